This design comes from an exercise in tuning for small area on the open sky130 flow, not from production work.
Only simulation tests tie the RTL to the original design; equivalence was not proved.
Order is by start time. A run may have started before the one above it ended, and the first run may already hold edits.
The series may have gaps, and a smaller design here may also do less where the tests do not look.
The flow treats the clock pin as an ideal source. Dropping or thinning the clock tree relies on that and would not hold on a real chip.

**design/flow/config.mk**
```make
export PLATFORM = sky130hd
export DESIGN_NAME = traffic_control
export DESIGN_NICKNAME = traffic_control
export VERILOG_FILES = /design/flow/design.v
export SDC_FILE = /design/flow/constraint.sdc
export NUM_CORES = 4
export LEC_CHECK = 0
export ABC_AREA = 1
export CAP_MARGIN = 20
export CORE_AREA = 5 5 80 80
export CTS_BUF_LIST = sky130_fd_sc_hd__clkbuf_1 sky130_fd_sc_hd__clkbuf_2
export DIE_AREA = 0 0 85 85
export GPL_TIMING_DRIVEN = 0
export SLEW_MARGIN = 20
```
**design/flow/constraint.sdc**
```tcl
create_clock -name core_clock -period 5.0 [get_ports {CLK}]
set_input_delay 1.0000 -clock core_clock [delete_from_list [all_inputs] [get_ports {CLK}]]
set_output_delay 1.0000 -clock core_clock [all_outputs]
set_load 0.01 [all_outputs]
```
**design/flow/design.v**
```verilog
module traffic_control(GSN1,GSN2,GWE1,GWE2,RWE,RNS,SN1D1,SN1D2,SN2D1,SN2D2,WE1D1,WE1D2,WE2D1,WE2D2,CLK,RESET);
output GSN1,GSN2,GWE1,GWE2,RWE,RNS;
output [6:0] SN1D1,SN1D2,SN2D1,SN2D2,WE1D1,WE1D2,WE2D1,WE2D2;
input CLK,RESET;
reg [6:0] s;
wire [6:0] ns;
always @(posedge CLK or posedge RESET)
  if (RESET) s <= 0;
  else s <= ns;
wire new_n100, new_n101, new_n102, new_n103, new_n104, new_n105, new_n106, new_n107, new_n108, new_n109, new_n110, new_n111, new_n112, new_n114, new_n115, new_n116, new_n117, new_n118, new_n119, new_n121, new_n122, new_n123, new_n124, new_n125, new_n126, new_n127, new_n128, new_n129, new_n130, new_n131, new_n132, new_n133, new_n134, new_n135, new_n136, new_n137, new_n138, new_n139, new_n140, new_n141, new_n142, new_n145, new_n146, new_n147, new_n148, new_n149, new_n150, new_n151, new_n152, new_n153, new_n155, new_n159, new_n160, new_n161, new_n162, new_n163, new_n165, new_n167, new_n169, new_n170, new_n171, new_n172, new_n173, new_n174, new_n175, new_n176, new_n177, new_n178, new_n179, new_n180, new_n181, new_n182, new_n183, new_n184, new_n186, new_n187, new_n191, new_n192, new_n193, new_n194, new_n196, new_n197, new_n198, new_n199, new_n200, new_n201, new_n202, new_n203, new_n204, new_n206, new_n208, new_n212, new_n214, new_n216, new_n217, new_n218, new_n219, new_n220, new_n221, new_n222, new_n223, new_n224, new_n225, new_n226, new_n227, new_n228, new_n229, new_n231, new_n232, new_n233, new_n234, new_n235, new_n236, new_n237, new_n238, new_n239, new_n240, new_n241, new_n243, new_n244, new_n245, new_n246, new_n247, new_n250, new_n251, new_n252, new_n253, new_n254, new_n255, new_n256, new_n258, new_n259, new_n260, new_n261, new_n262, new_n265, new_n267, new_n268, new_n269, new_n270, new_n271, new_n272, new_n274, new_n275, new_n279, new_n280, new_n281, new_n282, new_n283, new_n284, new_n285, new_n289, new_n292, new_n293, new_n294, new_n295, new_n297, new_n298, new_n300, new_n301, new_n302, new_n304, new_n305, new_n307, new_n309, new_n310, new_n311, new_n312, new_n313, new_n314, new_n315, new_n316, new_n317, new_n318, new_n319, new_n320, new_n322, new_n324, new_n325, new_n326, new_n327, new_n328, new_n329, new_n331, new_n332, new_n333, new_n334, new_n336, new_n337, new_n339, new_n78, new_n79, new_n81, new_n82, new_n85, new_n86, new_n87, new_n88, new_n89, new_n91, new_n92, new_n93, new_n94, new_n95, new_n98, new_n99;
assign new_n78 = s[1] & s[0];
assign new_n79 = s[2] & new_n78;
assign GWE2 = s[5] & s[4];
assign new_n81 = s[3] & GWE2;
assign new_n82 = new_n79 & new_n81;
assign ns[6] = s[6] | new_n82;
assign GSN1 = ~s[5] & ~s[4];
assign new_n85 = ~GWE2 & ~GSN1;
assign new_n86 = ~s[4] & s[3];
assign new_n87 = ~s[1] & ~s[0];
assign new_n88 = ~s[2] & new_n87;
assign new_n89 = new_n86 & ~new_n88;
assign SN1D1[6] = new_n85 & ~new_n89;
assign new_n91 = s[3] & s[2];
assign new_n92 = new_n78 & new_n91;
assign new_n93 = ~s[4] & ~new_n92;
assign new_n94 = s[4] & s[3];
assign new_n95 = new_n79 & new_n94;
assign ns[4] = ~new_n93 & ~new_n95;
assign SN1D1[2] = ~SN1D1[6] | ns[4];
assign new_n98 = s[6] & ~s[5];
assign new_n99 = ~s[4] & s[2];
assign new_n100 = s[4] & ~s[2];
assign new_n101 = ~new_n99 & ~new_n100;
assign new_n102 = ~s[3] & s[1];
assign new_n103 = ~s[2] & ~new_n102;
assign new_n104 = s[3] & ~s[1];
assign new_n105 = s[2] & ~new_n104;
assign new_n106 = ~new_n103 & ~new_n105;
assign new_n107 = ~new_n101 & ~new_n106;
assign new_n108 = ~s[2] & new_n104;
assign new_n109 = ~s[4] & ~new_n108;
assign new_n110 = ~new_n105 & ~new_n109;
assign new_n111 = ~new_n107 & new_n110;
assign new_n112 = new_n98 & new_n111;
assign GWE1 = s[5] & ~s[4];
assign new_n114 = ~new_n102 & ~new_n104;
assign new_n115 = new_n101 & new_n114;
assign new_n116 = ~GWE1 & ~new_n115;
assign new_n117 = ~new_n91 & new_n98;
assign new_n118 = ~new_n116 & ~new_n117;
assign new_n119 = ~new_n112 & ~new_n118;
assign GSN2 = ~s[5] & s[4];
assign new_n121 = s[3] & GSN2;
assign new_n122 = ~s[4] & ~s[3];
assign new_n123 = ~s[0] & ~new_n122;
assign new_n124 = ~GWE1 & ~new_n123;
assign new_n125 = ~new_n121 & new_n124;
assign new_n126 = ~new_n119 & ~new_n125;
assign new_n127 = new_n111 & new_n119;
assign new_n128 = ~s[5] & ~s[1];
assign new_n129 = s[3] & new_n128;
assign new_n130 = ~s[3] & ~new_n128;
assign new_n131 = new_n99 & ~new_n130;
assign new_n132 = ~new_n129 & new_n131;
assign new_n133 = s[5] & new_n102;
assign new_n134 = new_n101 & new_n133;
assign new_n135 = new_n108 & GSN2;
assign new_n136 = ~new_n134 & ~new_n135;
assign new_n137 = ~new_n132 & new_n136;
assign new_n138 = new_n98 & new_n107;
assign new_n139 = new_n137 & new_n138;
assign new_n140 = ~new_n127 & ~new_n139;
assign new_n141 = ~new_n126 & new_n140;
assign new_n142 = new_n86 & new_n141;
assign WE1D1[6] = ~new_n85 & ~new_n142;
assign WE1D1[2] = ns[4] | ~WE1D1[6];
assign new_n145 = ~s[2] & ~new_n78;
assign new_n146 = s[6] & ~new_n145;
assign new_n147 = s[6] & s[0];
assign new_n148 = ~s[1] & ~new_n147;
assign new_n149 = s[2] & ~new_n148;
assign new_n150 = new_n122 & ~new_n149;
assign new_n151 = ~new_n146 & new_n150;
assign new_n152 = ~s[5] & ~new_n151;
assign new_n153 = WE1D1[2] & ~new_n152;
assign ns[5] = ~SN1D1[2] | new_n153;
assign new_n155 = ~s[3] & ~new_n79;
assign ns[3] = ~new_n92 & ~new_n155;
assign ns[2] = ~new_n79 & ~new_n145;
assign ns[1] = ~new_n78 & ~new_n87;
assign new_n159 = s[2] & ~new_n87;
assign new_n160 = ~s[3] & ~new_n159;
assign new_n161 = s[5] & new_n160;
assign new_n162 = ~ns[2] & new_n161;
assign new_n163 = ~new_n85 & ~new_n162;
assign SN1D1[4] = ~SN1D1[2] | new_n163;
assign new_n165 = s[4] & ~new_n160;
assign SN1D1[0] = SN1D1[4] | new_n165;
assign new_n167 = ~s[5] & new_n160;
assign SN1D1[5] = new_n163 | new_n167;
assign new_n169 = ~s[3] & ~s[2];
assign new_n170 = ~s[1] & ~new_n169;
assign new_n171 = s[5] & ~new_n102;
assign new_n172 = ~new_n170 & new_n171;
assign new_n173 = new_n100 & new_n172;
assign new_n174 = new_n106 & GSN2;
assign new_n175 = new_n99 & new_n133;
assign new_n176 = ~new_n174 & ~new_n175;
assign new_n177 = ~new_n173 & new_n176;
assign new_n178 = s[0] & ~new_n177;
assign new_n179 = ~SN1D1[4] & ~new_n170;
assign new_n180 = s[5] & ~s[1];
assign new_n181 = ~new_n91 & new_n180;
assign new_n182 = ~new_n89 & new_n181;
assign new_n183 = ~new_n179 & ~new_n182;
assign new_n184 = s[0] & ~new_n183;
assign SN1D2[5] = new_n177 & ~new_n184;
assign new_n186 = new_n107 & ~new_n183;
assign new_n187 = SN1D2[5] & new_n186;
assign SN1D2[0] = ~new_n178 & ~new_n187;
assign SN1D2[1] = new_n114 | new_n137;
assign SN1D2[2] = s[0] | new_n177;
assign new_n191 = ~s[0] & new_n114;
assign new_n192 = ~new_n107 & ~new_n191;
assign new_n193 = ~new_n110 & new_n192;
assign new_n194 = ~SN1D2[5] & new_n193;
assign SN1D2[3] = SN1D2[0] & ~new_n194;
assign new_n196 = ~new_n91 & ~new_n162;
assign new_n197 = s[4] & ns[1];
assign new_n198 = ~new_n196 & new_n197;
assign new_n199 = ~new_n81 & ~new_n167;
assign new_n200 = s[2] & ~new_n199;
assign new_n201 = ~GSN1 & ~new_n200;
assign new_n202 = ~new_n178 & new_n201;
assign new_n203 = ~new_n198 & new_n202;
assign new_n204 = s[0] & new_n203;
assign SN1D2[4] = SN1D2[0] & ~new_n204;
assign new_n206 = new_n86 & new_n88;
assign SN1D2[6] = new_n203 & ~new_n206;
assign new_n208 = ~new_n88 & new_n94;
assign SN2D1[6] = s[5] & ~new_n208;
assign SN2D1[2] = ~ns[4] | ~SN2D1[6];
assign SN2D1[4] = new_n152 | ~SN2D1[2];
assign new_n212 = GWE1 & ~new_n160;
assign SN2D1[0] = SN2D1[4] | new_n212;
assign new_n214 = GWE1 & new_n160;
assign SN2D1[5] = new_n152 | new_n214;
assign new_n216 = s[5] & ~new_n108;
assign new_n217 = ~new_n116 & ~new_n216;
assign new_n218 = ~new_n141 & new_n217;
assign new_n219 = ~new_n88 & ~new_n140;
assign new_n220 = ~new_n218 & ~new_n219;
assign new_n221 = ~new_n88 & ~new_n98;
assign new_n222 = ~s[5] & ~s[0];
assign new_n223 = s[5] & s[0];
assign new_n224 = ~new_n222 & ~new_n223;
assign new_n225 = ~new_n108 & ~new_n224;
assign new_n226 = ~new_n221 & new_n225;
assign new_n227 = ~new_n117 & new_n224;
assign new_n228 = ~new_n115 & new_n227;
assign new_n229 = ~GSN2 & ~new_n228;
assign SN2D2[4] = new_n226 | ~new_n229;
assign new_n231 = ~s[4] & ~new_n91;
assign new_n232 = s[5] & ~new_n231;
assign new_n233 = GSN1 & new_n106;
assign new_n234 = s[4] & s[2];
assign new_n235 = new_n102 & new_n234;
assign new_n236 = ~new_n172 & ~new_n235;
assign new_n237 = ~new_n233 & new_n236;
assign new_n238 = s[6] & ~new_n237;
assign new_n239 = ~new_n232 & ~new_n238;
assign new_n240 = ~s[6] & ~new_n137;
assign new_n241 = new_n239 & ~new_n240;
assign WE1D2[1] = new_n216 | new_n241;
assign new_n243 = new_n119 & WE1D2[1];
assign new_n244 = ~s[0] & ~new_n243;
assign new_n245 = SN1D2[1] & ~new_n217;
assign new_n246 = ~new_n244 & new_n245;
assign new_n247 = ~SN2D2[4] & ~new_n246;
assign SN2D2[0] = ~new_n220 | ~new_n247;
assign SN2D2[1] = GSN2 | new_n220;
assign new_n250 = s[6] & ~new_n103;
assign new_n251 = ~new_n105 & ~new_n250;
assign new_n252 = ~new_n247 & ~new_n251;
assign new_n253 = new_n247 & new_n251;
assign new_n254 = GSN1 & ~new_n253;
assign new_n255 = ~new_n252 & new_n254;
assign new_n256 = s[0] & new_n243;
assign WE1D2[5] = new_n140 & ~new_n256;
assign new_n258 = SN1D2[0] & WE1D2[5];
assign new_n259 = ~SN2D2[4] & ~new_n258;
assign new_n260 = s[5] & new_n193;
assign new_n261 = ~new_n259 & ~new_n260;
assign new_n262 = ~new_n255 & new_n261;
assign SN2D2[5] = ~new_n220 | new_n262;
assign SN2D2[2] = ~SN2D2[4] | SN2D2[5];
assign new_n265 = ~new_n247 & ~new_n259;
assign SN2D2[3] = ~new_n220 | new_n265;
assign new_n267 = new_n153 & SN1D2[3];
assign new_n268 = new_n262 & ~new_n267;
assign new_n269 = ~new_n247 & ~new_n268;
assign new_n270 = ~WE1D1[2] & new_n152;
assign new_n271 = new_n247 & new_n262;
assign new_n272 = ~new_n270 & ~new_n271;
assign SN2D2[6] = new_n269 | ~new_n272;
assign new_n274 = ~new_n146 & new_n167;
assign new_n275 = new_n85 & ~new_n274;
assign WE1D1[4] = ~WE1D1[2] | new_n275;
assign WE1D1[0] = new_n165 | WE1D1[4];
assign WE1D1[5] = new_n161 | new_n275;
assign new_n279 = ~s[3] & ~new_n99;
assign new_n280 = ~new_n98 & new_n279;
assign new_n281 = new_n117 & ~new_n279;
assign new_n282 = ~new_n280 & ~new_n281;
assign new_n283 = ~ns[1] & new_n282;
assign new_n284 = ns[1] & ~new_n282;
assign new_n285 = ~new_n283 & ~new_n284;
assign WE1D2[3] = ~new_n243 | ~new_n285;
assign WE1D2[0] = new_n193 | WE1D2[3];
assign WE1D2[2] = s[0] | new_n140;
assign new_n289 = ~s[0] & WE1D2[3];
assign WE1D2[4] = new_n126 | new_n289;
assign WE1D2[6] = new_n141 | ~WE1D2[2];
assign new_n292 = s[0] & ~new_n239;
assign new_n293 = ~new_n137 & ~new_n147;
assign new_n294 = ~new_n292 & ~new_n293;
assign new_n295 = new_n94 & new_n294;
assign WE2D1[6] = ~s[5] & ~new_n295;
assign new_n297 = s[6] & ns[4];
assign new_n298 = ~SN1D1[6] & ~new_n297;
assign WE2D1[2] = ~WE2D1[6] | new_n298;
assign new_n300 = s[5] & ~s[2];
assign new_n301 = new_n151 & new_n300;
assign new_n302 = s[5] & ~new_n301;
assign WE2D1[4] = ~WE2D1[2] | new_n302;
assign new_n304 = ~s[3] & ~new_n149;
assign new_n305 = ~s[4] & ~new_n304;
assign WE2D1[0] = WE2D1[4] | new_n305;
assign new_n307 = ~s[5] & ~new_n150;
assign WE2D1[5] = ~new_n301 & ~new_n307;
assign new_n309 = ~s[6] & ~s[0];
assign new_n310 = ~new_n147 & ~new_n309;
assign new_n311 = new_n241 & ~new_n310;
assign new_n312 = SN1D1[2] & WE1D1[4];
assign new_n313 = s[6] & s[1];
assign new_n314 = ~new_n148 & ~new_n313;
assign new_n315 = SN2D1[2] & ~new_n314;
assign new_n316 = SN1D2[0] & new_n315;
assign new_n317 = new_n312 & ~new_n316;
assign new_n318 = ~new_n217 & new_n310;
assign new_n319 = ~GWE2 & ~new_n318;
assign new_n320 = ~new_n317 & new_n319;
assign WE2D2[4] = ~new_n311 & ~new_n320;
assign new_n322 = SN2D2[2] & new_n311;
assign WE2D2[0] = WE2D2[4] | new_n322;
assign new_n324 = ~s[5] & new_n193;
assign new_n325 = ~s[6] & ~new_n314;
assign new_n326 = ~s[0] & ~new_n325;
assign new_n327 = ~new_n108 & new_n314;
assign new_n328 = ~new_n326 & ~new_n327;
assign new_n329 = ~new_n312 & new_n328;
assign WE2D2[3] = ~new_n320 | new_n329;
assign new_n331 = ~new_n324 & WE2D2[3];
assign new_n332 = ~s[5] & ~new_n107;
assign new_n333 = ~new_n175 & ~new_n206;
assign new_n334 = ~new_n332 & new_n333;
assign WE2D2[1] = ~new_n331 | new_n334;
assign new_n336 = new_n103 & GWE1;
assign new_n337 = new_n331 & ~new_n336;
assign WE2D2[2] = ~new_n318 | new_n337;
assign new_n339 = ~new_n147 & new_n217;
assign WE2D2[5] = new_n337 | new_n339;
assign WE2D2[6] = ~GWE2 & new_n294;
assign SN1D1[1] = 1'b1;
assign SN2D1[1] = 1'b1;
assign WE1D1[1] = 1'b1;
assign WE2D1[1] = 1'b1;
assign ns[0] = ~s[0];
assign RWE = ~s[5];
assign RNS = s[5];
assign SN1D1[3] = SN1D1[0];
assign SN2D1[3] = SN2D1[0];
assign WE1D1[3] = WE1D1[0];
assign WE2D1[3] = WE2D1[0];
endmodule
```
**design/flow/flow/run.sh**
```bash
#!/bin/bash
# The standard ORFS layout (standard.sh) with three changes:
#  - synthesis maps the logic with an area-only ABC script (flow/abc_area.script):
#    no buffering or upsizing inside ABC, and no half/full-adder extraction;
#  - ports that carry the same signal are not given extra synthesis buffers
#    (each port still gets its own port buffer in placement);
#  - the port buffers are the smallest buffer cell, buf_1.
set -euo pipefail
W=$PWD
rm -rf "$W/scripts"
cp -r "$FLOW_HOME/scripts" "$W/scripts"
cp "$W/flow/abc_area.script" "$W/scripts/abc_area.script"
export SCRIPTS_DIR="$W/scripts"
export ADDER_MAP_FILE=
export SYNTH_INSBUF=0
export BUFFER_PORTS_ARGS="-buffer_cell sky130_fd_sc_hd__buf_1"
bash standard.sh > "$W/standard.log" 2>&1
```
**design/flow/flow/abc_area.script**
```
strash
dch -f
amap
topo
```
**design/flow/standard.sh**
```bash
#!/bin/bash
# synth_recipe.tcl (not shown) runs the flow's synth.tcl, then flattens the netlist and writes it again
# the make line also repeats each setting of config.mk as NAME=value (left out here)
make -C /OpenROAD-flow-scripts/flow DESIGN_CONFIG=/design/flow/config.mk WORK_HOME=/design/flow/orfs CLKGATE_MAP_FILE= SYNTH_SCRIPT=/design/flow/synth_recipe.tcl "${@:-finish}"
```
==> metrics.cfg, run 1 <==
[outcome]
status=finished clean

[placed_design]
port_buffers=59
routabilityCongestion=0.988
dp_hpwl_mm=4.19
placed_area_mm2=0.00144
place_inst=341
place_ws_ps=-549

[global_routing]
grt_max_degree=18
grt_antenna_before_repair=0
overflow=0
grt_pass1_vias=1757
track_usage_pct=14.0
grt_pass1_wl_mm=8.60

[layout]
diodes=0
nNetsFinal=291
top_register=s
syn_to_final_growth_pct=52.1
fin_cells=360
final_common_cell=buf_1
reg.largest.list=s (7)
drive_gt1_share_pct=17.0
final_cell_mix=58 x buf_1, 43 x nor2_1, 31 x nand2_1, 27 x clkinv_1, 18 x o21ai_0
final_area_mm2=0.00170
largest_reg_flops=7

[critical_path]
worstSetupPathType=flop to output pin
worstSetupEndpointType=output pin
path_common_cell=nand2_1
crit_path_start_kind=flop
critPathRequiredTime_ps=4000
crit_arrival_ps=3760
crit_fanout=5
cpMaxStageDelayCell=dfrtp_2
slowest_delay_ps=410
cp_cell_sequence=clkinvlp_4 > nor2_4 > nor2_1 > nor2_2 > nor2_1 > or2_1 > o22ai_2 > inv_2 > a31oi_4 > nor2_2 > a31oi_2 > nand2_2 > nand2_1 > nand2_1 > a31oi_1 > a211oi_2 > nand2_1 > o21a_1 > o21ai_0 > o21ai_1 > clkbuf_2

[timing]
tns_ps=0
maxSlewViolCount=0
worst_slew_pin_slew_ps=639
post-route-period-util_pct=95.2
max_slew_margin_pct=57.0
worst_slack_ps=238
final_hold_viol_count=0
max_freq_ghz=0.210
skew_ps=1.27
fin_crit_ps=4760
final-setup-viol-count=0

[floorplanning]
rows=27
die_y_um=85
io_pins=64
start_util_pct=20.4
fp.dieW_um=85
core_mm2=0.00547
dieArea_mm2=0.00723

[detailed_routing]
drc_errors=0
wl_per_cell_um=15.2
vias=1836
drt_pass1_iterations=4
avgViaCountPerCell=5.10
postRouteAntennaNets=0
drt_iter0_markers=239
wl_mm=5.46

[yosys]
synth_area_mm2=0.00112
seq_area_frac_synth_pct=15.7
ys_ff_latch=7
syn_inst=207
avgSynthCellArea_um2=5.40
yosysUniqueCellTypes=25
yosys_warnings=1

[clock_network]
insertion_delay_ps=220
cts_tree=yes
path_clk_slew_ps=70
cts_buffers=3
htreeDepth=1
clock_path_buffers=2
clock_sinks=7
cts_hold_buf=0
root_buffer=clkbuf_2

[hold_path]
hold_class=flop to flop

[job]
cap_viol_max_count=0

[logic make-up after synthesis]
| kind of cell | synth area share [%] |
|---|---|
| other | 0.335 |
| AND/OR/NAND/NOR | 33.9 |
| AO/OA/AOI/OAI | 38.7 |
| flip-flops | 15.7 |
| buffers and inverters | 11.4 |
[stage by stage]
stage | hold WS [ps] | utilization (%)
floorplan | 528 | -
global placement | 575 | 26.3
detailed placement | 571 | 26.3
CTS | 586 | 27.7
global route | 615 | 31.1
finish | 581 | 31.1
[path summary, 6_finish.rpt]
kind	start	slack, ps	to	depth (start not counted)
max reg2reg	s[1]	2330	s[5]	14
max in group asynchronous	RESET	4190	s[5]	2
min	s[2]	580	s[2]	1
max	s[1]	240	WE2D2[5]	21
min in group asynchronous	RESET	630	s[1]	2
min reg2reg	s[2]	580	s[2]	1
[final cells by class]
type                    count  area (µm²)
multi-input cells         169         932
fillers                   653        3770
inverters                  34         143
flip-flops and latches      7         183
clock buffers               4        18.8
repair buffers             74         335
well taps                  72        90.1
[timing repair]
action / CTS / global route
setup buffers: 3 / 12
setup endpoints to repair: 12 / 10
gates resized for setup: 15 / 28
cloned: 0 / 0
pin swaps: 1 / 4
[worst max-delay path: cells and delay by family, from the launching register on]
family / cells / cell delay, ps
compound gates: 8 / 1330
buf+inv: 3 / 430
simple gates: 10 / 1370
flops: 1 / 410
[cells in the mapped netlist (all sizes together)]
cell type / instances / share of area, %
o22a: 1 / 0.78
conb: 1 / 0.34
a21o: 2 / 1.3
o211ai: 3 / 2.0
a31oi: 6 / 3.4
o221ai: 2 / 1.6
a211oi: 2 / 1.3
o21a: 2 / 1.3
o2111ai: 1 / 0.78
a21boi: 1 / 0.67
nand3: 4 / 1.8
o22ai: 11 / 6.2
o21bai: 3 / 2.0
a21oi: 7 / 3.1
a221oi: 2 / 1.6
or2: 2 / 1.1
a22oi: 1 / 0.67
o31ai: 2 / 1.3
nand2: 32 / 11
o32ai: 1 / 0.78
o21ai: 22 / 9.8
nor2: 51 / 17
nor3: 7 / 3.1
clkinv: 34 / 11
dfrtp: 7 / 16
[metal layers]
layer  track usage, %  wire, µm
met3             1.94       531
met1             20.0      2350
met4             3.45        38
met2             22.1      2540
met5                0         0
Power of run 1 is not shown: the default activity estimate is doubtful for this run.
==> inputs of run 2 (changes only) <==
==> design/flow/flow/abc_area.script (replaced) <==
strash
dch -f
map
topo
==> metrics.cfg, run 2 <==
[timing]
final_hold_viol_count=0  ; unchanged
fin_crit_ps=4640  ; -123 ps
max_freq_ghz=0.216  ; +2.7%
max_slew_margin_pct=45.2  ; -12 points
rsz0062_at_grt=false
worst_slew_pin_slew_ps=813  ; +175 ps
tns_ps=0  ; unchanged
post-route-period-util_pct=92.8  ; -2.5 points
final-setup-viol-count=0  ; unchanged
skew_ps=0.399  ; -0.866 ps
maxSlewViolCount=0  ; unchanged

[critical_path]
cp_num_buf_inv=2  ; -1
path_common_cell=nand2_1
crit_fanout=12  ; +7
cp_top_family=simple AND/OR/NAND/NOR gates
cpMaxStageDelayCell=o21ai_0
crit_arrival_ps=3640  ; -120 ps
worstSetupPathType=flop to output pin
crit_path_start_kind=flop
cp_cell_sequence=clkinv_1 > nor2_1 > a21oi_1 > o21ai_0 > nand3_1 > nand2_1 > nand4_1 > nand4_1 > a22oi_1 > o21ai_0 > nand3_1 > nand2_1 > nand2_1 > buf_1
worstSetupEndpointType=output pin
slowest_delay_ps=680  ; +270 ps
critPathRequiredTime_ps=4000  ; about the same

[clock_network]
path_clk_slew_ps=60  ; about the same
cts_setup_buffers=0  ; -3
root_buffer=clkbuf_2
clock_sinks=7  ; unchanged
cts_buffers=3  ; unchanged
insertion_delay_ps=220  ; about the same
clock_path_buffers=2  ; unchanged
htreeDepth=1  ; unchanged
cts_tree=yes

[detailed_routing]
drt_iter0_markers=334  ; +40%
drt_pass1_iterations=5  ; +1
postRouteAntennaNets=0  ; unchanged
wl_per_cell_um=14.0  ; -7.6%
vias=1937  ; +5.5%
avgViaCountPerCell=5.14  ; +0.74%
drc_errors=0  ; unchanged
wl_mm=5.29  ; -3.2%

[global_routing]
overflow=0  ; unchanged
grt_pass1_wl_mm=8.15  ; -5.3%
track_usage_pct=13.5  ; -0.53 points
grt_max_degree=22  ; +4
grt_antenna_before_repair=0  ; unchanged
grt_pass1_vias=1697  ; -3.4%

[layout]
final_util_pct=29.1  ; -1.9 points
reg.largest.list=s (7)
drive_gt1_share_pct=3.28  ; -14 points
final_cell_mix=77 x nand2_1, 59 x buf_1, 32 x nor2_1, 29 x clkinv_1, 22 x nand3_1
largest_reg_flops=7  ; unchanged
diodes=0  ; unchanged
nNetsFinal=308  ; +5.8%
top_register=s
seq_area_um2=176  ; -3.4%
final_common_cell=nand2_1
multi_input_area_um2=980  ; +5.1%
fillers=634  ; -2.9%
syn_to_final_growth_pct=27.4

[yosys]
synth-main-ff-cell=dfrtp_1
synth_area_mm2=0.00125  ; +12%
synth_edf_count=0  ; unchanged
syn_inst=239  ; +15%
ys_ff_latch=7  ; unchanged
yosysUniqueCellTypes=27  ; +8.0%
yosys_warnings=1  ; unchanged
synthTopCellsByCount=77 x nand2_1, 32 x nor2_1, 29 x clkinv_1
yosys.area.top_type_share_pct=23.1  ; +6.0 points
seq_area_frac_synth_pct=14.0  ; -1.7 points
async_flop_share_pct=100  ; unchanged
avgSynthCellArea_um2=5.24  ; -3.0%
yosys.cell_count.top_type=nand2_1
synth_top_area_cell=nand2_1
synth_area_leaders=nand2_1 23%, dfrtp_1 14%, nor2_1 9.6%

[placed_design]
routabilityCongestion=0.893  ; -9.6%
dp_hpwl_mm=4.21  ; +0.41%
port_buffers=59  ; unchanged

[floorplanning]
rows=27  ; unchanged
core_mm2=0.00547  ; unchanged
io_pins=64  ; unchanged
start_util_pct=22.9  ; +2.4 points
fp.dieW_um=85  ; unchanged
dieArea_mm2=0.00723  ; unchanged
die_y_um=85  ; unchanged

[job]
cap_viol_max_count=0  ; unchanged

[outcome]
status=finished clean

[hold_path]
hold_class=input port to async pin

run 2: path summary, 6_finish.rpt:
kind	from	to	slack, ps	cells after the start
worst max register to register	s[2]	s[5]	2060	10
worst min-delay path	RESET	s[2]	630	2
max in group asynchronous	RESET	s[5]	4200	2
min in group core_clock	s[3]	s[3]	740	2
worst max-delay path	s[2]	WE2D2[0]	360	14
worst min register to register	s[3]	s[3]	740	2
run 2: logic make-up after synthesis:
kind of cell | count (synthesis) | synth area share (%)
AND/OR/NAND/NOR | 149 | 50.7
other | 1 | 0.299
flip-flops | 7 | 14.0
buffers and inverters | 29 | 8.69
AO/OA/AOI/OAI | 51 | 25.0
XOR/XNOR | 2 | 1.40
run 2: layout make-up:
type / count / area share [%]
repair buffers: 59 / 13.9
well taps: 72 / 5.65
flip-flops and latches: 7 / 11.1
inverters: 29 / 6.82
multi-input cells: 206 / 61.4
clock buffers: 4 / 1.18
run 2: routing by layer:
metal	part of all wire (%)	global-route usage, %
met1	40	16.5
met2	47	24.1
met3	9.9	1.65
met4	2.4	4.75
met5	0	0
run 2: what timing repair did:
action | CTS | global route
gates resized for setup | 0 | 1
hold buffers | 0 | 0
setup endpoints to repair | 0 | 4
run 2: metrics by stage:
| stage | cell area [µm²] | setup slack [ps] | hold WS, ps | cells |
|---|---|---|---|---|
| floorplan | 1260 | 1270 | 630 | 242 |
| global placement | 1580 | 629 | 723 | 373 |
| detailed placement | 1580 | 582 | 723 | 373 |
| CTS | 1590 | 317 | 622 | 377 |
| global route | 1600 | 101 | 630 | 377 |
| finish | 1600 | 361 | 632 | 377 |
Power of run 2 is not shown: the default activity estimate is doubtful for this run.
==> inputs of run 3 (changes only) <==
==> design/flow/flow/abc_area.script (replaced) <==
strash
dch -f
map -D 2000
topo
==> metrics.cfg, run 3 <==
[detailed_routing]
avgViaCountPerCell=5.14  ; about the same
wl_per_cell_um=14.1  ; +0.83%
drc_errors=0  ; unchanged
drt_iter0_markers=166  ; -50%
vias=1902  ; -1.8%
wl_mm=5.23  ; -1.0%
drt_pass1_iterations=5  ; unchanged
postRouteAntennaNets=0  ; unchanged

[placed_design]
dp_hpwl_mm=4.20  ; about the same
place_ws_ps=-88.8  ; -671 ps
routabilityCongestion=0.936  ; +4.7%
placed_area_mm2=0.00150  ; -4.9%
port_buffers=59  ; unchanged

[clock_network]
clock_path_buffers=2  ; unchanged
root_buffer=clkbuf_2
htreeDepth=1  ; unchanged
cts_buffers=3  ; unchanged
cts_tree=yes
insertion_delay_ps=220  ; about the same
path_clk_slew_ps=70  ; about the same
cts_hold_buf=0  ; unchanged
clock_sinks=7  ; unchanged

[critical_path]
cpMaxStageDelayCell=dfrtp_2
crit_path_start_kind=flop
crit_fanout=8  ; -4
worstSetupEndpointType=output pin
slowest_delay_ps=490  ; -190 ps
cp_cell_sequence=nor2_1 > clkinv_1 > a21oi_1 > clkinv_1 > nor3_1 > o21ai_1 > o21ai_1 > a21oi_1 > a31oi_2 > buf_4 > nand2_1 > nand2_1 > clkinv_1 > nor2_1 > nand2_1 > a31oi_1 > o221ai_1 > buf_1
cp_top_family=compound AO/OA/AOI/OAI gates
crit_arrival_ps=3660  ; +20 ps
reg2reg_slack_ps=2220  ; +160 ps
cp_num_buf_inv=5  ; +3
worstSetupPathType=flop to output pin
critPathRequiredTime_ps=4000  ; about the same

[global_routing]
grt_antenna_before_repair=0  ; unchanged
grt_pass1_vias=1755  ; +3.4%
overflow=0  ; unchanged
grt_pass1_wl_mm=8.48  ; +4.1%
grt_max_degree=17  ; -23%
track_usage_pct=14.0  ; +0.51 points

[layout]
top_register=s
reg.largest.list=s (7)
final_common_cell=buf_1
drive_gt1_share_pct=10.1  ; +6.8 points
syn_to_final_growth_pct=37.4
diodes=0  ; unchanged
final_cell_mix=59 x buf_1, 46 x nand2_1, 44 x nor2_1, 33 x clkinv_1, 21 x o21ai_0
final_area_mm2=0.00161  ; +1.2%
largest_reg_flops=7  ; unchanged
nNetsFinal=301  ; -2.3%

[floorplanning]
io_pins=64  ; unchanged
rows=27  ; unchanged
core_mm2=0.00547  ; unchanged
fp.dieW_um=85  ; unchanged
die_y_um=85  ; unchanged
dieArea_mm2=0.00723  ; unchanged
start_util_pct=21.5  ; -1.4 points

[timing]
worst_slew_pin_slew_ps=517  ; -297 ps
final_hold_viol_count=0  ; unchanged
fin_crit_ps=4660  ; +23.1 ps
max_freq_ghz=0.215  ; -0.49%
final-setup-viol-count=0  ; unchanged
post-route-period-util_pct=93.2  ; +0.46 points
max_slew_margin_pct=65.3  ; +20 points
tns_ps=0  ; unchanged
skew_ps=9.06  ; +8.66 ps
worst_slack_ps=338  ; -23.1 ps
hold_ws_ps=640  ; +7.84 ps
maxSlewViolCount=0  ; unchanged

[yosys]
synth-main-ff-cell=dfrtp_1
yosys_warnings=1  ; unchanged
synth_edf_count=0  ; unchanged
ys_ff_latch=7  ; unchanged
yosysUniqueCellTypes=22  ; -19%
synthTopCellsByCount=48 x nor2_1, 47 x nand2_1, 37 x clkinv_1
synth_area_leaders=nor2_1 15%, nand2_1 15%, dfrtp_1 15%
avgSynthCellArea_um2=5.22  ; -0.36%
async_flop_share_pct=100  ; unchanged
syn_inst=225  ; -5.9%
seq_area_frac_synth_pct=14.9  ; +0.92 points
synth_top_area_cell=nor2_1
yosys.area.top_type_share_pct=15.3  ; -7.7 points
yosys.cell_count.top_type=nor2_1
synth_area_mm2=0.00117  ; -6.2%

[outcome]
status=finished clean

[hold_path]
hold_class=input port to async pin

[job]
cap_viol_max_count=0  ; unchanged

-- run 3: changes by cell type in the layout (fill, tap and decap cells not counted), moves of 5 or more --
cell	change
a21oi_1	+5
nand3_1	-9
nand4_1	-7
dfrtp_2	+5
dfrtp_1	-5
nor2_1	+12
nand2_1	-31
buf_4	+7
-- run 3: cells by family after synthesis --
kind of cell	after synthesis	synth area share, %
flip-flops	7	14.9
buffers and inverters	37	11.8
XOR/XNOR	2	1.49
other	1	0.319
AO/OA/AOI/OAI	66	33.7
AND/OR/NAND/NOR	112	37.8
-- run 3: final cells by class --
type / instances / area (µm²)
sequential: 7 / 183
clock buffer: 4 / 18.8
multi-input combinational: 184 / 896
fill: 647 / 3860
tap: 72 / 90.1
timing repair buffer: 66 / 274
inverter: 37 / 153
-- run 3: timing repair --
item,CTS,global route
setup buffers,0,7
gates cloned,0,0
endpoints found under the setup margin,8,10
pin swaps,0,2
gates resized for setup,2,20
-- run 3: stage by stage --
stage,utilization (%),cells
2_1_floorplan,-,228
3_3_place_gp,27.4,359
5_1_grt,29.5,370
3_5_place_dp,27.4,359
6_report,29.5,370
4_1_cts,27.8,363
-- run 3: final timing paths --
kind	from	endpoint	depth (start not counted)
max	s[0]	SN2D2[6]	18
min	RESET	s[6]	2
max reg2reg	s[4]	s[5]	12
min reg2reg	s[3]	s[3]	2
max in group asynchronous	RESET	s[2]	2
min in group core_clock	s[3]	s[3]	2
-- run 3: routing by layer --
metal  vias up  global-route usage [%]  routed length [µm]  share of wire [%]
met5         -                       0                   0                  0
met4         0                    5.61                 130                2.5
met3        16                    1.75                 570                 11
met2       145                    20.1                2270                 43
met1       845                    20.8                2260                 43
li1        896                       -                   -                  -
Power of run 3 is not shown: the default activity estimate is doubtful for this run.
==> inputs of run 4 (changes only) <==
==> design/flow/flow/abc_area.script (replaced) <==
strash
&get -n
&dch -f
&nf -R 1000
&put
topo
==> metrics.cfg, run 4 <==
[global_routing]
track_usage_pct=13.6  ; -0.39 points
overflow=0  ; unchanged
grt_antenna_before_repair=0  ; unchanged
grt_pass1_wl_mm=8.09  ; -4.6%
grt_max_degree=21  ; +4
grt_pass1_vias=1621  ; -7.6%

[clock_network]
path_clk_slew_ps=70  ; about the same
cts_hold_buf=0  ; unchanged
cts_tree=yes
cts_buffers=3  ; unchanged
clock_path_buffers=2  ; unchanged
insertion_delay_ps=240  ; +20 ps
root_buffer=clkbuf_2
clock_sinks=7  ; unchanged
htreeDepth=1  ; unchanged

[detailed_routing]
postRouteAntennaNets=0  ; unchanged
drt_pass1_iterations=4  ; -1
vias=1750  ; -8.0%
wl_per_cell_um=15.7  ; +11%
avgViaCountPerCell=5.09  ; -1.0%
drt_iter0_markers=178  ; +7.2%
wl_mm=5.39  ; +3.1%
drc_errors=0  ; unchanged

[critical_path]
critPathRequiredTime_ps=4000  ; about the same
reg2reg_slack_ps=2490  ; +270 ps
reg2reg_to=s[5]
crit_path_start_kind=flop
worstSetupEndpointType=output pin
r2r_cells=13  ; +1
crit_fanout=15  ; +7
r2r_start=s[3]
crit_arrival_ps=3890  ; +230 ps
worstSetupPathType=flop to output pin
setup.worst_path.start=s[3]

[placed_design]
port_buffers=59  ; unchanged
dp_hpwl_mm=4.01  ; -4.5%
routabilityCongestion=0.880  ; -5.9%

[timing]
worst_slew_pin_slew_ps=885  ; +368 ps
skew_ps=4.88  ; -4.18 ps
max_slew_margin_pct=40.3  ; -25 points
final_hold_viol_count=0  ; unchanged
final-setup-viol-count=0  ; unchanged
maxSlewViolCount=0  ; unchanged
hold_ws_ps=613  ; -26.5 ps
max_freq_ghz=0.204  ; -4.7%
post-route-period-util_pct=97.9  ; +4.6 points
fin_crit_ps=4890  ; +231 ps

[floorplanning]
die_y_um=85  ; unchanged
dieArea_mm2=0.00723  ; unchanged
start_util_pct=21.6  ; +0.16 points
io_pins=64  ; unchanged
core_mm2=0.00547  ; unchanged
rows=27  ; unchanged
fp.dieW_um=85  ; unchanged

[yosys]
yosys_warnings=1  ; unchanged
synth_area_leaders=dfrtp_1 15%, nand2_1 9.8%, nor2_1 9.2%
synth_area_mm2=0.00118  ; +0.75%
synth_top_area_cell=dfrtp_1
syn_inst=194  ; -14%
synthTopCellsByCount=31 x nand2_1, 29 x nor2_1, 17 x a21oi_1
avgSynthCellArea_um2=6.10  ; +17%
seq_area_frac_synth_pct=14.8  ; -0.11 points
synth_edf_count=0  ; unchanged
synth-main-ff-cell=dfrtp_1
yosys.area.top_type_share_pct=14.8  ; -0.54 points
yosys.cell_count.top_type=nand2_1
async_flop_share_pct=100  ; unchanged
yosysUniqueCellTypes=36  ; +64%
ys_ff_latch=7  ; unchanged

[outcome]
status=finished clean

[layout]
reg.largest.list=s (7)
drive_gt1_share_pct=15.4  ; +5.4 points
seq_area_um2=190  ; +4.1%
multi_input_area_mm2=0.00104  ; +16%
final_common_cell=buf_1
top_register=s
fillers=615  ; -4.9%
nNetsFinal=275  ; -8.6%
final_cell_mix=59 x buf_1, 30 x nand2_1, 25 x nor2_1, 15 x a21oi_1, 12 x clkinv_1
diodes=0  ; unchanged
largest_reg_flops=7  ; unchanged
syn_to_final_growth_pct=45.3

[hold_path]
hold_class=input port to async pin

[job]
cap_viol_max_count=0  ; unchanged

[run 4: cell count changes in the layout (fill, tap and decap cells not counted), sizes merged, moves of 4 or more]
| cell | previous run | this run |
|---|---|---|
| nand2b | 0 | 9 |
| nor2b | 0 | 10 |
| or2 | 0 | 4 |
| nor2 | 48 | 29 |
| o21a | 5 | 1 |
| clkinv | 33 | 13 |
| o21ai | 24 | 11 |
| a21boi | 2 | 6 |
| or3 | 0 | 4 |
| a21o | 2 | 6 |
| buf | 66 | 71 |
| nand3 | 13 | 5 |
| nand2 | 47 | 31 |
| xor2 | 2 | 6 |
[run 4: kinds of logic (layout without fill, tap and decap cells)]
family / after synthesis / count (layout) / synth area share [%]
simple gates: 101 / 101 / 39.6
buf+inv: 14 / 89 / 4.44
flops: 7 / 7 / 14.8
compound gates: 63 / 63 / 34.9
xor+xnor: 8 / 8 / 5.92
other cells: 1 / 4 / 0.317
[run 4: worst max path at each step]
stage	slack (ps)	end	cells after the start
after floorplan	190	WE2D2[5]	18
after global placement	-400	WE2D2[5]	18
after detailed placement	-440	WE2D2[5]	18
after CTS	10	WE2D2[5]	19
after global routing	-30	WE2D2[2]	19
final	110	WE2D2[2]	19
[run 4: metal layers]
layer	share of wire [%]	vias to the layer above	global-route usage [%]
met1	45	791	19.1
met5	0	-	0
li1	-	842	-
met2	45	105	20.8
met3	7.6	12	2.04
met4	2.3	0	5.04
[run 4: stage by stage]
stage / setup slack (ps) / setup TNS, ps / cell area, µm² / std cells / utilization [%]
floorplan: 188 / 0 / 1190 / 197 / -
global placement: -398 / -785 / 1510 / 328 / 27.5
detailed placement: -438 / -890 / 1510 / 328 / 27.5
CTS: 13.3 / 0 / 1560 / 333 / 28.6
global route: -27.1 / -27.1 / 1720 / 344 / 31.4
finish: 107 / 0 / 1720 / 344 / 31.4
[run 4: what timing repair did]
action                                  4_1_cts  5_1_grt
endpoints found under the setup margin        6        4
gates resized for setup                      18       19
buffers inserted                              1       11
[run 4: worst max-delay path, cell delays in order (launching register included)]
cell and delay, ps:
dfrtp_4 570, nor2b_4 200, nor2_2 90, a21oi_2 230, nor2b_4 80, nand2b_1 200
o22ai_2 200, o21ai_2 100, nand2b_1 210, nor2_1 120, nor2_1 70, nand2_1 140
nand2_1 110, nand2_1 120, o221ai_1 150, a21o_1 200, a21boi_2 180, a21boi_2 170
or3_1 350, buf_1 150
[run 4: layout make-up]
cell class / instances / area share, %
Multi-Input combinational cell: 176 / 60.7
Timing Repair Buffer: 71 / 18.8
Sequential cell: 7 / 11.1
Tap cell: 72 / 5.24
Inverter: 14 / 3.13
Clock buffer: 4 / 1.09
Power of run 4 is not shown: the default activity estimate is doubtful for this run.
==> inputs of run 5 (changes only) <==
--- a/design/flow/flow/run.sh
+++ b/design/flow/flow/run.sh
@@ -15,3 +15,4 @@
 export SYNTH_INSBUF=0
 export BUFFER_PORTS_ARGS="-buffer_cell sky130_fd_sc_hd__buf_1"
+export CTS_ARGS="-sink_clustering_enable -repair_clock_nets -buf_list sky130_fd_sc_hd__clkbuf_2 -root_buf sky130_fd_sc_hd__clkbuf_2 -sink_clustering_size 16 -sink_clustering_max_diameter 200 -dont_use_dummy_load"
 bash standard.sh > "$W/standard.log" 2>&1
==> design/flow/flow/abc_area.script (replaced) <==
strash
dch -f
map
topo
--- a/design/flow/config.mk
+++ b/design/flow/config.mk
@@ -8,7 +8,6 @@
 export ABC_AREA = 1
 export CAP_MARGIN = 20
-export CORE_AREA = 5 5 80 80
-export CTS_BUF_LIST = sky130_fd_sc_hd__clkbuf_1 sky130_fd_sc_hd__clkbuf_2
-export DIE_AREA = 0 0 85 85
+export CORE_AREA = 4 4 64 64
+export DIE_AREA = 0 0 68 68
 export GPL_TIMING_DRIVEN = 0
 export SLEW_MARGIN = 20
==> metrics.cfg, run 5 <==
[timing]
max_slew_margin_pct=56.5  ; +16 points
worst_slew_pin_slew_ps=652  ; -232 ps
tns_ps=0  ; unchanged
final-setup-viol-count=0  ; unchanged
rsz0062_at_grt=false
skew_ps=2.72  ; -2.16 ps
final_hold_viol_count=0  ; unchanged
maxSlewViolCount=0  ; unchanged
max_freq_ghz=0.220  ; +7.6%
worst_slack_ps=451  ; +344 ps
post-route-period-util_pct=91.0  ; -6.9 points
fin_crit_ps=4550  ; -344 ps

[critical_path]
critPathRequiredTime_ps=4000  ; about the same
crit_arrival_ps=3550  ; -340 ps
cp_num_buf_inv=3  ; +2
cp_top_family=simple AND/OR/NAND/NOR gates
worstSetupEndpointType=output pin
crit_path_start_kind=flop
slowest_delay_ps=550  ; -20 ps
crit_fanout=12  ; -3
worstSetupPathType=flop to output pin
path_common_cell=nand2_1
cpMaxStageDelayCell=dfrtp_1
reg2reg_slack_ps=2110  ; -380 ps
cp_cell_sequence=clkinv_1 > nor2_1 > clkinv_1 > nand2_1 > nand2_1 > a32oi_1 > nand3_1 > nand3_1 > nand2_1 > nand2_1 > o211ai_1 > nand3_1 > o311ai_0 > buf_1

[floorplanning]
io_pins=64  ; unchanged
core_mm2=0.00342  ; -38%
start_util_pct=36.7  ; +15 points
rows=21  ; -22%
dieArea_mm2=0.00462  ; -36%
fp.dieW_um=68  ; -20%
die_y_um=68  ; -20%

[global_routing]
grt_pass1_wl_mm=7.98  ; -1.4%
track_usage_pct=22.3  ; +8.7 points
grt_pass1_vias=1633  ; +0.74%
grt_max_degree=22  ; +4.8%
overflow=0  ; unchanged
grt_antenna_before_repair=0  ; unchanged

[layout]
syn_to_final_growth_pct=24.5
final_common_cell=nand2_1
final_cell_mix=77 x nand2_1, 59 x buf_1, 32 x nor2_1, 29 x clkinv_1, 22 x nand3_1
top_register=s
diodes=0  ; unchanged
nNetsFinal=308  ; +12%
largest_reg_flops=7  ; unchanged
reg.largest.list=s (7)
drive_gt1_share_pct=3.29  ; -12 points

[clock_network]
root_buffer=clkbuf_2
cts_tree=yes
htreeDepth=1  ; unchanged
cts_hold_buf=0  ; unchanged
cts_buffers=3  ; unchanged
clock_path_buffers=2  ; unchanged
path_clk_slew_ps=60  ; about the same
insertion_delay_ps=220  ; -20 ps
clock_sinks=7  ; unchanged

[placed_design]
port_buffers=59  ; unchanged
dp_hpwl_mm=3.96  ; -1.2%
routabilityCongestion=0.952  ; +8.2%
place_ws_ps=613  ; +1050 ps

[yosys]
yosys.cell_count.top_type=nand2_1
synth-main-ff-cell=dfrtp_1
async_flop_share_pct=100  ; unchanged
syn_inst=239  ; +23%
yosys.area.top_type_share_pct=23.1  ; +8.3 points
synthTopCellsByCount=77 x nand2_1, 32 x nor2_1, 29 x clkinv_1
synth_area_mm2=0.00125  ; +5.8%
ys_ff_latch=7  ; unchanged
synth_top_area_cell=nand2_1
synth_edf_count=0  ; unchanged
avgSynthCellArea_um2=5.24  ; -14%
yosysUniqueCellTypes=27  ; -25%
yosys_warnings=1  ; unchanged
synth_area_leaders=nand2_1 23%, dfrtp_1 14%, nor2_1 9.6%
seq_area_frac_synth_pct=14.0  ; -0.81 points

[detailed_routing]
wl_per_cell_um=14.2  ; -9.1%
postRouteAntennaNets=0  ; unchanged
drt_pass1_iterations=5  ; +1
drt_iter0_markers=217  ; +22%
wl_mm=4.99  ; -7.5%
drc_errors=0  ; unchanged
vias=1943  ; +11%
avgViaCountPerCell=5.55  ; +9.1%

[outcome]
status=finished clean

[hold_path]
hold_class=input port to async pin

[job]
cap_viol_max_count=0  ; unchanged

run 5: path summary, 6_finish.rpt:
| kind | from | cells past startpoint | end |
|---|---|---|---|
| max | s[3] | 14 | WE2D2[1] |
| min | RESET | 2 | s[4] |
| max reg2reg | s[3] | 10 | s[5] |
| min reg2reg | s[3] | 2 | s[3] |
| max in group asynchronous | RESET | 2 | s[5] |
| min in group core_clock | s[3] | 2 | s[3] |
run 5: cell families after synthesis:
kind of cell    share of synthesized area [%]
other cells                             0.299
buf+inv                                  8.69
compound gates                           25.0
xor+xnor                                 1.40
flops                                    14.0
simple gates                             50.7
run 5: repair_timing:
action	4_1_cts	5_1_grt
gates resized for setup	0	2
setup endpoints to repair	0	5
setup buffers	0	0
run 5: cell type report:
class                   instances  area, µm²
flip-flops and latches          7        176
fillers                       404       1860
well taps                      46       57.6
multi-input cells             206        980
repair buffers                 59        221
inverters                      29        109
clock buffers                   3       15.0
run 5: metal layers:
| metal | global-route usage (%) | vias up | routed length [µm] |
|---|---|---|---|
| li1 | - | 952 | - |
| met1 | 31.3 | 855 | 2120 |
| met2 | 36.0 | 126 | 2230 |
| met3 | 1.81 | 10 | 563 |
| met4 | 6.70 | 0 | 72 |
| met5 | 0 | - | 0 |
run 5: through the flow:
step                cell area [µm²]  util [%]  hold WS (ps)  instances
global placement               1540      45.2           712        347
detailed placement             1540      45.2           714        347
floorplan                      1260         -           630        242
global route                   1560      45.6           659        350
finish                         1560      45.6           654        350
CTS                            1560      45.6           644        350
run 5: worst register-to-register path, delay by kind of cell, from the launching register on:
kind                   cells  cell delay (ps)
AOI/OAI and AO/OA          1              530
buffers and inverters      2              550
DFF                        1              550
and+or+nand+nor            7             1180
Power of run 5 is not shown: the default activity estimate is doubtful for this run.
==> inputs of run 6 (changes only) <==
--- a/design/flow/flow/run.sh
+++ b/design/flow/flow/run.sh
@@ -15,4 +15,5 @@
 export SYNTH_INSBUF=0
 export BUFFER_PORTS_ARGS="-buffer_cell sky130_fd_sc_hd__buf_1"
+export SKIP_REPAIR_TIE_FANOUT=1
 export CTS_ARGS="-sink_clustering_enable -repair_clock_nets -buf_list sky130_fd_sc_hd__clkbuf_2 -root_buf sky130_fd_sc_hd__clkbuf_2 -sink_clustering_size 16 -sink_clustering_max_diameter 200 -dont_use_dummy_load"
 bash standard.sh > "$W/standard.log" 2>&1
==> design/flow/flow/abc_area.script (replaced) <==
strash
&get -n
&dc2
&put
strash
dch -f
map
topo
==> metrics.cfg, run 6 <==
[outcome]
status=finished clean

[layout]
multi_input_area_um2=965  ; -1.5%
reg.largest.list=s (7)
top_register=s
syn_to_final_growth_pct=23.4
fillers=398  ; -1.5%
largest_reg_flops=7  ; unchanged
drive_gt1_share_pct=5.00  ; +1.7 points
seq_area_um2=176  ; unchanged
diodes=0  ; unchanged
final_common_cell=nand2_1
nNetsFinal=304  ; -1.3%
final_cell_mix=67 x nand2_1, 59 x buf_1, 34 x nor2_1, 33 x clkinv_1, 24 x nand3_1

[detailed_routing]
vias=1918  ; -1.3%
drt_iter0_markers=258  ; +19%
wl_mm=4.98  ; about the same
wl_per_cell_um=14.4  ; +1.1%
drt_pass1_iterations=6  ; +1
drc_errors=0  ; unchanged
postRouteAntennaNets=0  ; unchanged
avgViaCountPerCell=5.54  ; -0.15%

[critical_path]
cp_cell_sequence=clkinv_1 > nor2_1 > nand3_1 > nand2_1 > nand2_1 > nand3_1 > nand2_1 > nand4_1 > nand2_1 > o311ai_0 > nand3_1 > nand3_1 > o21ai_0 > buf_1
crit_arrival_ps=3510  ; -40 ps
crit_path_start_kind=flop
crit_end=WE2D2[5]
worstSetupEndpointType=output pin
cp_num_buf_inv=2  ; -1
path_depth=14  ; unchanged
critPathRequiredTime_ps=4000  ; about the same
r2r_cells=9  ; -1
slowest_delay_ps=550  ; about the same
worstSetupPathType=flop to output pin
setup.worst_path.start=s[2]
crit_fanout=12  ; unchanged
cp_top_family=simple AND/OR/NAND/NOR gates
reg2reg_to=s[5]
cpMaxStageDelayCell=dfrtp_1
r2r_start=s[5]
reg2reg_slack_ps=2430  ; +320 ps

[yosys]
seq_area_frac_synth_pct=13.9  ; -0.12 points
synth_area_mm2=0.00126  ; +0.90%
synth_area_leaders=nand2_1 20%, dfrtp_1 14%, nor2_1 10%
yosys.cell_count.top_type=nand2_1
synth_top_area_cell=nand2_1
syn_inst=238  ; -0.42%
synth_edf_count=0  ; unchanged
synth-main-ff-cell=dfrtp_1
synthTopCellsByCount=67 x nand2_1, 34 x nor2_1, 33 x clkinv_1
async_flop_share_pct=100  ; unchanged
yosys.area.top_type_share_pct=19.9  ; -3.2 points
ys_ff_latch=7  ; unchanged
yosys_warnings=1  ; unchanged
avgSynthCellArea_um2=5.31  ; +1.3%
yosysUniqueCellTypes=29  ; +7.4%

[floorplanning]
io_pins=64  ; unchanged
dieArea_mm2=0.00462  ; unchanged
start_util_pct=37.0  ; +0.33 points
core_mm2=0.00342  ; unchanged
rows=21  ; unchanged
fp.dieW_um=68  ; unchanged
die_y_um=68  ; unchanged

[clock_network]
clock_path_buffers=2  ; unchanged
insertion_delay_ps=220  ; about the same
clock_sinks=7  ; unchanged
cts_tree=yes
root_buffer=clkbuf_2
htreeDepth=1  ; unchanged
cts_setup_buffers=0  ; unchanged
cts_buffers=3  ; unchanged
path_clk_slew_ps=70  ; about the same
cts_hold_buf=0  ; unchanged

[timing]
tns_ps=0  ; unchanged
post-route-period-util_pct=90.3  ; -0.70 points
fin_crit_ps=4510  ; -35.0 ps
maxSlewViolCount=0  ; unchanged
final_hold_viol_count=0  ; unchanged
worst_slew_pin_slew_ps=662  ; +9.64 ps
max_freq_ghz=0.222  ; +0.78%
max_slew_margin_pct=55.4  ; -1.1 points
rsz0062_at_grt=false
final-setup-viol-count=0  ; unchanged
skew_ps=12.7  ; +10.0 ps

[hold_path]
hold_class=input port to async pin

[global_routing]
grt_max_degree=23  ; +4.5%
grt_pass1_vias=1631  ; -0.12%
grt_pass1_wl_mm=7.78  ; -2.5%
grt_antenna_before_repair=0  ; unchanged
track_usage_pct=21.5  ; -0.80 points
overflow=0  ; unchanged

[placed_design]
routabilityCongestion=0.983  ; +3.2%
dp_hpwl_mm=3.97  ; +0.21%
port_buffers=59  ; unchanged

[job]
cap_viol_max_count=0  ; unchanged

[run 6: cell count changes in the layout (fill, tap and decap cells not counted), sizes merged, moves of 2 or more]
cell	previous run	this run
nand3	22	24
a21oi	12	9
nand2	77	67
nand4	7	5
nor2	32	34
conb	4	1
o21ai	17	19
xor2	0	2
clkinv	29	33
[run 6: cell families (layout without fill, tap and decap cells)]
logic type             after synthesis  count (layout)  synth area share, %
buffers and inverters               33              95                 9.80
flip-flops                           7               7                 13.9
other                                1               1                0.297
AND/OR/NAND/NOR                    145             145                 50.3
XOR/XNOR                             3               3                 2.08
AO/OA/AOI/OAI                       49              49                 23.7
[run 6: cell type report]
class                      count  area share [%]
multi-input combinational    198            61.9
timing repair buffer          59            14.2
sequential                     7            11.3
inverter                      33            7.95
tap                           46            3.69
clock buffer                   3           0.963
[run 6: worst min path at each step]
stage	cells past startpoint	slack, ps	from	end
2_1_floorplan	2	630	s[6]	s[6]
3_3_place_gp	2	760	s[2]	s[2]
3_5_place_dp	1	750	s[3]	s[3]
4_1_cts	2	630	RESET	s[6]
5_1_grt	2	650	RESET	s[0]
6_report	2	630	RESET	s[1]
[run 6: worst reg2reg max path: stages, from the launching register on]
cell      delay [ps]
dfrtp_2          650
clkinv_1         380
nor2_1           420
o21ai_0          160
nand2_1          140
o21a_1           230
nand3_1          160
nand3_1          200
nand2_1           70
nand2_1          100
[run 6: stage by stage]
step	hold WS (ps)	utilization, %	area, µm²	worst slack, ps	cells
floorplan	633	-	1260	1070	238
global placement	762	45.2	1540	570	343
detailed placement	752	45.2	1540	609	343
CTS	628	45.6	1560	365	346
global route	647	45.6	1560	68.2	346
finish	633	45.6	1560	486	346
[run 6: timing repair]
item                       in CTS  in global routing
gates resized for setup         0                  1
hold endpoints to repair        0                  0
setup endpoints to repair       0                  5
[run 6: per-layer routing]
metal,GRT usage [%],wire [µm]
met1,32.0,2270
met2,33.6,2230
met3,3.61,478
met4,1.24,0
met5,0,0
Power of run 6 is not shown: the default activity estimate is doubtful for this run.
==> inputs of run 7 (changes only) <==
==> design/flow/design.v (replaced) <==
module traffic_control(GSN1,GSN2,GWE1,GWE2,RWE,RNS,SN1D1,SN1D2,SN2D1,SN2D2,WE1D1,WE1D2,WE2D1,WE2D2,CLK,RESET);
output GSN1,GSN2,GWE1,GWE2,RWE,RNS;
output [6:0] SN1D1,SN1D2,SN2D1,SN2D2,WE1D1,WE1D2,WE2D1,WE2D2;
input CLK,RESET;
reg [6:0] s;
wire [6:0] ns;
always @(posedge CLK or posedge RESET)
  if (RESET) s <= 0;
  else s <= ns;
wire new_n100, new_n101, new_n102, new_n104, new_n105, new_n106, new_n107, new_n108, new_n109, new_n110, new_n111, new_n112, new_n113, new_n114, new_n115, new_n116, new_n118, new_n119, new_n120, new_n121, new_n122, new_n123, new_n124, new_n125, new_n126, new_n127, new_n128, new_n129, new_n130, new_n131, new_n132, new_n134, new_n135, new_n138, new_n139, new_n140, new_n141, new_n142, new_n143, new_n144, new_n145, new_n146, new_n147, new_n148, new_n149, new_n150, new_n151, new_n152, new_n153, new_n154, new_n155, new_n156, new_n157, new_n164, new_n165, new_n166, new_n167, new_n169, new_n171, new_n173, new_n174, new_n175, new_n176, new_n177, new_n178, new_n179, new_n180, new_n181, new_n182, new_n183, new_n184, new_n185, new_n187, new_n188, new_n189, new_n190, new_n191, new_n192, new_n194, new_n195, new_n199, new_n200, new_n201, new_n202, new_n204, new_n205, new_n206, new_n207, new_n208, new_n209, new_n211, new_n215, new_n217, new_n219, new_n220, new_n221, new_n222, new_n223, new_n224, new_n225, new_n226, new_n227, new_n228, new_n229, new_n230, new_n231, new_n232, new_n234, new_n235, new_n236, new_n237, new_n238, new_n239, new_n240, new_n241, new_n243, new_n244, new_n245, new_n246, new_n247, new_n250, new_n251, new_n252, new_n253, new_n254, new_n255, new_n256, new_n258, new_n259, new_n260, new_n261, new_n262, new_n265, new_n267, new_n268, new_n269, new_n270, new_n271, new_n272, new_n274, new_n275, new_n279, new_n280, new_n281, new_n282, new_n283, new_n284, new_n285, new_n289, new_n292, new_n293, new_n294, new_n295, new_n297, new_n298, new_n300, new_n301, new_n302, new_n304, new_n306, new_n308, new_n309, new_n310, new_n311, new_n312, new_n313, new_n314, new_n315, new_n316, new_n317, new_n319, new_n321, new_n323, new_n324, new_n325, new_n326, new_n327, new_n329, new_n330, new_n332, new_n79, new_n80, new_n81, new_n82, new_n85, new_n86, new_n87, new_n88, new_n89, new_n90, new_n91, new_n92, new_n93, new_n94, new_n95, new_n96, new_n97, new_n98, new_n99;
assign GWE2 = s[5] & s[4];
assign new_n79 = s[1] & s[0];
assign new_n80 = s[2] & new_n79;
assign new_n81 = s[3] & new_n80;
assign new_n82 = GWE2 & new_n81;
assign ns[6] = s[6] | new_n82;
assign GSN1 = ~s[5] & ~s[4];
assign new_n85 = ~GWE2 & ~GSN1;
assign new_n86 = ~s[3] & s[1];
assign new_n87 = ~s[2] & ~new_n86;
assign new_n88 = s[3] & ~s[1];
assign new_n89 = s[2] & ~new_n88;
assign new_n90 = ~new_n87 & ~new_n89;
assign new_n91 = ~s[4] & s[2];
assign new_n92 = s[4] & ~s[2];
assign new_n93 = ~new_n91 & ~new_n92;
assign new_n94 = ~new_n90 & ~new_n93;
assign new_n95 = ~s[2] & new_n88;
assign new_n96 = ~s[4] & ~new_n95;
assign new_n97 = ~new_n89 & ~new_n96;
assign new_n98 = ~new_n94 & new_n97;
assign new_n99 = s[6] & ~s[5];
assign new_n100 = new_n98 & new_n99;
assign new_n101 = ~new_n86 & ~new_n88;
assign new_n102 = new_n93 & new_n101;
assign GWE1 = s[5] & ~s[4];
assign new_n104 = ~new_n102 & ~GWE1;
assign new_n105 = s[3] & s[2];
assign new_n106 = new_n99 & ~new_n105;
assign new_n107 = ~new_n104 & ~new_n106;
assign new_n108 = ~new_n100 & ~new_n107;
assign new_n109 = new_n98 & new_n108;
assign new_n110 = ~s[5] & ~s[1];
assign new_n111 = ~s[3] & ~new_n110;
assign new_n112 = s[3] & new_n110;
assign new_n113 = new_n91 & ~new_n112;
assign new_n114 = ~new_n111 & new_n113;
assign new_n115 = s[5] & new_n86;
assign new_n116 = new_n93 & new_n115;
assign GSN2 = ~s[5] & s[4];
assign new_n118 = new_n95 & GSN2;
assign new_n119 = ~new_n116 & ~new_n118;
assign new_n120 = ~new_n114 & new_n119;
assign new_n121 = new_n94 & new_n99;
assign new_n122 = new_n120 & new_n121;
assign new_n123 = ~new_n109 & ~new_n122;
assign new_n124 = s[0] & ~GSN2;
assign new_n125 = s[3] & ~new_n124;
assign new_n126 = s[4] & ~s[0];
assign new_n127 = ~GWE1 & ~new_n126;
assign new_n128 = ~new_n125 & new_n127;
assign new_n129 = ~new_n108 & ~new_n128;
assign new_n130 = new_n123 & ~new_n129;
assign new_n131 = ~s[4] & s[3];
assign new_n132 = new_n130 & new_n131;
assign WE1D1[6] = ~new_n85 & ~new_n132;
assign new_n134 = s[4] & ~new_n81;
assign new_n135 = ~s[4] & new_n81;
assign ns[4] = new_n134 | new_n135;
assign WE1D1[2] = ~WE1D1[6] | ns[4];
assign new_n138 = ~s[3] & ~new_n80;
assign new_n139 = ~s[1] & ~s[0];
assign new_n140 = s[2] & ~new_n139;
assign new_n141 = s[6] & ~s[0];
assign new_n142 = ~s[6] & s[1];
assign new_n143 = s[6] & s[0];
assign new_n144 = ~s[1] & new_n143;
assign new_n145 = ~new_n142 & ~new_n144;
assign new_n146 = ~new_n95 & ~new_n145;
assign new_n147 = ~new_n141 & ~new_n146;
assign new_n148 = new_n140 & ~new_n147;
assign new_n149 = new_n138 & ~new_n148;
assign new_n150 = ~s[4] & new_n149;
assign new_n151 = ~s[2] & ~new_n79;
assign new_n152 = s[6] & ~new_n151;
assign new_n153 = new_n150 & ~new_n152;
assign new_n154 = ~s[5] & ~new_n153;
assign new_n155 = WE1D1[2] & ~new_n154;
assign new_n156 = ~s[2] & new_n139;
assign new_n157 = new_n131 & ~new_n156;
assign SN1D1[6] = new_n85 & ~new_n157;
assign SN1D1[2] = ns[4] | ~SN1D1[6];
assign ns[5] = new_n155 | ~SN1D1[2];
assign ns[3] = ~new_n81 & ~new_n138;
assign ns[2] = ~new_n80 & ~new_n151;
assign ns[1] = ~new_n79 & ~new_n139;
assign new_n164 = ~s[3] & ~new_n140;
assign new_n165 = s[5] & new_n164;
assign new_n166 = ~ns[2] & new_n165;
assign new_n167 = ~new_n85 & ~new_n166;
assign SN1D1[4] = ~SN1D1[2] | new_n167;
assign new_n169 = s[4] & ~new_n164;
assign SN1D1[0] = SN1D1[4] | new_n169;
assign new_n171 = ~s[5] & new_n164;
assign SN1D1[5] = new_n167 | new_n171;
assign new_n173 = new_n90 & GSN2;
assign new_n174 = ~s[3] & ~s[2];
assign new_n175 = ~s[1] & ~new_n174;
assign new_n176 = s[5] & ~new_n86;
assign new_n177 = ~new_n175 & new_n176;
assign new_n178 = new_n92 & new_n177;
assign new_n179 = new_n91 & new_n115;
assign new_n180 = ~new_n178 & ~new_n179;
assign new_n181 = ~new_n173 & new_n180;
assign new_n182 = s[0] & ~new_n181;
assign new_n183 = ~SN1D1[4] & ~new_n175;
assign new_n184 = s[4] & s[3];
assign new_n185 = ~new_n156 & new_n184;
assign SN2D1[6] = s[5] & ~new_n185;
assign new_n187 = ~new_n92 & ~SN2D1[6];
assign new_n188 = SN1D1[5] & new_n187;
assign new_n189 = ~s[1] & SN1D1[4];
assign new_n190 = ~new_n188 & new_n189;
assign new_n191 = ~new_n183 & ~new_n190;
assign new_n192 = s[0] & ~new_n191;
assign SN1D2[5] = new_n181 & ~new_n192;
assign new_n194 = new_n94 & ~new_n191;
assign new_n195 = SN1D2[5] & new_n194;
assign SN1D2[0] = ~new_n182 & ~new_n195;
assign SN1D2[1] = new_n101 | new_n120;
assign SN1D2[2] = s[0] | new_n181;
assign new_n199 = ~s[0] & new_n101;
assign new_n200 = ~new_n94 & ~new_n97;
assign new_n201 = ~new_n199 & new_n200;
assign new_n202 = ~SN1D2[5] & new_n201;
assign SN1D2[3] = SN1D2[0] & ~new_n202;
assign new_n204 = ~new_n105 & ~new_n166;
assign new_n205 = s[4] & ns[1];
assign new_n206 = ~new_n204 & new_n205;
assign new_n207 = ~new_n182 & ~new_n206;
assign new_n208 = ~new_n188 & new_n207;
assign new_n209 = s[0] & new_n208;
assign SN1D2[4] = SN1D2[0] & ~new_n209;
assign new_n211 = new_n131 & new_n156;
assign SN1D2[6] = new_n208 & ~new_n211;
assign SN2D1[2] = ~ns[4] | ~SN2D1[6];
assign SN2D1[4] = new_n154 | ~SN2D1[2];
assign new_n215 = GWE1 & ~new_n164;
assign SN2D1[0] = SN2D1[4] | new_n215;
assign new_n217 = GWE1 & new_n164;
assign SN2D1[5] = new_n154 | new_n217;
assign new_n219 = ~new_n123 & ~new_n156;
assign new_n220 = s[5] & ~new_n95;
assign new_n221 = ~new_n104 & ~new_n220;
assign new_n222 = ~new_n130 & new_n221;
assign new_n223 = ~new_n219 & ~new_n222;
assign new_n224 = ~s[5] & ~s[0];
assign new_n225 = s[5] & s[0];
assign new_n226 = ~new_n224 & ~new_n225;
assign new_n227 = ~new_n106 & new_n226;
assign new_n228 = ~new_n102 & new_n227;
assign new_n229 = ~new_n99 & ~new_n156;
assign new_n230 = ~new_n95 & ~new_n226;
assign new_n231 = ~new_n229 & new_n230;
assign new_n232 = ~GSN2 & ~new_n231;
assign SN2D2[4] = new_n228 | ~new_n232;
assign new_n234 = ~s[4] & ~new_n105;
assign new_n235 = s[5] & ~new_n234;
assign new_n236 = new_n104 & new_n200;
assign new_n237 = ~new_n177 & ~new_n236;
assign new_n238 = s[6] & ~new_n237;
assign new_n239 = ~new_n235 & ~new_n238;
assign new_n240 = ~s[6] & ~new_n120;
assign new_n241 = new_n239 & ~new_n240;
assign WE1D2[1] = new_n220 | new_n241;
assign new_n243 = new_n108 & WE1D2[1];
assign new_n244 = ~s[0] & ~new_n243;
assign new_n245 = SN1D2[1] & ~new_n221;
assign new_n246 = ~new_n244 & new_n245;
assign new_n247 = ~SN2D2[4] & ~new_n246;
assign SN2D2[0] = ~new_n223 | ~new_n247;
assign SN2D2[1] = GSN2 | new_n223;
assign new_n250 = s[6] & ~new_n87;
assign new_n251 = ~new_n89 & ~new_n250;
assign new_n252 = ~new_n247 & ~new_n251;
assign new_n253 = new_n247 & new_n251;
assign new_n254 = GSN1 & ~new_n253;
assign new_n255 = ~new_n252 & new_n254;
assign new_n256 = s[0] & new_n243;
assign WE1D2[5] = new_n123 & ~new_n256;
assign new_n258 = SN1D2[0] & WE1D2[5];
assign new_n259 = ~SN2D2[4] & ~new_n258;
assign new_n260 = s[5] & new_n201;
assign new_n261 = ~new_n259 & ~new_n260;
assign new_n262 = ~new_n255 & new_n261;
assign SN2D2[5] = ~new_n223 | new_n262;
assign SN2D2[2] = ~SN2D2[4] | SN2D2[5];
assign new_n265 = ~new_n247 & ~new_n259;
assign SN2D2[3] = ~new_n223 | new_n265;
assign new_n267 = new_n155 & SN1D2[3];
assign new_n268 = new_n262 & ~new_n267;
assign new_n269 = ~new_n247 & ~new_n268;
assign new_n270 = ~WE1D1[2] & new_n154;
assign new_n271 = new_n247 & new_n262;
assign new_n272 = ~new_n270 & ~new_n271;
assign SN2D2[6] = new_n269 | ~new_n272;
assign new_n274 = ~new_n152 & new_n171;
assign new_n275 = new_n85 & ~new_n274;
assign WE1D1[4] = ~WE1D1[2] | new_n275;
assign WE1D1[0] = new_n169 | WE1D1[4];
assign WE1D1[5] = new_n165 | new_n275;
assign new_n279 = ~s[3] & ~new_n91;
assign new_n280 = ~new_n99 & new_n279;
assign new_n281 = new_n106 & ~new_n279;
assign new_n282 = ~new_n280 & ~new_n281;
assign new_n283 = ~ns[1] & new_n282;
assign new_n284 = ns[1] & ~new_n282;
assign new_n285 = ~new_n283 & ~new_n284;
assign WE1D2[3] = ~new_n243 | ~new_n285;
assign WE1D2[0] = new_n201 | WE1D2[3];
assign WE1D2[2] = s[0] | new_n123;
assign new_n289 = ~s[0] & WE1D2[3];
assign WE1D2[4] = new_n129 | new_n289;
assign WE1D2[6] = new_n130 | ~WE1D2[2];
assign new_n292 = ~new_n120 & ~new_n143;
assign new_n293 = s[0] & ~new_n239;
assign new_n294 = ~new_n292 & ~new_n293;
assign new_n295 = new_n184 & new_n294;
assign WE2D1[6] = ~s[5] & ~new_n295;
assign new_n297 = s[6] & ns[4];
assign new_n298 = ~SN1D1[6] & ~new_n297;
assign WE2D1[2] = ~WE2D1[6] | new_n298;
assign new_n300 = s[5] & ~s[2];
assign new_n301 = new_n153 & new_n300;
assign new_n302 = s[5] & ~new_n301;
assign WE2D1[4] = ~WE2D1[2] | new_n302;
assign new_n304 = ~s[4] & ~new_n149;
assign WE2D1[0] = WE2D1[4] | new_n304;
assign new_n306 = ~s[5] & ~new_n150;
assign WE2D1[5] = ~new_n301 & ~new_n306;
assign new_n308 = ~s[6] & s[0];
assign new_n309 = ~new_n141 & ~new_n308;
assign new_n310 = new_n241 & new_n309;
assign new_n311 = SN1D1[2] & WE1D1[4];
assign new_n312 = new_n145 & SN2D1[2];
assign new_n313 = SN1D2[0] & new_n312;
assign new_n314 = new_n311 & ~new_n313;
assign new_n315 = ~new_n221 & ~new_n309;
assign new_n316 = ~GWE2 & ~new_n315;
assign new_n317 = ~new_n314 & new_n316;
assign WE2D2[4] = ~new_n310 & ~new_n317;
assign new_n319 = SN2D2[2] & new_n310;
assign WE2D2[0] = WE2D2[4] | new_n319;
assign new_n321 = new_n147 & ~new_n311;
assign WE2D2[3] = ~new_n317 | new_n321;
assign new_n323 = ~s[5] & new_n201;
assign new_n324 = WE2D2[3] & ~new_n323;
assign new_n325 = ~s[5] & ~new_n94;
assign new_n326 = ~new_n179 & ~new_n211;
assign new_n327 = ~new_n325 & new_n326;
assign WE2D2[1] = ~new_n324 | new_n327;
assign new_n329 = new_n87 & GWE1;
assign new_n330 = new_n324 & ~new_n329;
assign WE2D2[2] = ~new_n315 | new_n330;
assign new_n332 = ~new_n143 & new_n221;
assign WE2D2[5] = new_n330 | new_n332;
assign WE2D2[6] = ~GWE2 & new_n294;
assign SN1D1[1] = 1'b1;
assign SN2D1[1] = 1'b1;
assign WE1D1[1] = 1'b1;
assign WE2D1[1] = 1'b1;
assign ns[0] = ~s[0];
assign RWE = ~s[5];
assign RNS = s[5];
assign SN1D1[3] = SN1D1[0];
assign SN2D1[3] = SN2D1[0];
assign WE1D1[3] = WE1D1[0];
assign WE2D1[3] = WE2D1[0];
endmodule
==> design/flow/flow/abc_area.script (replaced) <==
strash
dch -f
map
topo
==> metrics.cfg, run 7 <==
[placed_design]
dp_hpwl_mm=3.91  ; -1.5%
routabilityCongestion=0.914  ; -6.9%
place_inst=334  ; -2.6%
port_buffers=59  ; unchanged

[yosys]
synth_top_area_cell=nand2_1
ys_ff_latch=7  ; unchanged
synth_area_mm2=0.00122  ; -3.7%
seq_area_frac_synth_pct=14.4  ; +0.53 points
synthXorXnorAreaFrac_pct=1.44  ; -0.64 points
yosysUniqueCellTypes=28  ; -3.4%
synth_compound_area_share_pct=32.4  ; +8.7 points
muxShareOfSynthArea_pct=0  ; unchanged
synth-main-ff-cell=dfrtp_1
syn_inst=229  ; -3.8%
synthTopCellsByCount=64 x nand2_1, 35 x nor2_1, 32 x clkinv_1
synth_edf_count=0  ; unchanged
async_flop_share_pct=100  ; unchanged
synth_fa_ha_area_share_pct=0  ; unchanged
synth_area_leaders=nand2_1 20%, dfrtp_1 14%, nor2_1 11%
yosys.cell_count.top_type=nand2_1
yosys.area.top_type_share_pct=19.7  ; -0.17 points
synth-simple-area-share_pct=41.6  ; -8.7 points
avgSynthCellArea_um2=5.32  ; +0.12%
synth_top_family_by_area=simple AND/OR/NAND/NOR gates
yosys_warnings=1  ; unchanged

[floorplanning]
fp.dieW_um=68  ; unchanged
rows=21  ; unchanged
start_util_pct=35.6  ; -1.4 points
core_mm2=0.00342  ; unchanged
dieArea_mm2=0.00462  ; unchanged
io_pins=64  ; unchanged
die_y_um=68  ; unchanged

[clock_network]
clock_path_buffers=2  ; unchanged
clock_sinks=7  ; unchanged
cts_buffers=3  ; unchanged
cts_tree=yes
insertion_delay_ps=210  ; about the same
root_buffer=clkbuf_2
htreeDepth=1  ; unchanged
path_clk_slew_ps=60  ; about the same

[timing]
fin_crit_ps=4560  ; +43.0 ps
max_freq_ghz=0.219  ; -0.94%
skew_ps=8.33  ; -4.38 ps
maxSlewViolCount=0  ; unchanged
worst_slew_pin_slew_ps=817  ; +155 ps
final-setup-viol-count=0  ; unchanged
rsz0062_at_grt=false
tns_ps=0  ; unchanged
final_hold_viol_count=0  ; unchanged
max_slew_margin_pct=45.2  ; -10 points
hold_ws_ps=678  ; +45.6 ps
post-route-period-util_pct=91.1  ; +0.86 points

[outcome]
status=finished clean

[critical_path]
reg2reg_slack_ps=2290  ; -140 ps
crit_fanout=10  ; -2
crit_path_start_kind=flop
crit_arrival_ps=3560  ; +50 ps
critPathRequiredTime_ps=4000  ; about the same
worstSetupPathType=flop to output pin
worstSetupEndpointType=output pin
reg2reg_to=s[5]
r2r_cells=10  ; +1
r2r_start=s[0]

[detailed_routing]
wl_mm=4.66  ; -6.5%
drt_pass1_iterations=4  ; -2
vias=1823  ; -5.0%
postRouteAntennaNets=0  ; unchanged
wl_per_cell_um=13.7  ; -4.6%
drc_errors=0  ; unchanged
drt_iter0_markers=199  ; -23%
avgViaCountPerCell=5.38  ; -3.0%

[layout]
drive_gt1_share_pct=3.75  ; -1.2 points
fin_cells=339  ; -2.0%
largest_reg_flops=7  ; unchanged
nNetsFinal=297  ; -2.3%
top_register=s
reg.largest.list=s (7)
final_common_cell=nand2_1
final_util_pct=45.3  ; -0.29 points
final_cell_mix=64 x nand2_1, 59 x buf_1, 35 x nor2_1, 30 x clkinv_1, 18 x o21ai_0
diodes=0  ; unchanged
syn_to_final_growth_pct=27.2

[global_routing]
grt_use_met3_pct=1.81  ; -1.8 points
overflow=0  ; unchanged
grt_pass1_vias=1603  ; -1.7%
grt-busiest-layer=met2
met2_usage_pct=33.3  ; -0.24 points
grt_max_degree=18  ; -22%
grtUsageMet1_pct=28.8  ; -3.2 points
grt_pass1_wl_mm=7.61  ; -2.2%
track_usage_pct=21.1  ; -0.41 points
grt_antenna_before_repair=0  ; unchanged

[hold_path]
hold_class=input port to async pin

[job]
cap_viol_max_count=0  ; unchanged

-- run 7: cell count changes after synthesis, sizes merged, moves of 3 or more --
| cell | before | now |
|---|---|---|
| a21oi | 9 | 15 |
| nand2 | 67 | 64 |
| o211ai | 5 | 9 |
| and2b | 3 | 0 |
| nand3 | 24 | 12 |
-- run 7: layout make-up --
cell class	instances	area, µm²
clock buffer	3	15.0
multi-input combinational	190	922
tap	46	57.6
timing repair buffer	61	249
sequential	7	178
inverter	32	128
fill	408	1870
-- run 7: logic make-up after synthesis --
logic type / after synthesis
compound gates: 63
xor+xnor: 2
buf+inv: 32
flops: 7
other cells: 1
simple gates: 124
-- run 7: how the worst max path moves through the flow --
stage          startpoint  endpoint  slack [ps]
3_3_place_gp         s[4]  WE2D2[5]         280
3_5_place_dp         s[4]  WE2D2[5]         360
6_report             s[3]  WE2D2[5]         440
5_1_grt              s[3]  WE2D2[5]          30
2_1_floorplan        s[5]  WE2D2[5]         830
4_1_cts              s[4]  WE2D2[5]          90
-- run 7: layer usage --
metal,vias to the layer above,part of all wire (%)
li1,921,-
met3,8,7.9
met1,813,43
met2,81,47
met5,-,0
met4,0,2.3
-- run 7: stage by stage --
stage	area, µm²	setup slack, ps
floorplan	1220	834
global placement	1500	276
detailed placement	1500	360
CTS	1510	85.6
global route	1550	31.7
finish	1550	443
-- run 7: repair_timing --
action                     4_1_cts  5_1_grt
buffers inserted                 0        2
resized for setup                0        6
setup endpoints to repair        0        8
hold buffers                     0        0
-- run 7: critical path: stages, from the launching register on --
cell and delay (ps):
dfrtp_1 510, clkinv_1 320, nor2_1 260, clkinv_1 90, o21ai_1 360, nand2_1 230
nand2_1 170, o21ai_0 150, nand4_1 120, nand2_1 140, o311ai_0 390, nand3_1 210
o211ai_1 140, o21ai_0 110, buf_1 150
Power of run 7 is not shown: the default activity estimate is doubtful for this run.
==> inputs of run 8 (changes only) <==
--- a/design/flow/flow/run.sh
+++ b/design/flow/flow/run.sh
@@ -17,3 +17,4 @@
 export SKIP_REPAIR_TIE_FANOUT=1
 export CTS_ARGS="-sink_clustering_enable -repair_clock_nets -buf_list sky130_fd_sc_hd__clkbuf_2 -root_buf sky130_fd_sc_hd__clkbuf_2 -sink_clustering_size 16 -sink_clustering_max_diameter 200 -dont_use_dummy_load"
+export POST_CTS_TCL="$W/flow/post_cts.tcl"
 bash standard.sh > "$W/standard.log" 2>&1
==> design/flow/flow/post_cts.tcl (new file) <==
# POST_CTS_TCL hook: with only a handful of flip-flops, one clock buffer is enough.
# Replace the clock tree CTS built (a root buffer feeding leaf buffers) by its root
# buffer alone, driving every flip-flop clock pin.
set block [ord::get_db_block]
set root ""
foreach inst [$block getInsts] {
  set it [$inst findITerm A]
  if {$it == "NULL" || $it == ""} continue
  set n [$it getNet]
  if {$n != "NULL" && $n != "" && [$n getName] == "CLK" && [string match "*clkbuf*" [[$inst getMaster] getName]]} { set root $inst }
}
puts "clock root: [$root getName]"
set rootnet [[$root findITerm X] getNet]
set leaves {}
foreach it [$rootnet getITerms] {
  set inst [$it getInst]
  if {$inst != $root && [string match "*clkbuf*" [[$inst getMaster] getName]]} { lappend leaves $inst }
}
foreach leaf $leaves {
  set onet [[$leaf findITerm X] getNet]
  foreach it [$onet getITerms] {
    if {[$it getInst] == $leaf} continue
    $it disconnect
    $it connect $rootnet
  }
  puts "removed [$leaf getName]"
  [$leaf findITerm A] disconnect
  [$leaf findITerm X] disconnect
  odb::dbInst_destroy $leaf
  odb::dbNet_destroy $onet
}
==> metrics.cfg, run 8 <==
[global_routing]
grt_antenna_before_repair=0  ; unchanged
track_usage_pct=21.2  ; +0.10 points
grt_max_degree=18  ; unchanged
overflow=0  ; unchanged
grt_pass1_wl_mm=7.60  ; about the same
grt_pass1_vias=1589  ; -0.87%

[floorplanning]
fp.dieW_um=68  ; unchanged
die_y_um=68  ; unchanged
dieArea_mm2=0.00462  ; unchanged
rows=21  ; unchanged
io_pins=64  ; unchanged
core_mm2=0.00342  ; unchanged
start_util_pct=35.6  ; unchanged

[critical_path]
worstSetupEndpointType=output pin
worstSetupPathType=flop to output pin
crit_path_start_kind=flop
critPathRequiredTime_ps=4000  ; about the same
r2r_cells=10  ; unchanged
crit_arrival_ps=3580  ; +20 ps
crit_fanout=13  ; +3

[detailed_routing]
postRouteAntennaNets=0  ; unchanged
drt_iter0_markers=169  ; -15%
drc_errors=0  ; unchanged
drt_pass1_iterations=7  ; +3
vias=1837  ; +0.77%
avgViaCountPerCell=5.48  ; +2.0%
wl_mm=4.69  ; +0.62%
wl_per_cell_um=14.0  ; +1.8%

[outcome]
status=finished clean

[yosys]
seq_area_frac_synth_pct=14.4  ; unchanged
syn_inst=229  ; unchanged
synth_top_area_cell=nand2_1
yosys_warnings=1  ; unchanged
synth_area_mm2=0.00122  ; unchanged
synthTopCellsByCount=64 x nand2_1, 35 x nor2_1, 32 x clkinv_1
synth_edf_count=0  ; unchanged
yosys.area.top_type_share_pct=19.7  ; unchanged
yosysUniqueCellTypes=28  ; unchanged
yosys.cell_count.top_type=nand2_1
avgSynthCellArea_um2=5.32  ; unchanged
async_flop_share_pct=100  ; unchanged
synth_area_leaders=nand2_1 20%, dfrtp_1 14%, nor2_1 11%
ys_ff_latch=7  ; unchanged
synth-main-ff-cell=dfrtp_1

[timing]
final_hold_viol_count=0  ; unchanged
fin_crit_ps=4580  ; +23.4 ps
max_freq_ghz=0.218  ; -0.51%
final-setup-viol-count=0  ; unchanged
worst_slew_pin_slew_ps=815  ; -1.84 ps
maxSlewViolCount=0  ; unchanged
post-route-period-util_pct=91.6  ; +0.47 points
tns_ps=0  ; unchanged
max_slew_margin_pct=45.3  ; +0.12 points
skew_ps=0.109  ; -8.23 ps

[layout]
diodes=0  ; unchanged
reg.largest.list=s (7)
top_register=s
largest_reg_flops=7  ; unchanged
final_area_mm2=0.00151  ; -2.5%
final_util_pct=44.2  ; -1.1 points
final_common_cell=nand2_1
syn_to_final_growth_pct=24.0
nNetsFinal=293  ; -1.3%
final_cell_mix=64 x nand2_1, 59 x buf_1, 35 x nor2_1, 30 x clkinv_1, 18 x o21ai_0
drive_gt1_share_pct=2.08  ; -1.7 points

[clock_network]
clock_sinks=7  ; unchanged
insertion_delay_ps=130  ; -80 ps
path_clk_slew_ps=100  ; +40 ps

[placed_design]
dp_hpwl_mm=3.91  ; unchanged
port_buffers=59  ; unchanged
routabilityCongestion=0.914  ; unchanged
placed_area_mm2=0.00150  ; unchanged

[hold_path]
hold_class=input port to async pin

[job]
cap_viol_max_count=0  ; unchanged

[run 8: cell counts after synthesis]
Identical to the previous run, type by type.
[run 8: layout make-up]
| class | count | area, µm² |
|---|---|---|
| fillers | 412 | 1910 |
| repair buffers | 59 | 221 |
| inverters | 32 | 128 |
| well taps | 46 | 57.6 |
| clock buffers | 1 | 5.00 |
| flip-flops and latches | 7 | 176 |
| multi-input cells | 190 | 922 |
[run 8: logic make-up after synthesis]
group / after synthesis / synth area share [%]
and+or+nand+nor: 124 / 41.6
AOI/OAI and AO/OA: 63 / 32.4
buffers and inverters: 32 / 9.87
DFF: 7 / 14.4
xor gates and xnor gates: 2 / 1.44
other: 1 / 0.308
[run 8: per-layer routing]
| metal | part of all wire [%] | track usage [%] | routed length [µm] |
|---|---|---|---|
| met5 | 0 | 0 | 0 |
| met1 | 43 | 29.0 | 2020 |
| met4 | 2.3 | 7.44 | 108 |
| met2 | 46 | 34.5 | 2160 |
| met3 | 8.5 | 1.81 | 397 |
[run 8: final timing paths]
check	from	endpoint	slack, ps
hold / removal	RESET	s[5]	750
min in group core_clock	s[3]	s[3]	780
setup / recovery	s[4]	WE2D2[5]	420
max in group asynchronous	RESET	s[5]	4090
setup reg to reg	s[2]	s[5]	2250
hold reg to reg	s[3]	s[3]	780
[run 8: worst max-delay path, cell delays in order (launching register included)]
cell and delay, ps:
dfrtp_1 570, clkinvlp_4 350, nor2_1 260, clkinv_1 100
o21ai_1 360, nand2_1 230, nand2_1 170, o21ai_0 150
nand4_1 120, nand2_1 140, o311ai_0 390, nand3_1 210
o211ai_1 150, o21ai_0 110, buf_1 150
[run 8: per-stage QoR]
stage	setup slack, ps	hold WS (ps)	std cells
2_1_floorplan	834	658	229
3_3_place_gp	276	759	334
3_5_place_dp	360	757	334
5_1_grt	-3.86	748	335
6_report	420	747	335
Power of run 8 is not shown: the default activity estimate is doubtful for this run.
==> inputs of run 9 (changes only) <==
==> design/flow/flow/abc_area.script (replaced) <==
strash
dch -f
map -D 2200
topo
==> metrics.cfg, run 9 <==
[timing]
hold_ws_ps=620  ; -127 ps
rsz0062_at_grt=true
final_hold_viol_count=0  ; unchanged
post-route-period-util_pct=92.6  ; +1.0 points
final-setup-viol-count=0  ; unchanged
fin_crit_ps=4630  ; +51.3 ps
max_freq_ghz=0.216  ; -1.1%
worst_slack_ps=368  ; -51.3 ps
maxSlewViolCount=0  ; unchanged
tns_ps=0  ; unchanged
skew_ps=0.266  ; +0.158 ps

[layout]
largest_reg_flops=7  ; unchanged
final_util_pct=44.1  ; -0.11 points
top_register=s
final_common_cell=buf_1
diodes=0  ; unchanged
drive_gt1_share_pct=8.10  ; +6.0 points
reg.largest.list=s (7)
final_cell_mix=59 x buf_1, 48 x nor2_1, 43 x nand2_1, 35 x clkinv_1, 21 x o21ai_0
nNetsFinal=288  ; -1.7%
syn_to_final_growth_pct=28.8

[yosys]
yosys.area.top_type_share_pct=16.4  ; -3.4 points
async_flop_share_pct=100  ; unchanged
yosysUniqueCellTypes=25  ; -11%
yosys_warnings=1  ; unchanged
synthTopCellsByCount=51 x nor2_1, 44 x nand2_1, 39 x clkinv_1
yosys.cell_count.top_type=nor2_1
syn_inst=223  ; -2.6%
synth_edf_count=0  ; unchanged
synth_area_leaders=nor2_1 16%, dfrtp_1 15%, nand2_1 14%
ys_ff_latch=7  ; unchanged
synth_area_mm2=0.00117  ; -3.9%
avgSynthCellArea_um2=5.25  ; -1.3%
seq_area_frac_synth_pct=15.0  ; +0.58 points
synth_top_area_cell=nor2_1
synth-main-ff-cell=dfrtp_1

[placed_design]
routabilityCongestion=0.917  ; +0.32%
dp_hpwl_mm=3.82  ; -2.3%
place_ws_ps=16.0  ; -344 ps
port_buffers=59  ; unchanged

[outcome]
status=finished clean

[critical_path]
reg2reg_slack_ps=2220  ; -30 ps
critPathRequiredTime_ps=4000  ; about the same
r2r_start=s[3]
crit_fanout=8  ; -5
crit_arrival_ps=3630  ; +50 ps
worstSetupEndpointType=output pin
reg2reg_to=s[5]
crit_path_start_kind=flop
r2r_cells=13  ; +3
worstSetupPathType=flop to output pin

[detailed_routing]
drt_iter0_markers=148  ; -12%
drc_errors=0  ; unchanged
wl_mm=4.66  ; -0.47%
avgViaCountPerCell=5.33  ; -2.7%
vias=1760  ; -4.2%
postRouteAntennaNets=0  ; unchanged
drt_pass1_iterations=5  ; -2
wl_per_cell_um=14.1  ; +1.0%

[clock_network]
insertion_delay_ps=140  ; about the same
clock_sinks=7  ; unchanged
path_clk_slew_ps=110  ; about the same

[hold_path]
holdPathEnd=s[0]
hold_depth=1
min_from=s[0]
hold_class=flop to flop

[global_routing]
grt_pass1_vias=1640  ; +3.2%
grt_max_degree=16  ; -2
grt_pass1_wl_mm=7.78  ; +2.3%
grt_antenna_before_repair=0  ; unchanged
overflow=0  ; unchanged
track_usage_pct=21.7  ; +0.52 points

[job]
cap_viol_max_count=0  ; unchanged

[floorplanning]
core_mm2=0.00342  ; unchanged
io_pins=64  ; unchanged
die_y_um=68  ; unchanged
fp.dieW_um=68  ; unchanged
rows=21  ; unchanged
start_util_pct=34.2  ; -1.4 points
dieArea_mm2=0.00462  ; unchanged

run 9: cells by family after synthesis:
logic type	after synthesis	share of synthesized area [%]
AO/OA/AOI/OAI	62	32.7
XOR/XNOR	2	1.50
buffers and inverters	39	12.5
flip-flops	7	15.0
other	1	0.321
AND/OR/NAND/NOR	112	38.0
run 9: critical path, cell delays in order, from the launching register on:
cell and delay (ps):
dfrtp_2 480, clkinv_1 210, nor2_1 250, clkinv_1 150
a21oi_1 220, nor2_1 100, a22oi_1 260, a32o_1 280
nor2_1 100, a21oi_1 190, nand2_1 170, nand2_1 110
nand2_1 80, a31o_2 230, nand3_1 80, o21ai_0 110
o21bai_1 210, o21ai_0 80, buf_1 170
run 9: metal layers:
layer | track usage (%) | wire length [µm]
met5 | 0 | 0
met3 | 2.30 | 480
met2 | 35.3 | 2090
met4 | 3.97 | 56
met1 | 31.0 | 2040
run 9: stage by stage:
step                      cells  area [µm²]
after detailed placement    328        1450
final                       330        1510
after global routing        330        1510
after global placement      328        1450
after floorplan             223        1170
run 9: worst max-delay path by stage:
stage	start	end	slack, ps	cells after the start
6_report	s[2]	WE2D2[5]	370	18
5_1_grt	s[3]	WE2D2[5]	-30	19
3_5_place_dp	s[5]	WE2D2[0]	20	17
3_3_place_gp	s[5]	WE2D2[0]	-40	17
2_1_floorplan	s[5]	WE2D2[5]	440	16
run 9: layout make-up:
cell class	instances	area [µm²]
clock buffers	1	5.00
fillers	404	1910
inverters	39	156
multi-input cells	177	876
flip-flops and latches	7	183
well taps	46	57.6
repair buffers	60	229
Power of run 9 is not shown: the default activity estimate is doubtful for this run.
==> inputs of run 10 (changes only) <==
==> design/flow/flow/abc_area.script (replaced) <==
strash
dch -f
amap
topo
==> metrics.cfg, run 10 <==
[outcome]
status=finished clean

[layout]
seq_area_um2=185  ; +1.4%
final_cell_mix=58 x buf_1, 44 x nor2_1, 28 x clkinv_1, 24 x nand2_1, 24 x o21ai_0
reg.largest.list=s (7)
final_common_cell=buf_1
top_register=s
multi_input_area_um2=906  ; +3.4%
fillers=380  ; -5.9%
diodes=0  ; unchanged
nNetsFinal=290  ; +0.69%
largest_reg_flops=7  ; unchanged
drive_gt1_share_pct=19.2  ; +11 points
syn_to_final_growth_pct=50.4

[detailed_routing]
wl_per_cell_um=14.9  ; +5.1%
drt_iter0_markers=230  ; +55%
postRouteAntennaNets=0  ; unchanged
avgViaCountPerCell=5.61  ; +5.1%
wl_mm=4.93  ; +5.7%
vias=1861  ; +5.7%
drc_errors=0  ; unchanged
drt_pass1_iterations=6  ; +1

[hold_path]
hold_class=flop to flop

[timing]
max_freq_ghz=0.211  ; -2.2%
worst_slew_pin_slew_ps=816
max_slew_margin_pct=45.0
maxSlewViolCount=0  ; unchanged
tns_ps=0  ; unchanged
fin_crit_ps=4740  ; +105 ps
skew_ps=0.172  ; -0.0946 ps
final_hold_viol_count=0  ; unchanged
final-setup-viol-count=0  ; unchanged
post-route-period-util_pct=94.7  ; +2.1 points

[critical_path]
crit_arrival_ps=3740  ; +110 ps
cp_top_family=compound AO/OA/AOI/OAI gates
cpMaxStageDelayCell=dfrtp_2
crit_fanout=11  ; +3
path_common_cell=nor2_1
critPathRequiredTime_ps=4000  ; about the same
worstSetupPathType=flop to output pin
crit_path_start_kind=flop
slowest_delay_ps=500  ; +20 ps
cp_cell_sequence=inv_4 > nor2_2 > nand2_1 > clkinv_1 > nor2_1 > nor2_1 > nor2_1 > a21oi_1 > nor3_1 > o32ai_2 > a21boi_1 > a31oi_2 > buf_4 > a21oi_1 > a221o_1 > nand3_1 > a21o_1 > buf_1
cp_num_buf_inv=4  ; +1
worstSetupEndpointType=output pin

[floorplanning]
io_pins=64  ; unchanged
die_y_um=68  ; unchanged
rows=21  ; unchanged
start_util_pct=32.6  ; -1.7 points
core_mm2=0.00342  ; unchanged
fp.dieW_um=68  ; unchanged
dieArea_mm2=0.00462  ; unchanged

[yosys]
synth_top_area_cell=nor2_1
seq_area_frac_synth_pct=15.7  ; +0.77 points
avgSynthCellArea_um2=5.35  ; +1.9%
yosys_warnings=1  ; unchanged
ys_ff_latch=7  ; unchanged
synth_area_mm2=0.00111  ; -4.9%
yosysUniqueCellTypes=27  ; +8.0%
yosys.area.top_type_share_pct=19.2  ; +2.9 points
synthTopCellsByCount=57 x nor2_1, 37 x clkinv_1, 28 x o21ai_0
synth_area_leaders=nor2_1 19%, dfrtp_1 16%, o21ai_0 13%
yosys.cell_count.top_type=nor2_1
synth-main-ff-cell=dfrtp_1
async_flop_share_pct=100  ; unchanged
synth_edf_count=0  ; unchanged
syn_inst=208  ; -6.7%

[global_routing]
grt_max_degree=17  ; +1
overflow=0  ; unchanged
grt_pass1_vias=1628  ; -0.73%
grt_pass1_wl_mm=7.65  ; -1.6%
grt_antenna_before_repair=0  ; unchanged
track_usage_pct=21.6  ; -0.13 points

[clock_network]
insertion_delay_ps=140  ; about the same
clock_sinks=7  ; unchanged
path_clk_slew_ps=120  ; about the same

[placed_design]
port_buffers=59  ; unchanged
dp_hpwl_mm=3.70  ; -3.2%
routabilityCongestion=0.964  ; +5.1%

[job]
cap_viol_max_count=0  ; unchanged

run 10: changes by cell type in the layout (fill, tap and decap cells not counted), moves of 5 or more:
cell	delta
buf_4	+16
clkinv_1	-7
nand2_1	-19
nand3_1	-6
nor2_2	+9
o211ai_1	-5
run 10: layout make-up:
cell class,count,share of cell area [%]
multi-input cells,164,54.2
well taps,46,3.44
inverters,37,8.90
clock buffers,1,0.299
flip-flops and latches,7,11.1
repair buffers,77,22.1
run 10: metal layers:
metal | vias to the layer above | GRT usage (%) | wire length [µm]
met5 | - | 0 | 0
li1 | 869 | - | -
met2 | 142 | 33.8 | 2260
met4 | 0 | 7.69 | 140
met1 | 830 | 29.8 | 1980
met3 | 20 | 3.12 | 552
run 10: kinds of logic after synthesis:
family | after synthesis | share of synthesized area (%)
flops | 7 | 15.7
simple gates | 99 | 36.3
other cells | 1 | 0.337
compound gates | 64 | 35.1
buf+inv | 37 | 12.5
run 10: worst paths after layout:
path,start,endpoint,slack [ps],cells after the start
max,s[0],WE2D2[0],260,18
min,s[0],s[0],650,1
max reg2reg,s[3],s[5],2480,13
min reg2reg,s[0],s[0],650,1
max in group asynchronous,RESET,s[5],4120,2
min in group asynchronous,RESET,s[5],700,2
run 10: through the flow:
step | setup slack, ps | util (%) | instances | hold slack (ps) | area (µm²)
global route | -20.5 | 49.0 | 332 | 661 | 1670
global placement | -492 | 40.7 | 313 | 672 | 1390
detailed placement | -457 | 40.7 | 313 | 669 | 1390
floorplan | 56.1 | - | 208 | 592 | 1110
finish | 263 | 49.0 | 332 | 653 | 1670
Power of run 10 is not shown: the default activity estimate is doubtful for this run.

## what the ideal ports hide
The results above use ideal ports. As a check the final layouts listed here were re-extracted and re-timed, cells and wires unchanged.
Step 1: set_driving_cell puts a clkbuf_16 on CLK and a buf_2 on each other input, an assumption about the parent block.
Step 2 adds t to the input delays and takes it off the output delays; t is the mean of the earliest and latest rising clock arrival at the registers after step 1. Input paths then give back, and output paths get back, about the clock's delay inside the block.
Slacks: ideal ports / drivers / drivers and shift; pairs: ideal ports / drivers.
run | shift t [ns] | slack for setup (ns) | worst setup path at the end | clock arrival spread, ns | worst data-port slew with drivers (ns)
run 1 | 0.239 | 0.238 / 0.218 / 0.458 | register to output | 0.001 / 0.001 | 0.03
run 2 | 0.235 | 0.361 / 0.343 / 0.578 | register to output | 0.001 / 0.001 | 0.03
run 3 | 0.240 | 0.338 / 0.318 / 0.558 | register to output | 0.009 / 0.009 | 0.03
run 4 | 0.256 | 0.107 / 0.088 / 0.344 | register to output | 0.005 / 0.005 | 0.03
run 5 | 0.230 | 0.451 / 0.435 / 0.665 | register to output | 0.003 / 0.002 | 0.03
run 6 | 0.233 | 0.486 / 0.469 / 0.703 | register to output | 0.013 / 0.013 | 0.03
run 7 | 0.224 | 0.443 / 0.426 / 0.650 | register to output | 0.008 / 0.008 | 0.03
run 8 | 0.148 | 0.420 / 0.402 / 0.550 | register to output | 0.000 / 0.000 | 0.03
run 9 | 0.153 | 0.368 / 0.352 / 0.505 | register to output | 0.001 / 0.000 | 0.03
run 10 | 0.162 | 0.263 / 0.246 / 0.407 | register to output | 0.001 / 0.001 | 0.03
After both steps setup and hold are still met in every run listed.
